Background: an optimization exercise with open tools, aiming at small area, a short achievable clock period and few clock cycles per item. Do not read the settings as production practice.
Where RTL was checked, it was by simulation tests only, not by an equivalence proof against the original.
Runs are listed by start time; runs that overlapped did not see each other's results, and the first one shown may already differ from the original design.
The series may have gaps, and a smaller design here may also do less where the tests do not look.
Only the layout flow was run in runs 2 and 3; the RTL was not checked for function there.

File: flow/config.mk
export PLATFORM = sky130hd
export DESIGN_NAME = cordic_magphase
export DESIGN_NICKNAME = cordic_magphase
export VERILOG_FILES = /design/flow/design.v
export SDC_FILE = /design/flow/constraint.sdc
export NUM_CORES = 4
export LEC_CHECK = 0
export CAP_MARGIN = 20
export CORE_MARGIN = 2
export CORE_UTILIZATION = 40
export SLEW_MARGIN = 20
File: flow/constraint.sdc
create_clock -name core_clock -period 20.0 [get_ports {clk}]
set_input_delay 4.0000 -clock core_clock [delete_from_list [all_inputs] [get_ports {clk}]]
set_output_delay 4.0000 -clock core_clock [all_outputs]
set_load 0.01 [all_outputs]
File: flow/design.v
module cordic_magphase #(
    parameter integer INPUT_WIDTH      = 16,
    parameter integer INT_WIDTH        = 32,
    parameter integer ITERATIONS       = 32,
    parameter integer GAIN_FRAC_BITS   = 28,
    parameter integer OUTPUT_FRAC_BITS = 14
) (
    input  wire                          clk,
    input  wire                          rst_n,
    input  wire                          start,
    input  wire signed [INPUT_WIDTH-1:0] x_in,
    input  wire signed [INPUT_WIDTH-1:0] y_in,
    output reg                           busy,
    output reg                           done,
    output reg  signed [INT_WIDTH-1:0]   magnitude,
    output reg  signed [INT_WIDTH-1:0]   phase
);
    localparam IDLE         = 2'd0;
    localparam ITERATE      = 2'd1;
    localparam POST_PROCESS = 2'd2;
    localparam DONE_STATE   = 2'd3;
    reg [1:0] state, state_next;
    reg signed [INT_WIDTH-1:0] x_reg, y_reg, x_next, y_next;
    reg signed [INT_WIDTH-1:0] z_reg, z_next;
    reg [5:0]                  iter_cnt, iter_cnt_next;
    reg signed [1:0] pi_correction, pi_correction_next;  
    localparam [31:0] PI_CONST32    = 32'h3243F6A8;  
    localparam [31:0] TWOPI_CONST32 = 32'h6487ED51;  
    localparam [31:0] K_INV32       = 32'd162600000;
    localparam signed [INT_WIDTH-1:0] PI_CONST    = {{(INT_WIDTH-32){PI_CONST32[31]}}, PI_CONST32};
    localparam signed [INT_WIDTH-1:0] TWOPI_CONST = {{(INT_WIDTH-32){TWOPI_CONST32[31]}}, TWOPI_CONST32};
    localparam signed [INT_WIDTH-1:0] K_INV       = {{(INT_WIDTH-32){K_INV32[31]}}, K_INV32};
    function signed [31:0] atan_lut;
        input [4:0] idx;
        begin
            case (idx)
                4'd0:  atan_lut = 32'sh0C90FDAA;
                4'd1:  atan_lut = 32'sh076B19C1;
                4'd2:  atan_lut = 32'sh03EB6EBF;
                4'd3:  atan_lut = 32'sh01FD5BA9;
                4'd4:  atan_lut = 32'sh00FFAAE0;
                4'd5:  atan_lut = 32'sh007FF55B;
                4'd6:  atan_lut = 32'sh003FFEA8;
                4'd7:  atan_lut = 32'sh001FFFDA;
                4'd8:  atan_lut = 32'sh000FFFEF;
                4'd9:  atan_lut = 32'sh0007FFFF;
                4'd10: atan_lut = 32'sh0003FFFF;
                4'd11: atan_lut = 32'sh0001FFFF;
                4'd12: atan_lut = 32'sh0000FFFF;
                4'd13: atan_lut = 32'sh00007FFF;
                4'd14: atan_lut = 32'sh00003FFF;
                4'd15: atan_lut = 32'sh00001FFF;  
                5'd16: atan_lut = 32'sh00000FFF;  
                5'd17: atan_lut = 32'sh000007FF;  
                5'd18: atan_lut = 32'sh000003FF;  
                5'd19: atan_lut = 32'sh000001FF;  
                5'd20: atan_lut = 32'sh000000FF;  
                5'd21: atan_lut = 32'sh0000007F;  
                5'd22: atan_lut = 32'sh0000003F;  
                5'd23: atan_lut = 32'sh0000001F;  
                5'd24: atan_lut = 32'sh0000000F;  
                5'd25: atan_lut = 32'sh00000007;  
                5'd26: atan_lut = 32'sh00000003;  
                5'd27: atan_lut = 32'sh00000001;  
                default: atan_lut = 32'sh00000000;  
            endcase
        end
    endfunction
    wire signed [47:0] mag_prod = x_reg * K_INV;  
    wire signed [INT_WIDTH-1:0] mag_corr = mag_prod >>> GAIN_FRAC_BITS;
    reg  signed [INT_WIDTH-1:0] phase_tmp;
    always @(posedge clk or negedge rst_n) begin
        if (!rst_n) begin
            state     <= IDLE;
            busy      <= 1'b0;
            done      <= 1'b0;
            x_reg     <= 0;
            y_reg     <= 0;
            z_reg     <= 0;
            iter_cnt  <= 0;
            magnitude <= 0;
            phase     <= 0;
            pi_correction <= 2'sd0;
        end else begin
            state    <= state_next;
            x_reg    <= x_next;
            y_reg    <= y_next;
            z_reg    <= z_next;
            iter_cnt <= iter_cnt_next;
            pi_correction <= pi_correction_next;
            busy     <= (state_next != IDLE) && (state_next != DONE_STATE);
            done     <= (state_next == DONE_STATE);
            if (state_next == DONE_STATE) begin
                magnitude <= ((mag_corr < 0) ? -mag_corr : mag_corr) << OUTPUT_FRAC_BITS;
                case (pi_correction)
                    -2'sd1: phase_tmp = z_next - PI_CONST;
                    2'sd0:  phase_tmp = z_next;
                    default: phase_tmp = z_next + PI_CONST;
                endcase
                if (phase_tmp > PI_CONST)
                    phase_tmp = phase_tmp - TWOPI_CONST;
                else if (phase_tmp < -PI_CONST)
                    phase_tmp = phase_tmp + TWOPI_CONST;
                phase <= phase_tmp;
            end
        end
    end
    always @* begin
        state_next          = state;
        x_next              = x_reg;
        y_next              = y_reg;
        z_next              = z_reg;
        iter_cnt_next       = iter_cnt;
        pi_correction_next  = pi_correction;
        case (state)
            IDLE, DONE_STATE: begin
                if (start) begin
                    x_next = {{(INT_WIDTH-INPUT_WIDTH){x_in[INPUT_WIDTH-1]}}, x_in};
                    y_next = {{(INT_WIDTH-INPUT_WIDTH){y_in[INPUT_WIDTH-1]}}, y_in};
                    if (x_next < 0) begin
                        x_next = -x_next;
                        y_next = -y_next;
                        pi_correction_next = (y_next >= 0) ? 2'sd1 : -2'sd1;
                    end else begin
                        pi_correction_next = 2'sd0;
                    end
                    z_next        = 0;
                    iter_cnt_next = 0;
                    state_next    = ITERATE;
                end else begin
                    state_next    = IDLE;
                end
            end
            ITERATE: begin
                if (iter_cnt < ITERATIONS) begin
                    if (y_reg >= 0) begin
                        x_next = x_reg + (y_reg >>> iter_cnt);
                        y_next = y_reg - (x_reg >>> iter_cnt);
                        z_next = z_reg + atan_lut(iter_cnt[4:0]);
                    end else begin
                        x_next = x_reg - (y_reg >>> iter_cnt);
                        y_next = y_reg + (x_reg >>> iter_cnt);
                        z_next = z_reg - atan_lut(iter_cnt[4:0]);
                    end
                    iter_cnt_next = iter_cnt + 1'b1;
                    if (iter_cnt == ITERATIONS-1)
                        state_next = POST_PROCESS;
                end else begin
                    state_next = POST_PROCESS;
                end
            end
            POST_PROCESS: begin
                state_next = DONE_STATE;
            end
            default: state_next = IDLE;
        endcase
    end
endmodule
File: flow/run.sh
#!/bin/bash
# synth_recipe.tcl (not shown) runs the flow's synth.tcl, then flattens the netlist and writes it again
# the make line also repeats each setting of config.mk as NAME=value (left out here)
make -C /OpenROAD-flow-scripts/flow DESIGN_CONFIG=/design/flow/config.mk WORK_HOME=/design/flow/orfs CLKGATE_MAP_FILE= SYNTH_SCRIPT=/design/flow/synth_recipe.tcl finish
==> flow_summary.yaml, run 1 <==
status:
  status: "timing/DRC/antenna clean"
final_layout:
  nets: 4332
  drive_gt1_share_pct: 7.44
  area_delta_synth_final_pct: 7.62
  fillCellCount: 7793
  antenna_cells: 0
timing:
  setup_viol: 0
  max_clock_freq_mhz: 96.9
  layout_min_cycle_time_ns: 10.32
  skew_ns: 0.0178
  drv_slew: 0
  period_share_pct: 51.6
  fin_tns_setup_ns: 0
  finalHoldViolCount: 0
  max_slew_margin_pct: 32.7
  worstMarginPinSlew_ns: 1.00
  rsz0062_at_grt: "false"
route:
  wl_per_cell_microns: 19.0
  first_pass_iters: 6
  wirelength_mm: 91.3
  viasPerCell: 5.78
  drc_errors: 0
  ant_nets: 0
  drt_iter0_drc: 2506
  vias: 27864
logic_synthesis:
  synthFlopType: "dfrtp_1"
  synth_edf_count: 0
  synth_area_sq_um: 30800
  ys_seq_area_share_pct: 12.8
  yosysWarnings: 1
  synth_top_area_cell: "ha_1"
  syn_avg_cell_area_sq_um: 8.11
  synthArstFlopShare_pct: 100
  synth_cell_types: 114
  netlist.area_leader.share_pct: 14.1
  synth_area_leaders: "ha_1 (14%), dfrtp_1 (13%), fa_1 (11%), mux4_2 (5.3%), inv_1 (4.8%)"
  yosys_register_bits: 158
  syn_inst: 3795
critical_path:
  r2r_cells: 36
  crit_fanout: 38
  r2r-start: "iter_cnt[1]"
  worstPathRequired_ns: 20.42
  rrSetupSlack_ns: 9.88
  timing.rr.end: "phase[9]"
  worstPathArrival_ns: 10.74
  crit_chain: "clkdlybuf4s50_1 > and2b_1 > buf_4 > nor2_2 > buf_4 > o32ai_1 > and2_1 > ha_1 > a41o_1 > o31ai_4 > a21oi_1 > or3_1 > a221oi_1 > o21ai_1 > a2bb2oi_1 > nand3_1 > a221oi_2 > mux2i_1 > nand2_1 > o311ai_4 > buf_4 > a21oi_1 > or3_1 > a31oi_1"
  critical_path_class: "primary input to flip-flop"
  cpPeakStageDelay_ns: 0.55
  cpMostUsedCell: "buf_4"
  cp-end-kind: "flip-flop"
  endpoint: "phase[9]"
  critPathSlowestCell: "clkdlybuf4s50_1"
  startpoint_type: "primary input"
  critPathLaunch: "start"
placed_design:
  place_congestion: 0.924
  io_buffers: 86
  hpwl_mm: 70.5
die:
  io_pins: 101
  die_w_microns: 281
  coreArea_sq_um: 76100
  die_h_microns: 281
  rows: 101
  initial_core_util_pct: 40.5
  dieArea_sq_um: 79200
clock_network:
  cts_resized: 0
  postCtsSetupBuffers: 0
  clk_pin_slew_worst_paths_ns: 0.08
  clockBufferDepth: 2
  hold_buffers: 0
  cts_root_buffer: "clkbuf_16"
  cts_tree: "done"
  cts.sinks: 158
  htreeDepth: 4
  cts-buffers-inserted: 17
  clock_latency_ns: 0.51
global_route:
  antenna_found_initial: 0
  overflow: 0
  grt_max_degree: 94
  grt_pass1_wl_mm: 147
  first_global_vias: 26751
  grt_usage_pct: 23.2
run:
  max_cap_viol_count: 0
min_path:
  hp-class: "flip-flop to flip-flop"
metrics by stage:
stage	worst slack, ns	std cells	hold slack (ns)	util, %	cell area, sq um
after floorplan	10.77	3808	0.505	-	30800
after global placement	9.38	4786	0.497	42.8	32600
after detailed placement	9.26	4786	0.504	42.8	32600
after CTS	9.79	4818	0.522	43.6	33100
after global routing	8.90	4818	0.545	43.6	33100
final	9.68	4818	0.515	43.6	33100
kinds of logic after synthesis:
logic type | count (synthesis) | synth area share [%]
compound gates | 1023 | 22.0
other cells | 1 | 0.0122
flops | 158 | 12.8
buf+inv | 591 | 7.78
mux | 150 | 7.98
xor+xnor | 242 | 6.93
fa+ha+maj | 523 | 25.5
simple gates | 1107 | 16.9
routing by layer:
layer  vias up  GRT usage [%]  part of all wire, %
li1      13521              -                    -
met3       128           2.44                  4.9
met5         -              0                    0
met4         0           7.36                  2.7
met2       812           37.1                   46
met1     13403           32.7                   47
synthesized netlist by cell type (all sizes together), types with 21 or more instances:
| cell | instances |
|---|---|
| a211oi | 40 |
| a21oi | 260 |
| and2 | 26 |
| or3 | 33 |
| xnor2 | 165 |
| o21a | 33 |
| mux2 | 33 |
| nor2 | 288 |
| clkbuf | 125 |
| o21ai | 254 |
| xor2 | 77 |
| a211o | 22 |
| a21o | 46 |
| and3 | 28 |
| fa | 175 |
| nor3 | 103 |
| o31ai | 36 |
| ha | 347 |
| nand2b | 31 |
| inv | 394 |
| nand2 | 365 |
| dfrtp | 158 |
| mux4 | 73 |
| a31oi | 58 |
| o21bai | 22 |
| nand4 | 29 |
| nand3 | 85 |
| mux2i | 44 |
| o211ai | 34 |
| or2 | 22 |
| buf | 70 |
| nor2b | 21 |
| o22ai | 30 |
final cells by class:
class / count / area (sq um) / area share (%)
well taps: 1030 / 1290 / 3.89
inverters: 396 / 1490 / 4.49
clock buffers: 19 / 433 / 1.31
flip-flops and latches: 158 / 3960 / 12.0
multi-input cells: 3059 / 24500 / 74.0
repair buffers: 143 / 1290 / 3.89
clock inverters: 13 / 150 / 0.453
critical path, delay by kind of cell:
family	cells	cell delay (ns)
adder cells (fa/ha/maj)	1	0.32
AO/OA/AOI/OAI	11	2.71
buffers and inverters	4	1.55
multiplexers	1	0.41
AND/OR/NAND/NOR	7	1.70
worst min-delay path by stage:
stage / start / endpoint / slack [ns] / depth (start not counted)
2_1_floorplan: y_reg[2] / y_reg[2] / 0.51 / 2
3_3_place_gp: magnitude[17] / magnitude[17] / 0.50 / 2
3_5_place_dp: magnitude[20] / magnitude[20] / 0.50 / 1
4_1_cts: magnitude[20] / magnitude[20] / 0.52 / 1
5_1_grt: magnitude[20] / magnitude[20] / 0.54 / 1
6_report: magnitude[16] / magnitude[16] / 0.52 / 2
cell usage in the layout (no fill, tap or decap), types with 28 or more instances in the layout:
master / netlist / routed
a21oi_1: 257 / 257
o21a_1: 33 / 33
a31oi_1: 57 / 57
a211oi_1: 39 / 39
nor3_1: 103 / 103
buf_4: 21 / 57
xnor2_1: 163 / 163
nor2_1: 287 / 285
ha_1: 347 / 345
nand4_1: 28 / 28
mux4_2: 73 / 73
o31ai_1: 31 / 31
nand3_1: 83 / 83
fa_1: 175 / 175
clkdlybuf4s50_1: 0 / 85
xor2_1: 77 / 77
o211ai_1: 31 / 31
dfrtp_1: 158 / 152
inv_1: 390 / 388
or3_1: 33 / 33
o22ai_1: 30 / 30
nand2b_1: 31 / 31
mux2_2: 33 / 33
nand2_1: 364 / 364
mux2i_1: 44 / 44
o21ai_0: 233 / 232
a21o_1: 46 / 46
Testbench counts, summed over its fixed seeds: cycles 108,800, ops 3,200.
Power of run 1 is left out: the tool's default activity adds up to more than one toggle a clock period on the data nets, which glitch-free logic cannot reach.
==> run 2, diff against run 1 <==
==> flow/design.v (replaced) <==
module cordic_magphase (
    input  wire        clk,
    input  wire        rst_n,
    input  wire        start,
    input  wire signed [15:0] x_in,
    input  wire signed [15:0] y_in,
    output reg         busy,
    output reg         done,
    output wire [31:0] magnitude,
    output wire [31:0] phase
);
    reg [3:0] cnt;
    reg [16:0] xr;               
    reg signed [16:0] yr;
    reg signed [29:0] zr;
    reg cneg, cpos;              
    reg [15:0] mag_r;
    reg [30:0] ph_r;
    assign magnitude = {2'b00, mag_r, 14'b0};
    assign phase = {ph_r[30], ph_r};
    wire xneg = x_in[15];
    wire [16:0] xa = xneg ? -{x_in[15], x_in} : {x_in[15], x_in};
    wire signed [16:0] ya = xneg ? -{y_in[15], y_in} : {y_in[15], y_in};
    wire [16:0] xs0;
    wire signed [16:0] ys0;
    reg  [16:0] xsh0;
    reg  signed [16:0] ysh0;
    reg  [29:0] at0;
    always @* begin
        case (cnt)
        0: begin xsh0 = xr >> 0; ysh0 = yr >>> 0; at0 = 30'd210828714; end
        1: begin xsh0 = xr >> 2; ysh0 = yr >>> 2; at0 = 30'd65760959; end
        2: begin xsh0 = xr >> 4; ysh0 = yr >>> 4; at0 = 30'd16755424; end
        3: begin xsh0 = xr >> 6; ysh0 = yr >>> 6; at0 = 30'd4193960; end
        4: begin xsh0 = xr >> 8; ysh0 = yr >>> 8; at0 = 30'd1048559; end
        5: begin xsh0 = xr >> 10; ysh0 = {17{yr[16]}}; at0 = 30'd262143; end
        6: begin xsh0 = xr >> 12; ysh0 = {17{yr[16]}}; at0 = 30'd65535; end
        7: begin xsh0 = xr >> 14; ysh0 = {17{yr[16]}}; at0 = 30'd16383; end
        8: begin xsh0 = xr >> 16; ysh0 = {17{yr[16]}}; at0 = 30'd4095; end
        default: begin xsh0 = 17'bx; ysh0 = 17'bx; at0 = 30'bx; end
        endcase
    end
    wire d0 = ~yr[16];    
    assign xs0 = d0 ? xr + ysh0 : xr - ysh0;
    assign ys0 = d0 ? yr - xsh0 : yr + xsh0;
    wire [16:0] xs1;
    wire signed [16:0] ys1;
    reg  [16:0] xsh1;
    reg  signed [16:0] ysh1;
    reg  [29:0] at1;
    always @* begin
        case (cnt)
        0: begin xsh1 = xs0 >> 1; ysh1 = ys0 >>> 1; at1 = 30'd124459457; end
        1: begin xsh1 = xs0 >> 3; ysh1 = ys0 >>> 3; at1 = 30'd33381289; end
        2: begin xsh1 = xs0 >> 5; ysh1 = ys0 >>> 5; at1 = 30'd8385883; end
        3: begin xsh1 = xs0 >> 7; ysh1 = ys0 >>> 7; at1 = 30'd2097114; end
        4: begin xsh1 = xs0 >> 9; ysh1 = {17{ys0[16]}}; at1 = 30'd524287; end
        5: begin xsh1 = xs0 >> 11; ysh1 = {17{ys0[16]}}; at1 = 30'd131071; end
        6: begin xsh1 = xs0 >> 13; ysh1 = {17{ys0[16]}}; at1 = 30'd32767; end
        7: begin xsh1 = xs0 >> 15; ysh1 = {17{ys0[16]}}; at1 = 30'd8191; end
        8: begin xsh1 = xs0 >> 17; ysh1 = {17{ys0[16]}}; at1 = 30'd2047; end
        default: begin xsh1 = 17'bx; ysh1 = 17'bx; at1 = 30'bx; end
        endcase
    end
    wire d1 = ~ys0[16];    
    assign xs1 = d1 ? xs0 + ysh1 : xs0 - ysh1;
    assign ys1 = d1 ? ys0 - xsh1 : ys0 + xsh1;
    wire signed [29:0] zb = (cnt == 0) ? 30'sd0 : zr;
    wire signed [29:0] zs = zb + (d0 ? at0 : -at0) + (d1 ? at1 : -at1);
    wire tneg = yr[16];
    wire [16:0] xf = xr + (tneg ? 17'd14 : 17'd0);
    wire [39:0] prod = xf * 22'd2540625;
    wire signed [29:0] zf = tneg ? zr - 30'sd2036 : zr + 30'sd2036;
    wire signed [31:0] zfx = {{2{zf[29]}}, zf};
    reg signed [31:0] pt;
    always @* begin
        pt = cpos ? zfx + 32'sh3243F6A8 : cneg ? zfx - 32'sh3243F6A8 : zfx;
        if (pt > 32'sh3243F6A8) pt = pt - 32'sh6487ED51;
        else if (pt < -32'sh3243F6A8) pt = pt + 32'sh6487ED51;
    end
    always @(posedge clk or negedge rst_n) begin
        if (!rst_n) begin
            busy <= 1'b0;
            done <= 1'b0;
            cnt  <= 0;
        end else if (!busy) begin
            busy <= start;
            done <= 1'b0;
            cnt  <= 0;
        end else begin
            cnt  <= cnt + 1'b1;
            busy <= (cnt != 9);
            done <= (cnt == 9);
        end
    end
    always @(posedge clk) begin
        if (!busy) begin
            xr   <= xa;
            yr   <= ya;
            cneg <= xneg & ya[16];
            cpos <= xneg & ~ya[16];
        end else if (cnt != 9) begin
            xr <= xs1;
            yr <= ys1;
            zr <= zs;
        end
        if (busy && cnt == 9) begin
            mag_r <= prod[37:22];
            ph_r  <= pt[30:0];
        end
    end
endmodule
==> flow_summary.yaml, run 2 <==
final_layout:
  regMostFlops: "ph_r"
  top_regs: "ph_r: 31 flops, zr: 30 flops"
  area_delta_synth_final_pct: 9.24
  largest_reg_flops: 31
  fin_util_pct: 44.1
  fillCellCount: 5639
  layout.cells.non_filler: 3515
  drive_gt1_share_pct: 4.71
  antenna_cells: 0
  nets: 3191
  final_common_cell: "ha_1"
  final_cell_mix: "ha_1 (294), inv_1 (250), nor2_1 (212), nand2_1 (187), xnor2_1 (182)"
critical_path:
  rrSetupSlack_ns: 8.61
  cpLargestDelayFamily: "compound AO/OA/AOI/OAI gates"
  path_buf_inv: 5
  startpoint_type: "flip-flop"
  worstPathRequired_ns: 20.24
  r2r-start: "cnt[0]"
  critPathSlowestCell: "a2111oi_0"
  worstPathArrival_ns: 11.64
  crit_fanout: 39
  cpMostUsedCell: "o21ai_0"
  critPathLaunch: "cnt[0]"
  timing.rr.end: "zr[29]"
  cpPeakStageDelay_ns: 0.91
  worstSetupPathDepth: 39
  endpoint: "zr[29]"
  critical_path_class: "flip-flop to flip-flop"
  cp-end-kind: "flip-flop"
  r2r_cells: 39
die:
  initial_core_util_pct: 40.4
  rows: 87
  dieArea_sq_um: 58900
  coreArea_sq_um: 56400
  io_pins: 101
  die_h_microns: 243
  die_w_microns: 243
timing:
  layout_min_cycle_time_ns: 11.39
  setup_viol: 0
  drv_slew: 0
  fin_tns_setup_ns: 0
  max_clock_freq_mhz: 87.8
  whs_ns: 0.526
  skew_ns: 0.0239
  worstMarginPinSlew_ns: 1.15
  rsz0062_at_grt: "false"
  max_slew_margin_pct: 22.5
  period_share_pct: 57.0
  finalHoldViolCount: 0
clock_network:
  clockBufferDepth: 2
  clk_pin_slew_worst_paths_ns: 0.07
  cts_tree: "done"
  clock_latency_ns: 0.50
  htreeDepth: 4
  cts.sinks: 119
  hold_buffers: 0
  cts-buffers-inserted: 17
  cts_root_buffer: "clkbuf_16"
  cts_resized: 0
  postCtsSetupBuffers: 0
logic_synthesis:
  synthSimpleGateAreaFrac_pct: 16.6
  synthAdderAreaFrac_pct: 26.3
  yosysWarnings: 1
  synth_area_sq_um: 22800
  synth_area_leaders: "ha_1 (16%), edfxtp_1 (15%), fa_1 (10%), xnor2_1 (7.0%), inv_1 (4.1%)"
  synth.most_common_cell: "ha_1"
  synth_common_cells: "ha_1 (294), inv_1 (251), nor2_1 (212), nand2_1 (187), xnor2_1 (182)"
  yosys_register_bits: 119
  synthArstFlopShare_pct: 5.04
  synth_edf_count: 113
  syn_avg_cell_area_sq_um: 8.34
  synth_mux_area_share_pct: 0.412
  netlist.area_leader.share_pct: 16.2
  syn_inst: 2732
  synth_compound_area_share_pct: 23.1
  synth_top_family_by_area: "adder cells"
  synthXorXnorAreaFrac_pct: 11.2
  ys_seq_area_share_pct: 15.6
  synth_top_area_cell: "ha_1"
  synthFlopType: "edfxtp_1"
  synth_cell_types: 99
placed_design:
  place_congestion: 0.936
  place_inst: 3483
  io_buffers: 84
  hpwl_mm: 55.7
route:
  wl_per_cell_microns: 20.1
  viasPerCell: 5.83
  wirelength_mm: 70.6
  first_pass_iters: 9
  vias: 20505
  drc_errors: 0
  drt_iter0_drc: 1744
  ant_nets: 0
status:
  status: "timing/DRC/antenna clean"
global_route:
  antenna_found_initial: 0
  grt_pass1_wl_mm: 112
  overflow: 0
  grt_max_degree: 50
  grt_usage_pct: 24.0
  first_global_vias: 20103
min_path:
  holdCritStartpoint: "cnt[0]"
  hp-class: "flip-flop to flip-flop"
run:
  max_cap_viol_count: 0
[run 2: logic make-up (layout without fill, tap and decap cells)]
logic type,Yosys count,count (layout)
and+or+nand+nor,771,771
AOI/OAI and AO/OA,750,750
adders and majority gates,410,410
buffers and inverters,386,398
xor gates and xnor gates,286,286
DFF,119,119
muxes,9,9
other,1,16
[run 2: worst min-delay path by stage]
stage               endpoint  slack, ns  cells past startpoint
global placement      cnt[0]       0.50                      1
CTS                   cnt[0]       0.53                      1
global route          cnt[0]       0.55                      1
floorplan             cnt[0]       0.48                      1
detailed placement    cnt[0]       0.52                      1
finish                cnt[0]       0.53                      1
[run 2: per-stage QoR]
stage | instance area, sq um | setup WS [ns]
after floorplan | 22800 | 10.25
after global routing | 24900 | 7.73
after detailed placement | 24300 | 8.81
after global placement | 24300 | 9.02
final | 24900 | 8.61
after CTS | 24900 | 8.73
[run 2: final cells by class]
type | count | area [sq um] | area share [%]
Multi-Input combinational cell | 2242 | 17800 | 71.5
Sequential cell | 119 | 3540 | 14.2
Timing Repair Buffer | 114 | 1070 | 4.29
Clock inverter | 12 | 119 | 0.478
Tap cell | 756 | 946 | 3.80
Clock buffer | 20 | 457 | 1.84
Inverter | 252 | 947 | 3.81
[run 2: layer usage]
metal / track usage, % / vias to the layer above / routed length [microns]
li1: - / 9867 / -
met1: 32.5 / 9860 / 32200
met2: 38.6 / 657 / 31800
met3: 3.65 / 121 / 4100
met4: 9.42 / 0 / 2450
met5: 0 / - / 0
Power of run 2 is left out for the same reason.
==> run 3, diff against run 2 <==
==> flow/design.v (replaced) <==
module cordic_magphase (
    input  wire        clk,
    input  wire        rst_n,
    input  wire        start,
    input  wire [15:0] x_in,
    input  wire [15:0] y_in,
    output reg         busy,
    output reg         done,
    output wire [31:0] magnitude,
    output wire [31:0] phase
);
    reg [3:0] cnt;
    reg [16:0] xr;                   
    reg signed [16:0] yr;
    reg signed [31:0] zr;            
    reg cneg, cpos;                  
    reg [15:0] mag_r;
    reg [30:0] ph_r;
    assign magnitude = {2'b00, mag_r, 14'b0};
    assign phase = {ph_r[30], ph_r};
    wire xneg = x_in[15];
    wire [16:0] xa = xneg ? -{x_in[15], x_in} : {x_in[15], x_in};
    wire signed [16:0] ya = xneg ? -{y_in[15], y_in} : {y_in[15], y_in};
    wire last = (cnt == 7);
    wire post = (cnt == 8);
    wire [16:0] xs0;
    wire signed [16:0] ys0;
    reg  [16:0] xsh0;
    reg  signed [16:0] ysh0;
    always @* begin
        case (cnt)
        0: begin xsh0 = xr >> 0; ysh0 = yr >>> 0; end
        1: begin xsh0 = xr >> 2; ysh0 = yr >>> 2; end
        2: begin xsh0 = xr >> 4; ysh0 = yr >>> 4; end
        3: begin xsh0 = xr >> 6; ysh0 = yr >>> 6; end
        4: begin xsh0 = xr >> 8; ysh0 = yr >>> 8; end
        5: begin xsh0 = xr >> 10; ysh0 = {17{yr[16]}}; end
        6: begin xsh0 = xr >> 12; ysh0 = {17{yr[16]}}; end
        7: begin xsh0 = xr >> 14; ysh0 = {17{yr[16]}}; end
        default: begin xsh0 = 17'bx; ysh0 = 17'bx; end
        endcase
    end
    wire d0 = ~yr[16];    
    assign xs0 = d0 ? xr + ysh0 : xr - ysh0;
    assign ys0 = d0 ? yr - xsh0 : yr + xsh0;
    wire [16:0] xs1;
    wire signed [16:0] ys1;
    reg  [16:0] xsh1;
    reg  signed [16:0] ysh1;
    always @* begin
        case (cnt)
        0: begin xsh1 = xs0 >> 1; ysh1 = ys0 >>> 1; end
        1: begin xsh1 = xs0 >> 3; ysh1 = ys0 >>> 3; end
        2: begin xsh1 = xs0 >> 5; ysh1 = ys0 >>> 5; end
        3: begin xsh1 = xs0 >> 7; ysh1 = ys0 >>> 7; end
        4: begin xsh1 = xs0 >> 9; ysh1 = {17{ys0[16]}}; end
        5: begin xsh1 = xs0 >> 11; ysh1 = {17{ys0[16]}}; end
        6: begin xsh1 = xs0 >> 13; ysh1 = {17{ys0[16]}}; end
        7: begin xsh1 = xs0 >> 15; ysh1 = {17{ys0[16]}}; end
        default: begin xsh1 = 17'bx; ysh1 = 17'bx; end
        endcase
    end
    wire d1 = ~ys0[16];    
    wire [16:0] xadd1 = last ? {12'd0, xtail} : ysh1;
    assign xs1 = (d1 | last) ? xs0 + xadd1 : xs0 - ysh1;
    assign ys1 = d1 ? ys0 - xsh1 : ys0 + xsh1;
    wire [16:0] nx14 = xr;
    wire signed [7:0] ny14 = yr[7:0];
    wire nn14 = ny14[7];
    wire [16:0] nxs14 = nx14 >> 14;
    wire signed [7:0] ny15 = nn14 ? ny14 + $signed({1'b0, nxs14[6:0]}) : ny14 - $signed({1'b0, nxs14[6:0]});
    wire [16:0] nx15 = nx14 + nn14;
    wire nn15 = ny15[7];
    wire [16:0] nxs15 = nx15 >> 15;
    wire signed [7:0] ny16 = nn15 ? ny15 + $signed({1'b0, nxs15[6:0]}) : ny15 - $signed({1'b0, nxs15[6:0]});
    wire [16:0] nx16 = nx15 + nn15;
    wire nn16 = ny16[7];
    wire [16:0] nxs16 = nx16 >> 16;
    wire signed [7:0] ny17 = nn16 ? ny16 + $signed({1'b0, nxs16[6:0]}) : ny16 - $signed({1'b0, nxs16[6:0]});
    wire [16:0] nx17 = nx16 + nn16;
    wire nn17 = ny17[7];
    wire [4:0] xtail = {4'd0, nn15} + {4'd0, nn16} + (nn17 ? 5'd15 : 5'd0);
    reg signed [31:0] zt;
    always @* begin
        zt = 32'sd0;
        case (cnt)
        0: case ({cneg, cpos, d0, d1})
            4'd0: zt = 32'hEC03E895;
            4'd1: zt = 32'hFADA1C17;
            4'd2: zt = 32'h0525E3E9;
            4'd3: zt = 32'h13FC176B;
            4'd4: zt = 32'h1E47DF3D;
            4'd5: zt = 32'h2D1E12BF;
            4'd6: zt = 32'h3769DA91;
            4'd7: zt = 32'h46400E13;
            4'd8: zt = 32'hB9BFF1ED;
            4'd9: zt = 32'hC896256F;
            4'd10: zt = 32'hD2E1ED41;
            4'd11: zt = 32'hE1B820C3;
            default: zt = 32'bx;
            endcase
        1: case ({d0, d1})
            2'd0: zt = 32'hFA173598;
            2'd1: zt = 32'hFE11ECEA;
            2'd2: zt = 32'h01EE1316;
            2'd3: zt = 32'h05E8CA68;
            default: zt = 32'bx;
            endcase
        2: case ({d0, d1})
            2'd0: zt = 32'hFE805FC5;
            2'd1: zt = 32'hFF804A7B;
            2'd2: zt = 32'h007FB585;
            2'd3: zt = 32'h017FA03B;
            default: zt = 32'bx;
            endcase
        3: case ({d0, d1})
            2'd0: zt = 32'hFFA0017E;
            2'd1: zt = 32'hFFE00132;
            2'd2: zt = 32'h001FFECE;
            2'd3: zt = 32'h005FFE82;
            default: zt = 32'bx;
            endcase
        4: case ({d0, d1})
            2'd0: zt = 32'hFFE80012;
            2'd1: zt = 32'hFFF80010;
            2'd2: zt = 32'h0007FFF0;
            2'd3: zt = 32'h0017FFEE;
            default: zt = 32'bx;
            endcase
        5: case ({d0, d1})
            2'd0: zt = 32'hFFFA0002;
            2'd1: zt = 32'hFFFE0000;
            2'd2: zt = 32'h00020000;
            2'd3: zt = 32'h0005FFFE;
            default: zt = 32'bx;
            endcase
        6: case ({d0, d1})
            2'd0: zt = 32'hFFFE8002;
            2'd1: zt = 32'hFFFF8000;
            2'd2: zt = 32'h00008000;
            2'd3: zt = 32'h00017FFE;
            default: zt = 32'bx;
            endcase
        7: case ({d0, d1, ~nn16, ~nn17})
            4'd0: zt = 32'hFFFF8010;
            4'd1: zt = 32'hFFFF9FF6;
            4'd2: zt = 32'hFFFFA00E;
            4'd3: zt = 32'hFFFFBFF4;
            4'd4: zt = 32'hFFFFC00E;
            4'd5: zt = 32'hFFFFDFF4;
            4'd6: zt = 32'hFFFFE00C;
            4'd7: zt = 32'hFFFFFFF2;
            4'd8: zt = 32'h0000000E;
            4'd9: zt = 32'h00001FF4;
            4'd10: zt = 32'h0000200C;
            4'd11: zt = 32'h00003FF2;
            4'd12: zt = 32'h0000400C;
            4'd13: zt = 32'h00005FF2;
            4'd14: zt = 32'h0000600A;
            4'd15: zt = 32'h00007FF0;
            default: zt = 32'bx;
            endcase
        default: begin
            if (zr > 32'sh3243F6A8) zt = 32'h9B7812AF;
            else if (zr < -32'sh3243F6A8) zt = 32'h6487ED51;
            else zt = 32'd0;
        end
        endcase
    end
    wire signed [31:0] zb = (cnt == 0) ? 32'sd0 : zr;
    wire signed [31:0] zs = zb + zt;
    wire [39:0] prod = xr * 22'd2540625;
    always @(posedge clk or negedge rst_n) begin
        if (!rst_n) begin
            busy <= 1'b0;
            done <= 1'b0;
            cnt  <= 0;
        end else if (!busy) begin
            busy <= start;
            done <= 1'b0;
            cnt  <= 0;
        end else begin
            cnt  <= cnt + 1'b1;
            busy <= !post;
            done <= post;
        end
    end
    always @(posedge clk) begin
        if (!busy) begin
            xr   <= xa;
            yr   <= ya;
            cneg <= xneg & ya[16];
            cpos <= xneg & ~ya[16];
        end else begin
            xr <= xs1;
            yr <= ys1;
        end
        zr <= zs;
        if (busy && post) begin
            mag_r <= prod[37:22];
            ph_r  <= zs[30:0];
        end
    end
endmodule
==> flow_summary.yaml, run 3 <==
die:
  rows: 81
  io_pins: 101
  initial_core_util_pct: 40.5
  dieArea_sq_um: 51300
  die_w_microns: 227
  die_h_microns: 227
  coreArea_sq_um: 49000
critical_path:
  critical_path_class: "flip-flop to flip-flop"
  rrSetupSlack_ns: 8.03
  cp-end-kind: "flip-flop"
  timing.rr.end: "ph_r[30]"
  crit_fanout: 17
  r2r-start: "xr[14]"
  worstPathRequired_ns: 20.24
  worstPathArrival_ns: 12.21
  r2r_cells: 45
  cpPeakStageDelay_ns: 0.85
  critPathSlowestCell: "dfxtp_1"
  startpoint_type: "flip-flop"
  cpMostUsedCell: "ha_1"
global_route:
  antenna_found_initial: 0
  grt_usage_pct: 26.0
  first_global_vias: 18152
  grt_pass1_wl_mm: 103
  grt_max_degree: 64
  overflow: 0
clock_network:
  htreeDepth: 4
  cts.sinks: 121
  cts-buffers-inserted: 17
  clockBufferDepth: 2
  cts_tree: "done"
  clk_pin_slew_worst_paths_ns: 0.06
  cts_root_buffer: "clkbuf_16"
  hold_buffers: 0
  cts_resized: 0
  clock_latency_ns: 0.50
  postCtsSetupBuffers: 0
final_layout:
  area_delta_synth_final_pct: 10.6
  top_regs: "zr: 32 flops, ph_r: 31 flops"
  final_common_cell: "ha_1"
  final_cell_mix: "ha_1 (301), inv_1 (206), nor2_1 (184), a21oi_1 (165), nand2_1 (159)"
  largest_reg_flops: 32
  regMostFlops: "zr"
  drive_gt1_share_pct: 5.07
  nets: 2895
  fillCellCount: 4786
  antenna_cells: 0
timing:
  layout_min_cycle_time_ns: 11.97
  skew_ns: 0.0171
  finalHoldViolCount: 0
  period_share_pct: 59.8
  worstMarginPinSlew_ns: 0.977
  rsz0062_at_grt: "false"
  max_clock_freq_mhz: 83.5
  drv_slew: 0
  setup_viol: 0
  fin_tns_setup_ns: 0
  max_slew_margin_pct: 34.3
route:
  drt_iter0_drc: 1814
  wirelength_mm: 66.2
  first_pass_iters: 9
  wl_per_cell_microns: 21.0
  drc_errors: 0
  ant_nets: 0
  viasPerCell: 5.96
  vias: 18760
logic_synthesis:
  syn_inst: 2432
  synth.most_common_cell: "ha_1"
  synth_area_sq_um: 19800
  synthFlopType: "dfxtp_1"
  yosys_register_bits: 121
  synthArstFlopShare_pct: 4.96
  synth_area_leaders: "ha_1 (19%), fa_1 (8.9%), edfxtp_1 (7.4%), dfxtp_1 (6.7%), xnor2_1 (5.4%)"
  synth_cell_types: 102
  yosysWarnings: 1
  synth_edf_count: 49
  synth_top_area_cell: "ha_1"
  syn_avg_cell_area_sq_um: 8.15
  ys_seq_area_share_pct: 14.9
  synth_common_cells: "ha_1 (301), inv_1 (206), nor2_1 (184), a21oi_1 (165), nand2_1 (159)"
  netlist.area_leader.share_pct: 19.0
min_path:
  hp-class: "flip-flop to flip-flop"
  min_path_cells: 1
  holdCritStartpoint: "cnt[0]"
  whs_endpoint: "cnt[0]"
placed_design:
  hpwl_mm: 51.7
  place_congestion: 0.983
  io_buffers: 84
run:
  max_cap_viol_count: 0
status:
  status: "timing/DRC/antenna clean"
run 3: cell types whose count changed after synthesis, moves of 45 or more:
cell	previous run	this run
dfxtp_1	0	66
edfxtp_1	113	49
inv_1	251	206
xnor2_1	182	123
xor2_1	99	51
run 3: worst max path at each step:
stage / startpoint / end / cells after the start
floorplan: xr[15] / ph_r[29] / 47
global placement: xr[14] / ph_r[30] / 45
detailed placement: xr[14] / ph_r[30] / 45
CTS: xr[14] / ph_r[30] / 45
global route: xr[14] / ph_r[30] / 45
finish: xr[14] / ph_r[30] / 45
run 3: cells by family after synthesis:
logic type                 share of synthesized area (%)
DFF                                                 14.9
AOI/OAI and AO/OA                                   24.0
and+or+nand+nor                                     18.1
other                                             0.0189
xor gates and xnor gates                            7.81
adders and majority gates                           28.0
muxes                                              0.524
buffers and inverters                               6.75
run 3: area by class of cell:
type	count	area, sq um	area share, %
inverter	207	777	3.55
tap	664	831	3.79
multi-input combinational	1998	15600	71.3
clock buffer	22	475	2.17
sequential	121	2940	13.4
clock inverter	10	115	0.525
timing repair buffer	126	1160	5.28
run 3: layer usage:
metal  vias to the layer above  wire, microns  part of all wire (%)  global-route usage [%]
met5                         -              0                     0                       0
met4                         0           2350                   3.5                    10.5
met3                       134           4830                   7.3                    4.98
met2                       750          29400                    44                    40.9
met1                      8958          29600                    45                    35.1
li1                       8918              -                     -                       -
run 3: metrics by stage:
stage | hold slack (ns) | util, % | setup WS [ns] | std cells | area (sq um)
6_report | 0.524 | 44.8 | 8.03 | 3148 | 21900
2_1_floorplan | 0.480 | - | 9.95 | 2447 | 19900
3_5_place_dp | 0.513 | 43.5 | 8.23 | 3116 | 21300
5_1_grt | 0.547 | 44.8 | 7.09 | 3148 | 21900
4_1_cts | 0.522 | 44.8 | 8.22 | 3148 | 21900
3_3_place_gp | 0.501 | 43.5 | 8.57 | 3116 | 21300
run 3: worst max-delay path, delay by kind of cell (launching register included):
family	cells	cell delay, ns
compound gates	24	5.75
simple gates	10	2.17
fa+ha+maj	7	1.86
flops	1	0.85
buf+inv	2	0.67
mux	1	0.28
xor+xnor	1	0.09
Power of run 3 is left out for the same reason.
==> run 4, diff against run 3 <==
==> flow/design.v (replaced) <==
module cordic_magphase (
    input  wire        clk,
    input  wire        rst_n,
    input  wire        start,
    input  wire [15:0] x_in,
    input  wire [15:0] y_in,
    output reg         busy,
    output reg         done,
    output wire [31:0] magnitude,
    output wire [31:0] phase
);
    reg [4:0] cnt;
    reg [16:0] xr;                   
    reg signed [16:0] yr;
    reg signed [31:0] zr;
    reg cneg, cpos;                  
    reg [15:0] mag_r;
    reg [30:0] ph_r;
    assign magnitude = {2'b00, mag_r, 14'b0};
    assign phase = {ph_r[30], ph_r};
    wire xneg = x_in[15];
    wire [16:0] xa = xneg ? -{x_in[15], x_in} : {x_in[15], x_in};
    wire signed [16:0] ya = xneg ? -{y_in[15], y_in} : {y_in[15], y_in};
    wire last = (cnt == 5'd15);
    reg  post;                       
    reg  idle;                       
    wire d = ~yr[16];                
    reg  [16:0] xsh;
    reg  signed [16:0] ysh;
    wire signed [16:0] yfill = {17{yr[16]}};
    always @* begin
        xsh = xr >> cnt[3:0];
        ysh = (cnt[3] & (cnt[2:0] != 3'd0)) ? yfill : (yr >>> cnt[3:0]);
    end
    wire m14 = yr[16];
    wire signed [5:0] v14 = yr[5:0];
    wire signed [5:0] u14 = {3'b0, xr[16:14]};
    wire signed [5:0] v15 = m14 ? v14 + u14 : v14 - u14;
    wire m15 = v15[5];
    wire [16:0] w15 = xr + m14;
    wire signed [5:0] u15 = {4'b0, w15[16:15]};
    wire signed [5:0] v16 = m15 ? v15 + u15 : v15 - u15;
    wire m16 = v16[5];
    wire w16b = w15[16] | (&w15[15:0] & m15);    
    wire signed [5:0] u16 = {5'b0, w16b};
    wire signed [5:0] v17 = m16 ? v16 + u16 : v16 - u16;
    wire m17 = v17[5];
    reg n16, n17;
    always @(posedge clk) begin
        n16 <= m16;
        n17 <= m17;
    end
    wire n15 = yr[16];
    wire [4:0] xtail = {4'd0, n15} + {4'd0, n16} + (n17 ? 5'd15 : 5'd0);
    wire [16:0] xadd = last ? {12'd0, xtail} : ysh;
    wire [16:0] xs = (d | last) ? xr + xadd : xr - ysh;
    wire signed [16:0] ys = d ? yr - xsh : yr + xsh;
    reg [31:0] zt;
    always @* begin
        case (cnt)
        5'd0: case ({cneg, cpos, d})
            3'b000: zt = 32'hE41B7F96;
            3'b001: zt = 32'hFD3D7AEA;
            3'b010: zt = 32'h165F763E;
            3'b011: zt = 32'h2F817192;
            3'b100: zt = 32'hB1D788EE;
            3'b101: zt = 32'hCAF98442;
            default: zt = 32'bx;
            endcase
        5'd1: zt = d ? 32'h0ED63382 : 32'd0;
        5'd2: zt = d ? 32'h07D6DD7E : 32'd0;
        5'd3: zt = d ? 32'h03FAB752 : 32'd0;
        5'd4: zt = d ? 32'h01FF55C0 : 32'd0;
        5'd5: zt = d ? 32'h00FFEAB6 : 32'd0;
        5'd6: zt = d ? 32'h007FFD50 : 32'd0;
        5'd7: zt = d ? 32'h003FFFB4 : 32'd0;
        5'd8: zt = d ? 32'h001FFFDE : 32'd0;
        5'd9: zt = d ? 32'h000FFFFE : 32'd0;
        5'd10: zt = d ? 32'h0007FFFE : 32'd0;
        5'd11: zt = d ? 32'h0003FFFE : 32'd0;
        5'd12: zt = d ? 32'h0001FFFE : 32'd0;
        5'd13: zt = d ? 32'h0000FFFE : 32'd0;
        5'd14: zt = d ? 32'h00007FFE : 32'd0;
        5'd15: case ({d, n16, n17})
            3'd0: zt = 32'h00003FE4;
            3'd1: zt = 32'h00001FFE;
            3'd2: zt = 32'h00001FE6;
            3'd3: zt = 32'h00000000;
            3'd4: zt = 32'h00007FE2;
            3'd5: zt = 32'h00005FFC;
            3'd6: zt = 32'h00005FE4;
            3'd7: zt = 32'h00003FFE;
            endcase
        default: begin
            if (zr > 32'sh3243F6A8) zt = 32'h9B7812AF;
            else if (zr < -32'sh3243F6A8) zt = 32'h6487ED51;
            else zt = 32'd0;
        end
        endcase
    end
    wire [31:0] zs = zr + zt;
    function [79:0] csa(input [39:0] a, input [39:0] b, input [39:0] c);
        csa = {a ^ b ^ c, ((a & b) | (a & c) | (b & c)) << 1};
    endfunction
    wire [39:0] X = {23'd0, xr};
    wire [39:0] s0, c0, s1, c1, s2, c2, s3, c3, s4, c4, s5, c5, s6, c6;
    assign {s0, c0} = csa(X, X << 4, X << 6);
    assign {s1, c1} = csa(X << 10, X << 14, X << 15);
    assign {s2, c2} = csa(X << 17, X << 18, X << 21);
    assign {s3, c3} = csa(s0, c0, s1);
    assign {s4, c4} = csa(c1, s2, c2);
    assign {s5, c5} = csa(s3, c3, s4);
    assign {s6, c6} = csa(s5, c5, c4);
    wire [39:0] prod = s6 + c6;
    always @(posedge clk or negedge rst_n) begin
        if (!rst_n) begin
            busy <= 1'b0;
            idle <= 1'b1;
            done <= 1'b0;
            post <= 1'b0;
            cnt  <= 5'd0;
        end else if (idle) begin
            busy <= start;
            idle <= !start;
            done <= 1'b0;
            post <= 1'b0;
            cnt  <= 5'd0;
        end else begin
            cnt  <= cnt + 1'b1;
            busy <= !post;
            idle <= post;
            done <= post;
            post <= last;
        end
    end
    always @(posedge clk) begin
        if (idle) begin
            xr   <= xa;
            yr   <= ya;
            cneg <= xneg & ya[16];
            cpos <= xneg & ~ya[16];
        end else begin
            xr <= xs;
            yr <= ys;
        end
        zr <= idle ? 32'd0 : zs;
        if (post) begin
            mag_r <= prod[37:22];
            ph_r  <= zs[30:0];
        end
    end
endmodule
==> flow_summary.yaml, run 4 <==
status:
  status: "timing/DRC/antenna clean"
logic_synthesis:
  syn_inst: 1793
  synth_top_family_by_area: "adder cells"
  synthFlopType: "dfxtp_1"
  syn_avg_cell_area_sq_um: 8.79
  synth.most_common_cell: "ha_1"
  synth_area_sq_um: 15800
  synthXorXnorAreaFrac_pct: 7.01
  synth_edf_count: 49
  yosysWarnings: 1
  ys_seq_area_share_pct: 19.4
  netlist.area_leader.share_pct: 15.1
  yosys_register_bits: 126
  synth_area_leaders: "ha_1 (15%), fa_1 (12%), edfxtp_1 (9.3%), dfxtp_1 (8.6%), xnor2_1 (4.4%)"
  synth_cell_types: 88
  synthAdderAreaFrac_pct: 26.7
  synthSimpleGateAreaFrac_pct: 15.9
  synth_common_cells: "ha_1 (190), inv_1 (149), nor2_1 (146), nand2_1 (135), a21oi_1 (110)"
  synth_top_area_cell: "ha_1"
  synth_mux_area_share_pct: 6.76
  synth_compound_area_share_pct: 18.1
  synthArstFlopShare_pct: 7.14
critical_path:
  rrSetupSlack_ns: 13.57
  worstPathArrival_ns: 6.63
  crit_chain: "ha_1 > and3_1 > ha_1 > or4_1 > nor2_1 > a21oi_1 > ha_1 > a2111oi_0 > o21ai_0 > a41o_1 > a221oi_1 > o31a_1 > o21bai_1 > a211oi_1 > nor2_1"
  r2r-start: "cnt[1]"
  cp-end-kind: "flip-flop"
  critPathSlowestCell: "or4_1"
  critical_path_class: "flip-flop to flip-flop"
  timing.rr.end: "ph_r[29]"
  worstPathRequired_ns: 20.20
  r2r_cells: 15
  startpoint_type: "flip-flop"
  crit_fanout: 46
  cpPeakStageDelay_ns: 0.82
  cpMostUsedCell: "ha_1"
route:
  wl_per_cell_microns: 17.7
  first_pass_iters: 6
  wirelength_mm: 42.2
  drt_iter0_drc: 934
  vias: 13288
  drc_errors: 0
  viasPerCell: 5.56
  ant_nets: 0
timing:
  period_share_pct: 32.1
  fin_tns_setup_ns: 0
  skew_ns: 0.0221
  max_slew_margin_pct: 33.7
  worstMarginPinSlew_ns: 0.993
  rsz0062_at_grt: "false"
  max_clock_freq_mhz: 156
  drv_slew: 0
  layout_min_cycle_time_ns: 6.43
  setup_viol: 0
  finalHoldViolCount: 0
die:
  dieArea_sq_um: 41000
  initial_core_util_pct: 40.7
  die_h_microns: 202
  io_pins: 101
  rows: 72
  coreArea_sq_um: 38700
  die_w_microns: 202
final_layout:
  regMostFlops: "zr"
  nets: 2173
  layout.cells.non_filler: 2388
  top_regs: "zr: 32 flops, ph_r: 31 flops"
  largest_reg_flops: 32
  final_common_cell: "ha_1"
  final_cell_mix: "ha_1 (190), inv_1 (149), nor2_1 (146), nand2_1 (135), a21oi_1 (110)"
  fillCellCount: 3786
  fin_util_pct: 45.6
  antenna_cells: 0
  area_delta_synth_final_pct: 12.0
  drive_gt1_share_pct: 6.68
min_path:
  hp-class: "flip-flop to flip-flop"
  holdCritStartpoint: "zr[0]"
  whs_endpoint: "ph_r[0]"
  min_path_cells: 1
global_route:
  overflow: 0
  grt_usage_pct: 21.1
  grt_pass1_wl_mm: 68.7
  antenna_found_initial: 0
  first_global_vias: 13187
  grt_max_degree: 71
placed_design:
  hpwl_mm: 32.8
  io_buffers: 84
  place_congestion: 0.919
  place_inst: 2356
clock_network:
  clock_latency_ns: 0.47
  postCtsSetupBuffers: 0
  htreeDepth: 4
  cts.sinks: 126
  cts-buffers-inserted: 17
  cts_tree: "done"
  cts_resized: 0
  clk_pin_slew_worst_paths_ns: 0.06
  hold_buffers: 0
  cts_root_buffer: "clkbuf_16"
  clockBufferDepth: 2
run:
  max_cap_viol_count: 0
## run 4: changes by cell type after synthesis, moves of 33 or more
| cell | delta |
|---|---|
| ha_1 | -111 |
| inv_1 | -57 |
| nor2_1 | -38 |
| o21ai_0 | -52 |
| nor3_1 | -33 |
| xnor2_1 | -44 |
| a21oi_1 | -55 |
## run 4: worst max-delay path by stage
| stage | startpoint | end | slack (ns) | cells past startpoint |
|---|---|---|---|---|
| 2_1_floorplan | y_in[3] | yr[13] | 14.58 | 8 |
| 3_3_place_gp | cnt[1] | ph_r[29] | 13.86 | 15 |
| 3_5_place_dp | cnt[1] | ph_r[29] | 13.67 | 15 |
| 4_1_cts | cnt[1] | ph_r[29] | 13.65 | 15 |
| 5_1_grt | cnt[1] | ph_r[29] | 13.14 | 17 |
| 6_report | cnt[1] | ph_r[29] | 13.57 | 15 |
## run 4: cell families after synthesis
logic type / count (synthesis)
other cells: 1
mux: 78
simple gates: 512
flops: 126
buf+inv: 228
fa+ha+maj: 281
xor+xnor: 126
compound gates: 441
## run 4: metal layers
layer,track usage [%],up-vias,part of all wire [%]
li1,-,6524,-
met1,29.1,6357,48
met2,34.2,363,45
met3,3.18,44,4.9
met4,6.49,0,1.8
met5,0,-,0
## run 4: final cells by class
type / count / area, sq um / share of cell area, %
sequential: 126 / 3060 / 17.4
inverter: 150 / 563 / 3.19
multi-input combinational: 1454 / 11800 / 66.8
timing repair buffer: 108 / 1020 / 5.79
clock inverter: 15 / 136 / 0.773
tap: 518 / 648 / 3.67
clock buffer: 17 / 425 / 2.41
## run 4: critical path: cells and delay by family, from the launching register on
kind,cells,cell delay (ns)
AOI/OAI and AO/OA,8,2.39
adders and majority gates,3,1.18
DFF,1,0.74
and+or+nand+nor,4,1.84
## run 4: per-stage QoR
| stage | hold slack, ns | area [sq um] | worst slack [ns] |
|---|---|---|---|
| 3_5_place_dp | 0.653 | 17100 | 13.67 |
| 4_1_cts | 0.671 | 17600 | 13.65 |
| 3_3_place_gp | 0.684 | 17100 | 13.86 |
| 2_1_floorplan | 0.548 | 15800 | 14.58 |
| 6_report | 0.678 | 17600 | 13.57 |
| 5_1_grt | 0.705 | 17600 | 13.14 |
Testbench counts for the RTL of run 4, summed over its fixed seeds: cycles 57,600, ops 3,200.
Power of run 4 is left out for the same reason.
==> run 5, diff against run 4 <==
--- a/flow/design.v
+++ b/flow/design.v
@@ -21,4 +21,6 @@
     wire xneg = x_in[15];
-    wire [16:0] xa = xneg ? -{x_in[15], x_in} : {x_in[15], x_in};
-    wire signed [16:0] ya = xneg ? -{y_in[15], y_in} : {y_in[15], y_in};
+    wire [16:0] xa;
+    wire signed [16:0] ya;
+    cordic_magphase_negif negx (.v(x_in), .n(xneg), .r(xa));
+    cordic_magphase_negif negy (.v(y_in), .n(xneg), .r(ya));
     wire last = (cnt == 5'd15);
@@ -152 +154,17 @@
 endmodule
+module cordic_magphase_negif (
+    input  wire [15:0] v,
+    input  wire        n,
+    output wire [16:0] r
+);
+    wire [15:0] lo;                  
+    assign lo[0] = 1'b0;
+    genvar k;
+    generate
+        for (k = 1; k < 16; k = k + 1) begin : g
+            assign lo[k] = |v[k-1:0];
+        end
+    endgenerate
+    assign r[15:0] = v ^ ({16{n}} & lo);
+    assign r[16] = v[15] ^ (n & (|v));
+endmodule
==> flow/flow/run.sh (new file) <==
#!/bin/bash
# Layout flow: the standard flow (standard.sh: the standard synthesis
# script and ORFS steps, unchanged), with two settings added to config.mk:
#  - SYNTH_HIERARCHICAL 1: each module is mapped by ABC on its own, so the
#    small input-conditioning module is mapped for speed;
set -o pipefail
cp config.mk config_orig.txt
{
  echo "export SYNTH_HIERARCHICAL = 1"
  echo "export SETUP_SLACK_MARGIN = 15"
} >> config.mk
bash standard.sh > standard.log 2>&1
==> flow/standard.sh (new file) <==
#!/bin/bash
# synth_recipe.tcl (not shown) runs the flow's synth.tcl, then flattens the netlist and writes it again
# the make line also repeats each setting of config.mk as NAME=value (left out here)
make -C /OpenROAD-flow-scripts/flow DESIGN_CONFIG=/design/flow/config.mk WORK_HOME=/design/flow/orfs CLKGATE_MAP_FILE= SYNTH_SCRIPT=/design/flow/synth_recipe.tcl "${@:-finish}"
--- a/flow/config.mk
+++ b/flow/config.mk
@@ -11 +11,3 @@
 export SLEW_MARGIN = 20
+export SYNTH_HIERARCHICAL = 1
+export SETUP_SLACK_MARGIN = 15
removed: flow/run.sh
==> flow_summary.yaml, run 5 <==
status:
  status: "timing/DRC/antenna clean"
global_route:
  grt_pass1_wl_mm: 73.4
  grt_usage_pct: 21.8
  antenna_found_initial: 0
  grt_max_degree: 73
  overflow: 0
  first_global_vias: 13735
logic_synthesis:
  synthArstFlopShare_pct: 7.14
  syn_inst: 1845
  yosys_register_bits: 126
  synth_cell_types: 105
  synth.most_common_cell: "ha_1"
  netlist.area_leader.share_pct: 14.3
  ys_seq_area_share_pct: 18.6
  synth_edf_count: 49
  synthFlopType: "dfxtp_1"
  syn_avg_cell_area_sq_um: 8.90
  synth_area_leaders: "ha_1 (14%), fa_1 (11%), edfxtp_1 (9.0%), dfxtp_1 (8.3%), xnor2_1 (4.7%)"
  synth_common_cells: "ha_1 (188), inv_1 (153), nand2_1 (147), nor2_1 (126), a21oi_1 (113)"
  synth_area_sq_um: 16400
  yosysWarnings: 7
  synth_top_area_cell: "ha_1"
final_layout:
  fillCellCount: 3857
  nets: 2274
  seq_area_sq_um: 3110
  top_regs: "zr: 32 flops, ph_r: 31 flops"
  final_common_cell: "ha_1"
  antenna_cells: 0
  multi_input_area_sq_um: 12900
  final_cell_mix: "ha_1 (177), inv_1 (148), nand2_1 (146), nor2_1 (122), a21oi_1 (97)"
  drive_gt1_share_pct: 18.8
  regMostFlops: "zr"
  stdcell_area_sq_um: 19300
  largest_reg_flops: 32
  area_delta_synth_final_pct: 17.8
clock_network:
  cts.sinks: 126
  clk_pin_slew_worst_paths_ns: 0.07
  clockBufferDepth: 2
  cts_tree: "done"
  clock_latency_ns: 0.46
  htreeDepth: 4
  cts_root_buffer: "clkbuf_16"
  cts-buffers-inserted: 17
critical_path:
  path_buf_inv: 1
  critPathSlowestCell: "edfxtp_1"
  worstPathRequired_ns: 16.00
  worstPathArrival_ns: 1.01
  startpoint_type: "flip-flop"
  cp-end-kind: "output pin"
  cpPeakStageDelay_ns: 0.40
  cpLargestDelayFamily: "flip-flops"
  critical_path_class: "flip-flop to output pin"
  crit_chain: "buf_2"
  crit_fanout: 2
timing:
  max_clock_freq_mhz: 199
  skew_ns: 0.0140
  worstMarginPinSlew_ns: 0.813
  period_share_pct: 25.1
  fin_tns_setup_ns: 0
  rsz0062_at_grt: "true"
  max_slew_margin_pct: 45.6
  layout_min_cycle_time_ns: 5.01
  whs_ns: 0.665
  setup_viol: 0
  finalHoldViolCount: 0
  drv_slew: 0
placed_design:
  place_congestion: 0.918
  hpwl_mm: 33.4
  post_dp_cell_area_sq_um: 17700
  io_buffers: 84
die:
  initial_core_util_pct: 40.4
  die_w_microns: 207
  io_pins: 101
  die_h_microns: 207
  coreArea_sq_um: 40600
  rows: 74
  dieArea_sq_um: 42700
route:
  first_pass_iters: 6
  viasPerCell: 5.73
  vias: 14347
  ant_nets: 0
  wl_per_cell_microns: 18.8
  drt_iter0_drc: 1014
  drc_errors: 0
  wirelength_mm: 47.1
run:
  max_cap_viol_count: 0
min_path:
  hp-class: "flip-flop to flip-flop"
run 5: cell count changes after synthesis, moves of 19 or more:
cell     before  now
nor2b_1      22   45
nor3_1       27   46
nor2_1      146  126
and2_1       36   13
run 5: final timing paths:
kind / cells after the start / to / slack, ns / start
min in group asynchronous: 1 / cnt[4] / 3.86 / rst_n
setup / recovery: 1 / phase[30] / 14.99 / ph_r[30]
setup reg to reg: 18 / mag_r[9] / 15.13 / xr[16]
hold / removal: 1 / ph_r[0] / 0.66 / zr[0]
max in group asynchronous: 1 / post / 15.79 / rst_n
hold reg to reg: 1 / ph_r[0] / 0.66 / zr[0]
run 5: Yosys stat by module (local to each module, per instance):
module	copies in the design	area, sq um	cells	flip-flops and latches
cordic_magphase_negif	2	365	41	0
cordic_magphase	1	15700	1763	126
run 5: through the flow:
step | setup WS, ns | util (%) | instances
floorplan | 14.92 | - | 1860
global placement | 14.10 | 43.5 | 2402
detailed placement | 14.06 | 43.5 | 2402
CTS | 14.95 | 45.7 | 2462
global route | 14.91 | 47.6 | 2505
finish | 14.99 | 47.6 | 2505
run 5: worst reg2reg max path, delay by kind of cell (launching register included):
kind,cells,cell delay [ns]
AOI/OAI and AO/OA,6,1.03
and+or+nand+nor,2,0.72
buffers and inverters,5,0.49
adders and majority gates,5,2.15
DFF,1,0.36
run 5: cell type report:
class	count	area share (%)
clock buffer	20	2.31
multi-input combinational	1490	66.7
inverter	155	3.12
timing repair inverter	2	0.0647
timing repair buffer	168	7.44
tap	532	3.44
sequential	126	16.1
clock inverter	12	0.808
run 5: logic make-up after synthesis:
group / Yosys count / share of synthesized area, %
compound gates: 475 / 19.7
other cells: 1 / 0.0228
fa+ha+maj: 279 / 25.4
simple gates: 516 / 16.1
buf+inv: 244 / 6.26
flops: 126 / 18.6
mux: 79 / 7.23
xor+xnor: 125 / 6.67
run 5: timing repair:
action | in CTS | in global routing
resized for setup | 347 | 87
setup buffers | 26 | 36
setup endpoints to repair | 132 | 59
hold buffers | 0 | 0
pin swaps | 21 | 32
gates cloned | 2 | 7
hold endpoints to repair | 0 | 0
run 5: layer usage:
layer	vias to the layer above	global-route usage [%]	part of all wire, %
li1	6851	-	-
met1	6840	30.1	45
met2	547	35.0	46
met3	109	3.25	6.2
met4	0	6.96	3.0
met5	-	0	0
Testbench counts for the RTL of run 5, summed over its fixed seeds: cycles 57,600, ops 3,200.
Power of run 5 is left out for the same reason.
==> run 6, diff against run 5 <==
--- a/flow/flow/run.sh
+++ b/flow/flow/run.sh
@@ -10,2 +10,4 @@
   echo "export SETUP_SLACK_MARGIN = 15"
+  echo "export CTS_BUF_LIST = sky130_fd_sc_hd__clkbuf_8"
+  echo "export CTS_CLUSTER_SIZE = 30"
 } >> config.mk
--- a/flow/config.mk
+++ b/flow/config.mk
@@ -13 +13,3 @@
 export SETUP_SLACK_MARGIN = 15
+export CTS_BUF_LIST = sky130_fd_sc_hd__clkbuf_8
+export CTS_CLUSTER_SIZE = 30
==> flow_summary.yaml, run 6 <==
die:
  rows: 74
  io_pins: 101
  initial_core_util_pct: 40.4
  die_h_microns: 207
  coreArea_sq_um: 40600
  dieArea_sq_um: 42700
  die_w_microns: 207
global_route:
  overflow: 0
  use_met2_pct: 34.9
  grt-busiest-layer: "met2"
  use_met3_pct: 2.92
  grt_pass1_wl_mm: 73.1
  antenna_found_initial: 0
  grt_max_degree: 73
  grt_usage_pct: 21.7
  first_global_vias: 13643
  grt_use_met1_pct: 30.4
logic_synthesis:
  synth.most_common_cell: "ha_1"
  netlist.area_leader.share_pct: 14.3
  synth_top_area_cell: "ha_1"
  synth_area_leaders: "ha_1 (14%), fa_1 (11%), edfxtp_1 (9.0%), dfxtp_1 (8.3%), xnor2_1 (4.7%)"
  yosys_register_bits: 126
  synthFlopType: "dfxtp_1"
  yosysWarnings: 7
  synthArstFlopShare_pct: 7.14
  synth_cell_types: 105
  synth_area_sq_um: 16400
  synth_common_cells: "ha_1 (188), inv_1 (153), nand2_1 (147), nor2_1 (126), a21oi_1 (113)"
  syn_inst: 1845
  syn_avg_cell_area_sq_um: 8.90
  synth_edf_count: 49
  ys_seq_area_share_pct: 18.6
final_layout:
  final_cell_mix: "ha_1 (178), inv_1 (149), nand2_1 (146), nor2_1 (122), a21oi_1 (97)"
  regMostFlops: "zr"
  area_delta_synth_final_pct: 16.9
  nets: 2280
  top_regs: "zr: 32 flops, ph_r: 31 flops"
  final_common_cell: "ha_1"
  fin_util_pct: 47.2
  antenna_cells: 0
  drive_gt1_share_pct: 18.6
  largest_reg_flops: 32
  stdcell_area_sq_um: 19200
clock_network:
  cts_tree: "done"
  cts_root_buffer: "clkbuf_8"
  clock_latency_ns: 0.50
  htreeDepth: 4
  cts.sinks: 126
  hold_buffers: 0
  clockBufferDepth: 2
  clk_pin_slew_worst_paths_ns: 0.09
  cts-buffers-inserted: 17
route:
  ant_nets: 0
  first_pass_iters: 7
  vias: 14337
  drt_iter0_drc: 1068
  drc_errors: 0
  wirelength_mm: 47.2
  viasPerCell: 5.71
  wl_per_cell_microns: 18.8
timing:
  rsz0062_at_grt: "true"
  drv_slew: 0
  max_slew_margin_pct: 48.6
  fin_tns_setup_ns: 0
  layout_min_cycle_time_ns: 5.06
  finalHoldViolCount: 0
  worstMarginPinSlew_ns: 0.769
  setup_viol: 0
  skew_ns: 0.0210
  max_clock_freq_mhz: 198
  period_share_pct: 25.3
critical_path:
  worstPathArrival_ns: 1.06
  crit_chain: "buf_2"
  startpoint_type: "flip-flop"
  cpLargestDelayFamily: "flip-flops"
  critPathLaunch: "ph_r[30]"
  cp-end-kind: "output pin"
  r2r-start: "xr[4]"
  critPathSlowestCell: "edfxtp_1"
  cpPeakStageDelay_ns: 0.41
  path_buf_inv: 1
  crit_fanout: 2
  critical_path_class: "flip-flop to output pin"
  rrSetupSlack_ns: 15.14
  worstPathRequired_ns: 16.00
run:
  max_cap_viol_count: 0
placed_design:
  post_dp_cell_area_sq_um: 17700
  hpwl_mm: 33.4
  io_buffers: 84
  place_congestion: 0.918
min_path:
  holdCritStartpoint: "zr[0]"
  hp-class: "flip-flop to flip-flop"
status:
  status: "timing/DRC/antenna clean"
run 6: area by class of cell:
| class | count | area [sq um] |
|---|---|---|
| Tap cell | 532 | 666 |
| Clock inverter | 14 | 164 |
| Sequential cell | 126 | 3110 |
| Multi-Input combinational cell | 1490 | 12900 |
| Inverter | 155 | 607 |
| Timing Repair Buffer | 174 | 1490 |
| Fill cell | 3879 | 21500 |
| Timing Repair inverter | 2 | 12.5 |
| Clock buffer | 18 | 248 |
run 6: logic make-up after synthesis:
family                   after synthesis  share of synthesized area (%)
AO/OA/AOI/OAI                        475                           19.7
XOR/XNOR                             125                           6.67
adder cells (fa/ha/maj)              279                           25.4
buffers and inverters                244                           6.26
flip-flops                           126                           18.6
multiplexers                          79                           7.23
other                                  1                         0.0228
AND/OR/NAND/NOR                      516                           16.1
run 6: path summary, 6_finish.rpt:
check | endpoint | cells after the start
min in group asynchronous | cnt[4] | 1
worst max register to register | mag_r[15] | 18
worst min-delay path | ph_r[0] | 1
max in group asynchronous | post | 1
worst max-delay path | phase[30] | 1
worst min register to register | ph_r[0] | 1
run 6: per-module statistics from Yosys, one instance, submodules excluded:
module	flops+latches	cells	copies in the design	area, sq um
cordic_magphase_negif	0	41	2	365
cordic_magphase	126	1763	1	15700
run 6: per-layer routing:
| layer | wire length [microns] | part of all wire [%] | vias to the layer above |
|---|---|---|---|
| met5 | 0 | 0 | - |
| met3 | 2960 | 6.3 | 85 |
| met1 | 21400 | 45 | 6864 |
| li1 | - | - | 6870 |
| met4 | 1150 | 2.4 | 0 |
| met2 | 21700 | 46 | 518 |
run 6: timing repair:
| action | CTS | global route |
|---|---|---|
| resized for setup | 316 | 89 |
| endpoints found under the hold margin | 0 | 0 |
| gates cloned | 2 | 7 |
| buffers inserted | 23 | 45 |
| pin swaps | 17 | 32 |
| endpoints found under the setup margin | 131 | 106 |
run 6: stage by stage:
stage / hold slack, ns / setup slack (ns) / cells
finish: 0.668 / 14.94 / 2511
global route: 0.692 / 14.86 / 2511
floorplan: 0.535 / 14.92 / 1860
detailed placement: 0.641 / 14.06 / 2402
global placement: 0.645 / 14.10 / 2402
CTS: 0.671 / 14.88 / 2459
Power of run 6 is left out for the same reason.
==> run 7, diff against run 6 <==
--- a/flow/flow/run.sh
+++ b/flow/flow/run.sh
@@ -10,4 +10,2 @@
   echo "export SETUP_SLACK_MARGIN = 15"
-  echo "export CTS_BUF_LIST = sky130_fd_sc_hd__clkbuf_8"
-  echo "export CTS_CLUSTER_SIZE = 30"
 } >> config.mk
--- a/flow/config.mk
+++ b/flow/config.mk
@@ -9,3 +9,3 @@
 export CORE_MARGIN = 2
-export CORE_UTILIZATION = 40
+export CORE_UTILIZATION = 60
 export SLEW_MARGIN = 20
@@ -13,3 +13 @@
 export SETUP_SLACK_MARGIN = 15
-export CTS_BUF_LIST = sky130_fd_sc_hd__clkbuf_8
-export CTS_CLUSTER_SIZE = 30
==> flow_summary.yaml, run 7 <==
status:
  status: "timing/DRC/antenna clean"
min_path:
  hp-class: "flip-flop to flip-flop"
final_layout:
  regMostFlops: "zr"
  antenna_cells: 0
  nets: 2274
  area_delta_synth_final_pct: 16.1
  final_cell_mix: "ha_1 (176), inv_1 (148), nand2_1 (144), nor2_1 (122), a21oi_1 (101)"
  top_regs: "zr: 32 flops, ph_r: 31 flops"
  largest_reg_flops: 32
  final_common_cell: "ha_1"
  drive_gt1_share_pct: 19.0
  fin_util_pct: 70.9
critical_path:
  cp-end-kind: "flip-flop"
  endpoint: "yr[9]"
  timing.rr.end: "xr[15]"
  critPathLaunch: "y_in[0]"
  startpoint_type: "primary input"
  critPathSlowestCell: "nor4_4"
  path_buf_inv: 3
  worstSetupPathDepth: 9
  rrSetupSlack_ns: 15.13
  crit_chain: "buf_8 > nor4_4 > buf_4 > nand2_4 > buf_6 > o31ai_4 > xnor2_1 > nand2_1 > o21ai_1"
  cpPeakStageDelay_ns: 0.30
  crit_fanout: 3
  r2r_cells: 19
  cpLargestDelayFamily: "simple AND/OR/NAND/NOR gates"
  critical_path_class: "primary input to flip-flop"
  r2r-start: "cnt[1]"
  worstPathArrival_ns: 5.36
  worstPathRequired_ns: 20.38
clock_network:
  clockBufferDepth: 2
  clk_pin_slew_worst_paths_ns: 0.08
  htreeDepth: 4
  hold_buffers: 0
  cts-buffers-inserted: 17
  clock_latency_ns: 0.44
  cts_tree: "done"
  cts_root_buffer: "clkbuf_16"
  cts.sinks: 126
logic_synthesis:
  netlist.area_leader.share_pct: 14.3
  synth_top_area_cell: "ha_1"
  synthArstFlopShare_pct: 7.14
  syn_avg_cell_area_sq_um: 8.90
  synth_cell_types: 105
  yosysWarnings: 7
  synth_edf_count: 49
  synth_area_sq_um: 16400
  synthFlopType: "dfxtp_1"
  ys_seq_area_share_pct: 18.6
  synth_common_cells: "ha_1 (188), inv_1 (153), nand2_1 (147), nor2_1 (126), a21oi_1 (113)"
  synth_area_leaders: "ha_1 (14%), fa_1 (11%), edfxtp_1 (9.0%), dfxtp_1 (8.3%), xnor2_1 (4.7%)"
  synth.most_common_cell: "ha_1"
  yosys_register_bits: 126
  syn_inst: 1845
placed_design:
  hpwl_mm: 32.5
  io_buffers: 84
  place_congestion: 0.909
die:
  initial_core_util_pct: 61.1
  io_pins: 101
  rows: 60
  die_w_microns: 169
  die_h_microns: 169
  dieArea_sq_um: 28700
  coreArea_sq_um: 26900
route:
  drc_errors: 0
  ant_nets: 0
  vias: 14528
  viasPerCell: 6.28
  drt_iter0_drc: 1393
  wl_per_cell_microns: 19.9
  wirelength_mm: 46.1
  first_pass_iters: 5
global_route:
  use_met2_pct: 52.4
  use_met3_pct: 4.43
  grt_usage_pct: 31.6
  antenna_found_initial: 0
  grt_use_met1_pct: 43.4
  overflow: 0
  grt_pass1_wl_mm: 72.3
  grt-busiest-layer: "met2"
  first_global_vias: 13912
  grt_max_degree: 59
timing:
  worstMarginPinSlew_ns: 0.823
  max_clock_freq_mhz: 201
  max_slew_margin_pct: 44.9
  rsz0062_at_grt: "true"
  skew_ns: 0.0123
  finalHoldViolCount: 0
  drv_slew: 0
  layout_min_cycle_time_ns: 4.98
  fin_tns_setup_ns: 0
  period_share_pct: 24.9
  setup_viol: 0
run:
  max_cap_viol_count: 0
[run 7: cell counts after synthesis]
Identical to the previous run, type by type.
[run 7: how the worst min path moves through the flow]
stage	startpoint	endpoint	slack, ns	depth (start not counted)
after floorplan	idle	cneg	0.54	0
after global placement	zr[0]	ph_r[0]	0.61	1
after detailed placement	zr[0]	ph_r[0]	0.62	1
after CTS	zr[0]	ph_r[0]	0.64	1
after global routing	zr[0]	ph_r[0]	0.69	1
final	zr[0]	ph_r[0]	0.64	1
[run 7: through the flow]
step | instances | cell area, sq um | worst slack, ns | hold slack (ns)
5_1_grt | 2314 | 19100 | 14.90 | 0.689
6_report | 2314 | 19100 | 15.02 | 0.636
4_1_cts | 2278 | 18300 | 14.98 | 0.644
2_1_floorplan | 1860 | 16500 | 14.92 | 0.535
3_3_place_gp | 2212 | 17400 | 14.11 | 0.611
3_5_place_dp | 2212 | 17400 | 14.08 | 0.616
[run 7: final cells by class]
type                    count  area [sq um]
inverters                 155           596
repair inverters            2          12.5
repair buffers            168          1370
flip-flops and latches    126          3110
clock buffers              17           425
clock inverters            15           169
multi-input cells        1490         12900
fillers                  2183          7810
well taps                 341           427
[run 7: modules after synthesis, one instance, submodules excluded]
module	cells	flops+latches	times used
cordic_magphase	1763	126	1
cordic_magphase_negif	41	0	2
[run 7: kinds of logic after synthesis]
group	share of synthesized area, %
compound gates	19.7
xor+xnor	6.67
fa+ha+maj	25.4
buf+inv	6.26
flops	18.6
mux	7.23
other cells	0.0228
simple gates	16.1
[run 7: repair_timing]
action | 4_1_cts | 5_1_grt
buffers inserted | 30 | 33
gates cloned | 4 | 3
endpoints found under the setup margin | 133 | 50
hold endpoints to repair | 0 | 0
resized for setup | 352 | 122
pin swaps | 21 | 33
[run 7: per-layer routing]
metal	up-vias	wire length [microns]	share of wire (%)
met5	-	0	0
met4	0	1110	2.4
met3	96	3080	6.7
met2	548	21700	47
met1	7014	20200	44
li1	6870	-	-
[run 7: worst register-to-register path, stage by stage (launching register included)]
cell and delay, ns:
dfrtp_2 0.43, buf_12 0.21, mux4_2 0.53, mux2_2 0.33, mux2i_4 0.20, nor2_1 0.06, a21oi_1 0.14, ha_2 0.24
o2111ai_4 0.17, or2_1 0.31, mux2_1 0.32, a21oi_1 0.16, nor2_1 0.06, ha_1 0.37, nand2_2 0.10, or4_1 0.49
a31oi_4 0.22, o211a_1 0.21, o21a_1 0.12, o31ai_1 0.06
Power of run 7 is left out for the same reason.
==> run 8, diff against run 7 <==
--- a/flow/design.v
+++ b/flow/design.v
@@ -15,3 +15,2 @@
     reg signed [31:0] zr;
-    reg cneg, cpos;                  
     reg [15:0] mag_r;
@@ -26,2 +25,3 @@
     wire last = (cnt == 5'd15);
+    wire [31:0] zinit = ~xneg ? 32'hE41B7F96 : ya[16] ? 32'hB1D788EE : 32'h165F763E;
     reg  post;                       
@@ -62,11 +62,3 @@
         case (cnt)
-        5'd0: case ({cneg, cpos, d})
-            3'b000: zt = 32'hE41B7F96;
-            3'b001: zt = 32'hFD3D7AEA;
-            3'b010: zt = 32'h165F763E;
-            3'b011: zt = 32'h2F817192;
-            3'b100: zt = 32'hB1D788EE;
-            3'b101: zt = 32'hCAF98442;
-            default: zt = 32'bx;
-            endcase
+        5'd0: zt = d ? 32'h1921FB54 : 32'd0;
         5'd1: zt = d ? 32'h0ED63382 : 32'd0;
@@ -107,6 +99,7 @@
     wire [39:0] X = {23'd0, xr};
+    wire [39:0] N = {23'd0, ~xr};
     wire [39:0] s0, c0, s1, c1, s2, c2, s3, c3, s4, c4, s5, c5, s6, c6;
     assign {s0, c0} = csa(X, X << 4, X << 6);
-    assign {s1, c1} = csa(X << 10, X << 14, X << 15);
-    assign {s2, c2} = csa(X << 17, X << 18, X << 21);
+    assign {s1, c1} = csa(X << 10, N << 14, N << 16);
+    assign {s2, c2} = csa(X << 19, X << 21, 40'hFD80014000);
     assign {s3, c3} = csa(s0, c0, s1);
@@ -115,3 +108,4 @@
     assign {s6, c6} = csa(s5, c5, c4);
-    wire [39:0] prod = s6 + c6;
+    wire [39:0] psum = s6 + c6;
+    wire [15:0] prod = psum[37:22];
     always @(posedge clk or negedge rst_n) begin
@@ -141,4 +135,2 @@
             yr   <= ya;
-            cneg <= xneg & ya[16];
-            cpos <= xneg & ~ya[16];
         end else begin
@@ -147,5 +139,5 @@
         end
-        zr <= idle ? 32'd0 : zs;
+        zr <= idle ? zinit : zs;
         if (post) begin
-            mag_r <= prod[37:22];
+            mag_r <= prod;
             ph_r  <= zs[30:0];
--- a/flow/config.mk
+++ b/flow/config.mk
@@ -9,3 +9,3 @@
 export CORE_MARGIN = 2
-export CORE_UTILIZATION = 60
+export CORE_UTILIZATION = 40
 export SLEW_MARGIN = 20
==> flow_summary.yaml, run 8 <==
status:
  status: "timing/DRC/antenna clean"
logic_synthesis:
  ys_seq_area_share_pct: 19.0
  synthArstFlopShare_pct: 7.26
  synthAdderAreaFrac_pct: 25.5
  synth_common_cells: "ha_1 (203), nand2_1 (145), inv_1 (141), nor2_1 (122), a21oi_1 (121)"
  synth_compound_area_share_pct: 19.7
  synthSimpleGateAreaFrac_pct: 15.8
  synth_area_leaders: "ha_1 (16%), fa_1 (9.4%), edfxtp_1 (9.0%), dfxtp_1 (8.6%), xnor2_1 (5.0%)"
  syn_inst: 1777
  yosys_register_bits: 124
  synth_edf_count: 47
  synthXorXnorAreaFrac_pct: 6.90
  synthFlopType: "dfxtp_1"
  synth_top_area_cell: "ha_1"
  yosysWarnings: 7
  netlist.area_leader.share_pct: 16.1
  synth.most_common_cell: "ha_1"
  synth_area_sq_um: 15700
  syn_avg_cell_area_sq_um: 8.86
  synth_cell_types: 94
  synth_mux_area_share_pct: 6.67
  synth_top_family_by_area: "adder cells"
global_route:
  grt_max_degree: 77
  grt_usage_pct: 22.2
  overflow: 0
  grt_pass1_wl_mm: 72.1
  antenna_found_initial: 0
  first_global_vias: 13174
die:
  die_h_microns: 202
  initial_core_util_pct: 40.7
  io_pins: 101
  dieArea_sq_um: 41000
  coreArea_sq_um: 38700
  die_w_microns: 202
  rows: 72
timing:
  drv_slew: 0
  rsz0062_at_grt: "true"
  period_share_pct: 25.0
  worstMarginPinSlew_ns: 1.02
  finalHoldViolCount: 0
  skew_ns: 0.0149
  max_slew_margin_pct: 32.2
  fin_tns_setup_ns: 0
  max_clock_freq_mhz: 200
  setup_viol: 0
  layout_min_cycle_time_ns: 5.00
  setup_slack_ns: 15.00
final_layout:
  final_cell_mix: "ha_1 (197), nand2_1 (143), inv_1 (131), nor2_1 (116), a21oi_1 (109)"
  fin_util_pct: 47.9
  top_regs: "zr: 32 flops, ph_r: 31 flops"
  largest_reg_flops: 32
  final_common_cell: "ha_1"
  layout.cells.non_filler: 2425
  nets: 2206
  fillCellCount: 3755
  regMostFlops: "zr"
  area_delta_synth_final_pct: 17.7
  antenna_cells: 0
  drive_gt1_share_pct: 20.0
route:
  first_pass_iters: 5
  vias: 13847
  drc_errors: 0
  drt_iter0_drc: 983
  wirelength_mm: 46.9
  ant_nets: 0
  viasPerCell: 5.71
  wl_per_cell_microns: 19.3
critical_path:
  critical_path_class: "primary input to flip-flop"
  cp-end-kind: "flip-flop"
  critPathSlowestCell: "nor4_4"
  startpoint_type: "primary input"
  worstPathArrival_ns: 5.32
  cpPeakStageDelay_ns: 0.37
  crit_fanout: 3
  r2r_cells: 18
  crit_chain: "buf_6 > nor4_4 > nand3_2 > o31ai_2 > xnor2_1 > mux2_4"
  worstPathRequired_ns: 20.32
min_path:
  hp-class: "flip-flop to flip-flop"
  min_path_cells: 1
clock_network:
  cts_root_buffer: "clkbuf_16"
  clockBufferDepth: 2
  clock_latency_ns: 0.45
  cts.sinks: 124
  cts-buffers-inserted: 17
  htreeDepth: 4
  hold_buffers: 0
  clk_pin_slew_worst_paths_ns: 0.06
  cts_tree: "done"
run:
  max_cap_viol_count: 0
placed_design:
  hpwl_mm: 34.3
  place_inst: 2325
  place_congestion: 0.931
  io_buffers: 84
  dp_slack_ns: 13.48
[run 8: changes by cell type after synthesis, sizes merged, moves of 9 or more]
cell	previous run	this run
nor2b	45	17
fa	91	74
a21oi	113	122
a31oi	32	19
nand3	25	35
clkbuf	50	35
o21ai	100	118
inv	154	141
ha	188	203
buf	39	50
[run 8: stage by stage]
step	cell area, sq um	hold slack (ns)
global route	18500	0.650
finish	18500	0.601
global placement	17000	0.600
detailed placement	17000	0.589
floorplan	15800	0.539
CTS	17900	0.605
[run 8: area by class of cell]
type | instances | area [sq um] | area share, %
Multi-Input combinational cell | 1440 | 12300 | 66.2
Sequential cell | 124 | 3050 | 16.4
Timing Repair Buffer | 168 | 1360 | 7.35
Tap cell | 518 | 648 | 3.50
Inverter | 143 | 583 | 3.15
Clock buffer | 19 | 433 | 2.34
Clock inverter | 13 | 190 | 1.03
[run 8: cells by family after synthesis]
kind of cell | count (synthesis)
xor gates and xnor gates | 124
muxes | 68
buffers and inverters | 228
DFF | 124
and+or+nand+nor | 489
adders and majority gates | 277
other | 1
AOI/OAI and AO/OA | 466
[run 8: worst paths after layout]
path	startpoint	to	slack [ns]
hold reg to reg	zr[0]	ph_r[0]	0.60
setup / recovery	x_in[3]	xr[13]	15.00
setup reg to reg	xr[16]	mag_r[8]	15.17
max in group asynchronous	rst_n	idle	15.81
min in group asynchronous	rst_n	done	3.86
hold / removal	zr[0]	ph_r[0]	0.60
[run 8: Yosys stat by module, one instance, submodules excluded]
module | copies in the design | cells inside | area (sq um) | flops+latches
cordic_magphase | 1 | 1695 | 15000 | 124
cordic_magphase_negif | 2 | 41 | 365 | 0
[run 8: worst max-delay path, delay by kind of cell]
kind,cells,cell delay (ns)
mux,1,0.28
buf+inv,1,0.11
compound gates,1,0.25
simple gates,2,0.54
xor+xnor,1,0.14
[run 8: what timing repair did]
action,4_1_cts,5_1_grt
gates cloned,2,3
gates resized for setup,395,92
setup buffers,29,34
pin swaps,25,31
setup endpoints to repair,150,65
[run 8: routing by layer]
| metal | global-route usage (%) | routed length (microns) | vias up |
|---|---|---|---|
| met2 | 36.4 | 22200 | 438 |
| li1 | - | - | 6616 |
| met3 | 3.56 | 2650 | 57 |
| met1 | 30.5 | 21300 | 6736 |
| met4 | 5.74 | 745 | 0 |
| met5 | 0 | 0 | - |
Testbench counts for the RTL of run 8, summed over its fixed seeds: cycles 57,600, ops 3,200.
Power of run 8 is left out for the same reason.
==> run 9, diff against run 8 <==
==> flow/design.v (replaced) <==
module cordic_magphase (
    input  wire        clk,
    input  wire        rst_n,
    input  wire        start,
    input  wire [15:0] x_in,
    input  wire [15:0] y_in,
    output reg         busy,
    output reg         done,
    output wire [31:0] magnitude,
    output wire [31:0] phase
);
    reg [3:0] cnt;
    reg idle;                        
    reg post;                        
    reg wide;                        
    reg [16:0] xr;                   
    reg signed [16:0] yr;            
    reg signed [31:0] zr;
    reg [1:0] nr;                    
    reg [15:0] mag_r;
    reg [30:0] ph_r;
    assign magnitude = {2'b00, mag_r, 14'b0};
    assign phase = {ph_r[30], ph_r};
    wire xneg = x_in[15];
    wire [16:0] xa;
    wire signed [16:0] ya;
    cordic_magphase_negif negx (.v(x_in), .n(xneg), .r(xa));
    cordic_magphase_negif negy (.v(y_in), .n(xneg), .r(ya));
    wire [31:0] zinit = ~xneg ? 32'hE41B7F96 : ya[16] ? 32'hB1D788EE : 32'h165F763E;
    wire d = ~yr[16];                
    wire [16:0] xsh = xr >> cnt;
    wire signed [16:0] ysh = yr >>> cnt;
    wire signed [16:0] ys = d ? yr - xsh : yr + xsh;
    wire [1:0] o = {1'b0, nr[1]} + {1'b0, nr[0]};    
    wire n17 = yr[9];
    wire [4:0] ncnt = {3'd0, o} + ((cnt == 4'd13 && n17) ? 5'd15 : 5'd0);
    wire [16:0] xop = wide ? ysh : {12'd0, ncnt};
    wire xadd = ~wide | d;
    wire [16:0] xs = xadd ? xr + xop : xr - xop;
    wire m0, m1;
    wire [9:0] v2;
    cordic_magphase_narrow narrow (.x(xr), .k(cnt[1:0]), .o(o), .v0(yr[9:0]), .m({m0, m1}), .v2(v2));
    reg [31:0] zt;
    always @* begin
        case (cnt)
        4'd0: zt = d ? 32'h1921FB54 : 32'd0;
        4'd1: zt = d ? 32'h0ED63382 : 32'd0;
        4'd2: zt = d ? 32'h07D6DD7E : 32'd0;
        4'd3: zt = d ? 32'h03FAB752 : 32'd0;
        4'd4: zt = d ? 32'h01FF55C0 : 32'd0;
        4'd5: zt = d ? 32'h00FFEAB6 : 32'd0;
        4'd6: zt = d ? 32'h007FFD50 : 32'd0;
        4'd7: zt = d ? 32'h003FFFB4 : 32'd0;
        4'd8: zt = d ? 32'h001FFFDE : 32'd0;
        4'd9: zt = 32'd0;
        4'd10: case (nr)
            2'd0: zt = 32'h0017FFFC;
            2'd1: zt = 32'h000FFFFE;
            2'd2: zt = 32'h0007FFFE;
            2'd3: zt = 32'h00000000;
            endcase
        4'd11: case (nr)
            2'd0: zt = 32'h0005FFFC;
            2'd1: zt = 32'h0003FFFE;
            2'd2: zt = 32'h0001FFFE;
            2'd3: zt = 32'h00000000;
            endcase
        4'd12: case (nr)
            2'd0: zt = 32'h00017FFC;
            2'd1: zt = 32'h0000FFFE;
            2'd2: zt = 32'h00007FFE;
            2'd3: zt = 32'h00000000;
            endcase
        4'd13: case ({nr, n17})
            3'd0: zt = 32'h00007FE2;
            3'd1: zt = 32'h00005FFC;
            3'd2: zt = 32'h00005FE4;
            3'd3: zt = 32'h00003FFE;
            3'd4: zt = 32'h00003FE4;
            3'd5: zt = 32'h00001FFE;
            3'd6: zt = 32'h00001FE6;
            3'd7: zt = 32'h00000000;
            endcase
        default: begin
            if (zr > 32'sh3243F6A8) zt = 32'h9B7812AF;
            else if (zr < -32'sh3243F6A8) zt = 32'h6487ED51;
            else zt = 32'd0;
        end
        endcase
    end
    wire [31:0] zs = zr + zt;
    function [79:0] csa(input [39:0] a, input [39:0] b, input [39:0] c);
        csa = {a ^ b ^ c, ((a & b) | (a & c) | (b & c)) << 1};
    endfunction
    wire [39:0] X = {23'd0, xr};
    wire [39:0] N = {23'd0, ~xr};
    wire [39:0] s0, c0, s1, c1, s2, c2, s3, c3, s4, c4, s5, c5, s6, c6;
    assign {s0, c0} = csa(X, X << 4, X << 6);
    assign {s1, c1} = csa(X << 10, N << 14, N << 16);
    assign {s2, c2} = csa(X << 19, X << 21, 40'hFD80014000);
    assign {s3, c3} = csa(s0, c0, s1);
    assign {s4, c4} = csa(c1, s2, c2);
    assign {s5, c5} = csa(s3, c3, s4);
    assign {s6, c6} = csa(s5, c5, c4);
    wire [39:0] psum = s6 + c6;
    always @(posedge clk or negedge rst_n) begin
        if (!rst_n) begin
            busy <= 1'b0;
            idle <= 1'b1;
            done <= 1'b0;
            post <= 1'b0;
            wide <= 1'b1;
            cnt  <= 4'd0;
        end else if (idle) begin
            busy <= start;
            idle <= !start;
            done <= 1'b0;
            post <= 1'b0;
            wide <= 1'b1;
            cnt  <= 4'd0;
        end else begin
            cnt  <= cnt + 1'b1;
            busy <= !post;
            idle <= post;
            done <= post;
            post <= (cnt == 4'd13);
            wide <= (cnt < 4'd8);
        end
    end
    always @(posedge clk) begin
        if (idle) begin
            xr <= xa;
            yr <= ya;
        end else begin
            xr <= xs;
            if (wide) yr <= ys;
            else yr[9:0] <= v2;
        end
        nr <= wide ? 2'd0 : {m0, m1};
        zr <= idle ? zinit : zs;
        if (post) begin
            mag_r <= psum[37:22];
            ph_r  <= zs[30:0];
        end
    end
endmodule
module cordic_magphase_negif (
    input  wire [15:0] v,
    input  wire        n,
    output wire [16:0] r
);
    wire [15:0] lo;                  
    assign lo[0] = 1'b0;
    genvar k;
    generate
        for (k = 1; k < 16; k = k + 1) begin : g
            assign lo[k] = |v[k-1:0];
        end
    endgenerate
    assign r[15:0] = v ^ ({16{n}} & lo);
    assign r[16] = v[15] ^ (n & (|v));
endmodule
module cordic_magphase_narrow (
    input  wire [16:0] x,
    input  wire [1:0]  k,
    input  wire [1:0]  o,
    input  wire [9:0]  v0,
    output wire [1:0]  m,
    output wire [9:0]  v2
);
    reg [7:0] hi0;
    reg [6:0] hi1;
    reg lo0, lo1;
    always @* begin
        case (k)
        2'd1: begin hi0 = x[16:9];          hi1 = x[16:10];         lo0 = &x[8:3];  lo1 = &x[9:3];  end
        2'd2: begin hi0 = {2'd0, x[16:11]}; hi1 = {2'd0, x[16:12]}; lo0 = &x[10:3]; lo1 = &x[11:3]; end
        2'd3: begin hi0 = {4'd0, x[16:13]}; hi1 = {4'd0, x[16:14]}; lo0 = &x[12:3]; lo1 = &x[13:3]; end
        default: begin hi0 = {6'd0, x[16:15]}; hi1 = {6'd0, x[16]}; lo0 = &x[14:3]; lo1 = &x[15:3]; end
        endcase
    end
    wire [3:0] xo = {1'b0, x[2:0]} + {2'b0, o};
    wire g0 = xo[3];
    wire g1 = (xo >= 4'd7);
    assign m[1] = v0[9];
    wire cy0 = lo0 & g0;
    wire [10:0] s1 = {v0, 1'b1} + {m[1] ? {2'b0, hi0} : ~{2'b0, hi0}, m[1] ? cy0 : ~cy0};
    wire [9:0] v1 = s1[10:1];
    assign m[0] = v1[9];
    wire cy1 = lo1 & (m[1] ? g1 : g0);
    wire [10:0] s2 = {v1, 1'b1} + {m[0] ? {3'b0, hi1} : ~{3'b0, hi1}, m[0] ? cy1 : ~cy1};
    assign v2 = s2[10:1];
endmodule
==> flow_summary.yaml, run 9 <==
logic_synthesis:
  synth_top_area_cell: "ha_1"
  synth.most_common_cell: "ha_1"
  synth_mux_area_share_pct: 8.19
  synthXorXnorAreaFrac_pct: 8.29
  synth_area_leaders: "ha_1 (16%), edfxtp_1 (9.8%), fa_1 (8.9%), dfxtp_1 (7.4%), xnor2_1 (6.0%)"
  yosys_register_bits: 124
  synth_edf_count: 54
  synthFlopType: "dfxtp_1"
  netlist.area_leader.share_pct: 15.5
  synth_compound_area_share_pct: 19.3
  synth_area_sq_um: 16600
  synthAdderAreaFrac_pct: 24.4
  syn_avg_cell_area_sq_um: 8.98
  syn_inst: 1848
  ys_seq_area_share_pct: 18.5
  synth_top_family_by_area: "adder cells"
  yosysWarnings: 8
  synthSimpleGateAreaFrac_pct: 15.1
  synth_common_cells: "ha_1 (206), nand2_1 (150), inv_1 (143), a21oi_1 (113), xnor2_1 (113)"
  synth_cell_types: 102
  synthArstFlopShare_pct: 7.26
critical_path:
  cp-end-kind: "flip-flop"
  critical_path_class: "primary input to flip-flop"
  worstPathRequired_ns: 20.36
  endpoint: "zr[19]"
  worstPathArrival_ns: 5.46
  r2r-start: "nr[0]"
  critPathLaunch: "y_in[0]"
  startpoint_type: "primary input"
  r2r_cells: 24
  rrSetupSlack_ns: 15.15
  timing.rr.end: "yr[8]"
  crit_fanout: 6
die:
  io_pins: 101
  die_h_microns: 208
  initial_core_util_pct: 40.6
  rows: 74
  die_w_microns: 208
  dieArea_sq_um: 43100
  coreArea_sq_um: 40900
final_layout:
  largest_reg_flops: 32
  regMostFlops: "zr"
  antenna_cells: 0
  fillCellCount: 3962
  drive_gt1_share_pct: 21.3
  nets: 2291
  area_delta_synth_final_pct: 17.6
  top_regs: "zr: 32 flops, ph_r: 31 flops"
  final_cell_mix: "ha_1 (195), nand2_1 (147), inv_1 (134), xnor2_1 (111), a21oi_1 (107)"
  final_common_cell: "ha_1"
timing:
  period_share_pct: 25.5
  setup_viol: 0
  rsz0062_at_grt: "true"
  finalHoldViolCount: 0
  max_clock_freq_mhz: 196
  layout_min_cycle_time_ns: 5.10
  drv_slew: 0
  skew_ns: 0.0185
  max_slew_margin_pct: 25.5
  worstMarginPinSlew_ns: 1.12
  fin_tns_setup_ns: 0
clock_network:
  clock_latency_ns: 0.45
  cts_tree: "done"
  clk_pin_slew_worst_paths_ns: 0.07
  clockBufferDepth: 2
  cts.sinks: 124
  cts-buffers-inserted: 17
  htreeDepth: 4
  cts_root_buffer: "clkbuf_16"
route:
  wirelength_mm: 47.9
  wl_per_cell_microns: 19.0
  ant_nets: 0
  vias: 14224
  first_pass_iters: 5
  drc_errors: 0
  drt_iter0_drc: 1086
  viasPerCell: 5.64
global_route:
  grt_pass1_wl_mm: 74.1
  antenna_found_initial: 0
  grt_usage_pct: 21.4
  first_global_vias: 13617
  grt_max_degree: 63
  overflow: 0
placed_design:
  hpwl_mm: 34.5
  io_buffers: 84
  place_congestion: 0.918
min_path:
  min_path_cells: 1
  hp-class: "flip-flop to flip-flop"
status:
  status: "timing/DRC/antenna clean"
run:
  max_cap_viol_count: 0
[run 9: cell types whose count changed after synthesis, moves of 8 or more]
| cell | previous run | this run |
|---|---|---|
| nor2_1 | 122 | 110 |
| mux2i_1 | 18 | 39 |
| a211oi_1 | 24 | 12 |
| o21a_1 | 18 | 29 |
| a21oi_1 | 121 | 113 |
| nor3_1 | 39 | 31 |
| o21ai_0 | 111 | 96 |
| clkbuf_1 | 35 | 48 |
| xnor2_1 | 90 | 113 |
[run 9: how the worst min path moves through the flow]
| stage | slack [ns] | to | from |
|---|---|---|---|
| 2_1_floorplan | 0.55 | ph_r[0] | zr[0] |
| 3_3_place_gp | 0.61 | ph_r[0] | zr[0] |
| 3_5_place_dp | 0.63 | ph_r[0] | zr[0] |
| 4_1_cts | 0.66 | ph_r[0] | zr[0] |
| 5_1_grt | 0.70 | ph_r[0] | zr[0] |
| 6_report | 0.67 | ph_r[0] | zr[0] |
[run 9: timing repair]
item	CTS	global route
buffers inserted	23	56
endpoints found under the setup margin	139	59
hold buffers	0	0
pin swaps	28	46
hold endpoints to repair	0	0
gates cloned	1	4
gates resized for setup	385	108
[run 9: stage by stage]
step	utilization (%)	setup slack (ns)	area [sq um]	hold slack [ns]	std cells
finish	47.7	14.90	19500	0.670	2521
global route	47.7	14.81	19500	0.696	2521
CTS	45.8	14.86	18700	0.664	2461
floorplan	-	14.69	16700	0.548	1863
global placement	43.7	13.45	17900	0.615	2405
detailed placement	43.7	13.39	17900	0.631	2405
[run 9: cell type report]
cell class | instances | area [sq um] | area share [%]
clock buffers | 18 | 429 | 2.20
clock inverters | 14 | 144 | 0.737
inverters | 145 | 568 | 2.91
multi-input cells | 1501 | 13100 | 66.9
flip-flops and latches | 124 | 3120 | 16.0
well taps | 532 | 666 | 3.41
repair buffers | 186 | 1540 | 7.86
repair inverters | 1 | 5.00 | 0.0256
[run 9: logic make-up (layout without fill, tap and decap cells)]
kind of cell,after synthesis,after routing
fa+ha+maj,280,280
buf+inv,238,364
mux,94,94
simple gates,487,487
other cells,1,16
xor+xnor,155,155
compound gates,469,469
flops,124,124
[run 9: worst max-delay path, stage by stage]
cell and delay (ns):
buf_8 0.11, nor4_4 0.34, nand2_2 0.17, o21ai_4 0.18, mux2i_4 0.12, nand3_4 0.11, o41ai_2 0.08, a31o_2 0.24
a211oi_2 0.13
[run 9: metal layers]
layer  up-vias  routed length (microns)  track usage, %
met3        92                     2450            3.27
met4         0                     1330            6.82
met5         -                        0               0
met1      6820                    21300            28.4
met2       415                    22800            35.9
li1       6897                        -               -
[run 9: per-module statistics from Yosys, one instance, submodules excluded]
module,cells inside,times used,area (sq um)
cordic_magphase_negif,41,2,365
cordic_magphase_narrow,149,1,1290
cordic_magphase,1617,1,14600
Testbench counts for the RTL of run 9, summed over its fixed seeds: cycles 51,200, ops 3,200.
Power of run 9 is left out for the same reason.
==> run 10, diff against run 9 <==
--- a/flow/flow/run.sh
+++ b/flow/flow/run.sh
@@ -10,2 +10,4 @@
   echo "export SETUP_SLACK_MARGIN = 15"
+  echo "export CTS_BUF_LIST = sky130_fd_sc_hd__clkbuf_8"
+  echo "export CTS_CLUSTER_SIZE = 30"
 } >> config.mk
--- a/flow/config.mk
+++ b/flow/config.mk
@@ -13 +13,3 @@
 export SETUP_SLACK_MARGIN = 15
+export CTS_BUF_LIST = sky130_fd_sc_hd__clkbuf_8
+export CTS_CLUSTER_SIZE = 30
==> flow_summary.yaml, run 10 <==
route:
  wl_per_cell_microns: 19.0
  wirelength_mm: 47.8
  drt_iter0_drc: 1026
  vias: 14255
  first_pass_iters: 8
  viasPerCell: 5.66
  drc_errors: 0
  ant_nets: 0
die:
  coreArea_sq_um: 40900
  initial_core_util_pct: 40.6
  rows: 74
  die_h_microns: 208
  dieArea_sq_um: 43100
  die_w_microns: 208
  io_pins: 101
status:
  status: "timing/DRC/antenna clean"
global_route:
  grt_usage_pct: 21.4
  overflow: 0
  antenna_found_initial: 0
  first_global_vias: 13630
  grt_pass1_wl_mm: 74.0
  grt_max_degree: 63
critical_path:
  path_buf_inv: 1
  cp-end-kind: "flip-flop"
  crit_fanout: 6
  worstPathRequired_ns: 20.41
  worstSetupPathDepth: 9
  crit_chain: "buf_8 > nor4_4 > nand2_2 > o21ai_4 > mux2i_4 > nand3_4 > o41ai_2 > a31o_2 > a211oi_2"
  r2r_cells: 22
  worstPathArrival_ns: 5.47
  timing.rr.end: "xr[16]"
  cpLargestDelayFamily: "compound AO/OA/AOI/OAI gates"
  critPathSlowestCell: "nor4_4"
  rrSetupSlack_ns: 15.10
  r2r-start: "cnt[1]"
  cpPeakStageDelay_ns: 0.34
  startpoint_type: "primary input"
  critical_path_class: "primary input to flip-flop"
placed_design:
  io_buffers: 84
  place_congestion: 0.918
  place_inst: 2405
  hpwl_mm: 34.5
final_layout:
  fillCellCount: 4001
  area_delta_synth_final_pct: 16.0
  antenna_cells: 0
  layout.cells.non_filler: 2517
  drive_gt1_share_pct: 21.1
  nets: 2287
  top_regs: "zr: 32 flops, ph_r: 31 flops"
  regMostFlops: "zr"
  largest_reg_flops: 32
  final_cell_mix: "ha_1 (196), nand2_1 (148), inv_1 (134), xnor2_1 (111), a21oi_1 (105)"
  final_common_cell: "ha_1"
min_path:
  min_path_cells: 1
  holdCritStartpoint: "zr[0]"
  whs_endpoint: "ph_r[0]"
  hp-class: "flip-flop to flip-flop"
clock_network:
  htreeDepth: 4
  clockBufferDepth: 2
  clk_pin_slew_worst_paths_ns: 0.09
  cts_tree: "done"
  hold_buffers: 0
  cts_root_buffer: "clkbuf_8"
  cts-buffers-inserted: 17
  cts.sinks: 124
  clock_latency_ns: 0.50
logic_synthesis:
  synth.most_common_cell: "ha_1"
  synth_top_area_cell: "ha_1"
  syn_avg_cell_area_sq_um: 8.98
  synth_area_leaders: "ha_1 (16%), edfxtp_1 (9.8%), fa_1 (8.9%), dfxtp_1 (7.4%), xnor2_1 (6.0%)"
  syn_inst: 1848
  synthArstFlopShare_pct: 7.26
  yosys_register_bits: 124
  yosysWarnings: 8
  synth_cell_types: 102
  synth_area_sq_um: 16600
  netlist.area_leader.share_pct: 15.5
  synth_common_cells: "ha_1 (206), nand2_1 (150), inv_1 (143), a21oi_1 (113), xnor2_1 (113)"
  synth_edf_count: 54
  ys_seq_area_share_pct: 18.5
  synthFlopType: "dfxtp_1"
timing:
  finalHoldViolCount: 0
  worstMarginPinSlew_ns: 1.09
  rsz0062_at_grt: "true"
  period_share_pct: 25.3
  layout_min_cycle_time_ns: 5.06
  fin_tns_setup_ns: 0
  setup_viol: 0
  skew_ns: 0.0352
  drv_slew: 0
  max_clock_freq_mhz: 197
  max_slew_margin_pct: 27.0
run:
  max_cap_viol_count: 0
## run 10: cell counts after synthesis
Identical to the previous run, type by type.
## run 10: Yosys stat by module (local to each module, per instance)
module	cells	flops+latches
cordic_magphase	1617	124
cordic_magphase_narrow	149	0
cordic_magphase_negif	41	0
## run 10: cell type report
cell class / instances / area (sq um) / share of cell area (%)
timing repair inverter: 1 / 5.00 / 0.0260
multi-input combinational: 1501 / 13100 / 67.9
inverter: 145 / 568 / 2.95
tap: 532 / 666 / 3.46
sequential: 124 / 3120 / 16.2
timing repair buffer: 182 / 1450 / 7.52
clock buffer: 17 / 234 / 1.21
clock inverter: 15 / 148 / 0.766
## run 10: cell families after synthesis
group | Yosys count | synth area share [%]
buffers and inverters | 238 | 6.17
DFF | 124 | 18.5
and+or+nand+nor | 487 | 15.1
AOI/OAI and AO/OA | 469 | 19.3
other | 1 | 0.0226
xor gates and xnor gates | 155 | 8.29
adders and majority gates | 280 | 24.4
muxes | 94 | 8.19
## run 10: how the worst max path moves through the flow
stage / end / slack, ns / from
global placement: zr[19] / 13.45 / y_in[1]
detailed placement: zr[19] / 13.39 / y_in[1]
floorplan: zr[23] / 14.69 / y_in[1]
global route: zr[19] / 14.86 / y_in[0]
finish: zr[19] / 14.94 / y_in[0]
CTS: yr[14] / 14.91 / y_in[3]
## run 10: timing repair
action,4_1_cts,5_1_grt
gates cloned,1,3
gates resized for setup,370,101
endpoints found under the setup margin,139,99
pin swaps,30,51
buffers inserted,23,53
## run 10: worst reg2reg max path, cell delays in order, from the launching register on
cell and delay (ns):
dfrtp_2 0.50, clkinvlp_4 0.25, ha_4 0.29, and3_1 0.21
and3_1 0.20, ha_1 0.18, a21o_1 0.15, ha_1 0.26
nor2_1 0.14, o31ai_1 0.10, o41a_1 0.16, nand2_1 0.10
a21oi_1 0.08, xor2_1 0.17, and2_1 0.17, ha_1 0.32
nor2b_1 0.16, or4_1 0.51, nand2_1 0.16, o211ai_1 0.16
a41oi_1 0.29, or3_1 0.14, nand3_1 0.07
## run 10: metrics by stage
stage	setup slack (ns)	utilization, %	instance area [sq um]	hold WS (ns)
finish	14.94	47.1	19300	0.684
global route	14.86	47.1	19300	0.711
CTS	14.91	45.2	18500	0.680
detailed placement	13.39	43.7	17900	0.631
global placement	13.45	43.7	17900	0.615
floorplan	14.69	-	16700	0.548
## run 10: routing by layer
layer	share of wire (%)	global-route usage [%]	wire, microns	up-vias
li1	-	-	-	6889
met1	44	28.4	21100	6832
met4	2.8	6.92	1350	0
met5	0	0	0	-
met2	47	35.8	22700	443
met3	5.5	3.19	2640	91
Power of run 10 is left out for the same reason.
==> run 11, diff against run 10 <==
--- a/flow/flow/run.sh
+++ b/flow/flow/run.sh
@@ -9,5 +9,3 @@
   echo "export SYNTH_HIERARCHICAL = 1"
-  echo "export SETUP_SLACK_MARGIN = 15"
-  echo "export CTS_BUF_LIST = sky130_fd_sc_hd__clkbuf_8"
-  echo "export CTS_CLUSTER_SIZE = 30"
+  echo "export SETUP_SLACK_MARGIN = 14.85"
 } >> config.mk
--- a/flow/config.mk
+++ b/flow/config.mk
@@ -12,4 +12,2 @@
 export SYNTH_HIERARCHICAL = 1
-export SETUP_SLACK_MARGIN = 15
-export CTS_BUF_LIST = sky130_fd_sc_hd__clkbuf_8
-export CTS_CLUSTER_SIZE = 30
+export SETUP_SLACK_MARGIN = 14.85
==> flow_summary.yaml, run 11 <==
global_route:
  grt_max_degree: 89
  grt_pass1_wl_mm: 74.3
  first_global_vias: 13653
  antenna_found_initial: 0
  grt_usage_pct: 21.3
  overflow: 0
logic_synthesis:
  syn_inst: 1848
  synth_cell_types: 102
  synth_top_family_by_area: "adder cells"
  synth_mux_area_share_pct: 8.19
  synthSimpleGateAreaFrac_pct: 15.1
  yosysWarnings: 8
  synth_common_cells: "ha_1 (206), nand2_1 (150), inv_1 (143), a21oi_1 (113), xnor2_1 (113)"
  ys_seq_area_share_pct: 18.5
  synth_edf_count: 54
  synth.most_common_cell: "ha_1"
  synth_compound_area_share_pct: 19.3
  netlist.area_leader.share_pct: 15.5
  yosys_register_bits: 124
  synthFlopType: "dfxtp_1"
  synthAdderAreaFrac_pct: 24.4
  syn_avg_cell_area_sq_um: 8.98
  synth_area_leaders: "ha_1 (16%), edfxtp_1 (9.8%), fa_1 (8.9%), dfxtp_1 (7.4%), xnor2_1 (6.0%)"
  synth_top_area_cell: "ha_1"
  synthArstFlopShare_pct: 7.26
  synth_area_sq_um: 16600
  synthXorXnorAreaFrac_pct: 8.29
critical_path:
  cpLargestDelayFamily: "buffers and inverters"
  critPathSlowestCell: "nor4_4"
  startpoint_type: "primary input"
  cpPeakStageDelay_ns: 0.29
  critical_path_class: "primary input to flip-flop"
  critPathLaunch: "y_in[14]"
  path_buf_inv: 3
  r2r-start: "xr[3]"
  worstPathRequired_ns: 20.14
  cp-end-kind: "flip-flop"
  worstPathArrival_ns: 5.37
  rrSetupSlack_ns: 15.03
  crit_chain: "dlygate4sd2_1 > nor4_4 > nand2_2 > o21ai_4 > mux2i_4 > buf_4 > buf_6 > nor2_1 > a31oi_1"
  crit_fanout: 3
final_layout:
  final_common_cell: "ha_1"
  regMostFlops: "zr"
  antenna_cells: 0
  area_delta_synth_final_pct: 17.4
  final_cell_mix: "ha_1 (197), nand2_1 (149), inv_1 (135), xnor2_1 (110), a21oi_1 (109)"
  top_regs: "zr: 32 flops, ph_r: 31 flops"
  nets: 2270
  drive_gt1_share_pct: 16.2
  fin_util_pct: 47.6
  layout.cells.non_filler: 2500
  largest_reg_flops: 32
timing:
  setup_slack_ns: 14.78
  rsz0062_at_grt: "true"
  layout_min_cycle_time_ns: 5.22
  setup_viol: 0
  period_share_pct: 26.1
  finalHoldViolCount: 0
  max_clock_freq_mhz: 191
  fin_tns_setup_ns: 0
  worstMarginPinSlew_ns: 1.07
  drv_slew: 0
  max_slew_margin_pct: 29.0
  skew_ns: 0.0166
route:
  first_pass_iters: 5
  vias: 14109
  wirelength_mm: 46.7
  highest_layer: "met4"
  viasPerCell: 5.64
  routed-wl-met2_mm: 22.3
  drc_errors: 0
  wl_per_cell_microns: 18.7
  drt_iter0_drc: 1017
  met1Wirelength_mm: 20.8
  ant_nets: 0
  dr_wl_met3_mm: 2.30
clock_network:
  cts_root_buffer: "clkbuf_16"
  cts.sinks: 124
  cts_tree: "done"
  clk_pin_slew_worst_paths_ns: 0.06
  clock_latency_ns: 0.45
  hold_buffers: 0
  clockBufferDepth: 2
  htreeDepth: 4
  cts-buffers-inserted: 17
run:
  max_cap_viol_count: 0
die:
  initial_core_util_pct: 40.6
  io_pins: 101
  die_w_microns: 208
  die_h_microns: 208
  dieArea_sq_um: 43100
  rows: 74
  coreArea_sq_um: 40900
min_path:
  holdCritStartpoint: "idle"
  hp-class: "flip-flop to flip-flop"
placed_design:
  place_inst: 2407
  io_buffers: 84
  place_congestion: 0.905
  hpwl_mm: 34.2
  dp_slack_ns: 13.37
status:
  status: "timing/DRC/antenna clean"
[run 11: layout make-up]
type                            count  area (sq um)
Clock buffer                       19           433
Clock inverter                     13           143
Fill cell                        3929         21400
Inverter                          145           568
Multi-Input combinational cell   1501         13000
Sequential cell                   124          3100
Tap cell                          532           666
Timing Repair Buffer              165          1520
Timing Repair inverter              1          7.51
[run 11: kinds of logic (layout without fill, tap and decap cells)]
family	after synthesis	in the layout
xor gates and xnor gates	155	155
muxes	94	94
other	1	16
adders and majority gates	280	280
AOI/OAI and AO/OA	469	469
buffers and inverters	238	343
and+or+nand+nor	487	487
DFF	124	124
[run 11: per-module statistics from Yosys, one instance, submodules excluded]
module	flops+latches	cell area [sq um]	copies in the design	cells inside
cordic_magphase	124	14600	1	1617
cordic_magphase_negif	0	365	2	41
cordic_magphase_narrow	0	1290	1	149
[run 11: routing by layer]
| metal | vias up | GRT usage (%) |
|---|---|---|
| met3 | 78 | 3.36 |
| met1 | 6805 | 27.9 |
| met4 | 0 | 7.29 |
| met2 | 378 | 35.9 |
| li1 | 6848 | - |
| met5 | - | 0 |
[run 11: per-stage QoR]
step	cell area [sq um]	hold slack, ns
after global placement	17900	0.542
after floorplan	16700	0.548
after detailed placement	17900	0.558
after CTS	18800	0.588
final	19500	0.578
after global routing	19500	0.605
[run 11: what timing repair did]
action,in CTS,in global routing
cloned,1,2
buffers inserted,20,38
pin swaps,16,40
gates resized for setup,182,106
endpoints found under the setup margin,133,65
[run 11: path summary, 6_finish.rpt]
path                              to  cells after the start
max                           yr[16]                      9
min                             done                      1
max reg2reg                mag_r[10]                     16
min reg2reg                     done                      1
max in group asynchronous       post                      1
min in group asynchronous       done                      1
[run 11: worst reg2reg max path, cell delays in order (launching register included)]
cell      delay, ns
dfxtp_1        0.34
buf_8          0.18
fa_2           0.49
fa_1           0.50
fa_1           0.54
inv_1          0.06
fa_1           0.53
inv_1          0.04
ha_1           0.28
a211o_1        0.28
a211o_1        0.29
o21ai_2        0.22
o21ai_4        0.12
o21a_4         0.26
a221oi_4       0.30
nor2b_1        0.07
o31a_1         0.23
Power of run 11 is left out for the same reason.
==> run 12, diff against run 11 <==
--- a/flow/design.v
+++ b/flow/design.v
@@ -28,3 +28,3 @@
     cordic_magphase_negif negy (.v(y_in), .n(xneg), .r(ya));
-    wire [31:0] zinit = ~xneg ? 32'hE41B7F96 : ya[16] ? 32'hB1D788EE : 32'h165F763E;
+    reg cneg, cpos;                  
     wire d = ~yr[16];                
@@ -45,3 +45,11 @@
         case (cnt)
-        4'd0: zt = d ? 32'h1921FB54 : 32'd0;
+        4'd0: case ({cneg, cpos, d})
+            3'b000: zt = 32'h00000000;
+            3'b001: zt = 32'h1921FB54;
+            3'b010: zt = 32'h3243F6A8;
+            3'b011: zt = 32'h4B65F1FC;
+            3'b100: zt = 32'hCDBC0958;
+            3'b101: zt = 32'hE6DE04AC;
+            default: zt = 32'bx;
+            endcase
         4'd1: zt = d ? 32'h0ED63382 : 32'd0;
@@ -133,2 +141,4 @@
             yr <= ya;
+            cneg <= xneg & ya[16];
+            cpos <= xneg & ~ya[16];
         end else begin
@@ -139,3 +149,3 @@
         nr <= wide ? 2'd0 : {m0, m1};
-        zr <= idle ? zinit : zs;
+        zr <= idle ? 32'hE41B7F96 : zs;      
         if (post) begin
==> flow/flow/run.sh (replaced) <==
#!/bin/bash
# Layout flow: the standard flow (standard.sh: the standard synthesis
# script and ORFS steps, unchanged), with settings added to config.mk:
#  - SYNTH_HIERARCHICAL 1: each module is mapped by ABC on its own, so the
#    small modules on the paths from the inputs and the narrow iterations
#    are mapped for speed;
#  - SETUP_SLACK_MARGIN 15: ORFS's repair_timing sizes and buffers the
#    design for 15 ns of setup margin at the 20 ns clock;
set -o pipefail
cp config.mk config_orig.txt
{
  echo "export SYNTH_HIERARCHICAL = 1"
  echo "export SETUP_SLACK_MARGIN = 15"
  echo "export CTS_BUF_LIST = sky130_fd_sc_hd__clkbuf_8"
  echo "export CTS_CLUSTER_SIZE = 30"
} >> config.mk
bash standard.sh > standard.log 2>&1
--- a/flow/config.mk
+++ b/flow/config.mk
@@ -12,2 +12,4 @@
 export SYNTH_HIERARCHICAL = 1
-export SETUP_SLACK_MARGIN = 14.85
+export SETUP_SLACK_MARGIN = 15
+export CTS_BUF_LIST = sky130_fd_sc_hd__clkbuf_8
+export CTS_CLUSTER_SIZE = 30
==> flow_summary.yaml, run 12 <==
logic_synthesis:
  synth_area_leaders: "ha_1 (16%), edfxtp_1 (10%), fa_1 (9.0%), dfxtp_1 (7.4%), xnor2_1 (6.3%)"
  synth_area_sq_um: 16400
  synth_cell_types: 103
  syn_avg_cell_area_sq_um: 9.14
  yosysWarnings: 8
  synthArstFlopShare_pct: 7.14
  netlist.area_leader.share_pct: 15.6
  synth.most_common_cell: "ha_1"
  synth_common_cells: "ha_1 (205), nand2_1 (133), inv_1 (132), xnor2_1 (118), nor2_1 (112)"
  synthFlopType: "dfxtp_1"
  synth_top_area_cell: "ha_1"
  syn_inst: 1793
  yosys_register_bits: 126
  synth_edf_count: 56
  ys_seq_area_share_pct: 19.1
placed_design:
  place_congestion: 0.959
  io_buffers: 84
  hpwl_mm: 34.5
  dp_slack_ns: 13.81
final_layout:
  regMostFlops: "zr"
  final_cell_mix: "ha_1 (191), nand2_1 (129), inv_1 (119), xnor2_1 (113), buf_4 (113)"
  drive_gt1_share_pct: 25.0
  largest_reg_flops: 32
  top_regs: "zr: 32 flops, ph_r: 31 flops"
  fin_util_pct: 47.9
  area_delta_synth_final_pct: 18.7
  final_common_cell: "ha_1"
  nets: 2276
route:
  ant_nets: 0
  wl_per_cell_microns: 19.1
  vias: 14144
  drt_iter0_drc: 849
  wirelength_mm: 47.9
  drc_errors: 0
  viasPerCell: 5.64
  first_pass_iters: 5
min_path:
  min_path_cells: 1
  hp-class: "flip-flop to flip-flop"
status:
  status: "timing/DRC/antenna clean"
timing:
  layout_min_cycle_time_ns: 5.05
  worstMarginPinSlew_ns: 0.975
  max_clock_freq_mhz: 198
  fin_tns_setup_ns: 0
  rsz0062_at_grt: "true"
  drv_slew: 0
  max_slew_margin_pct: 35.0
  setup_slack_ns: 14.95
  setup_viol: 0
  whs_ns: 0.598
  period_share_pct: 25.3
  finalHoldViolCount: 0
  skew_ns: 0.0237
critical_path:
  cpPeakStageDelay_ns: 0.52
  cp-end-kind: "flip-flop"
  crit_fanout: 16
  crit_chain: "buf_4 > buf_16 > mux4_2 > mux4_2 > mux2_4 > inv_1 > ha_2 > nand4_1 > nand2b_4 > a21boi_2 > o22a_1 > nor2_1 > ha_1 > and3_1 > a311oi_2 > o21ai_2 > a21o_1 > nand4_1 > nand4b_1 > xnor3_1 > mux2_2"
  worstPathRequired_ns: 20.37
  critPathSlowestCell: "mux4_2"
  r2r_cells: 21
  critical_path_class: "flip-flop to flip-flop"
  startpoint_type: "flip-flop"
  worstPathArrival_ns: 5.43
global_route:
  grt_max_degree: 113
  first_global_vias: 13777
  grt_usage_pct: 22.3
  overflow: 0
  antenna_found_initial: 1
  grt_pass1_wl_mm: 74.5
die:
  die_w_microns: 206
  die_h_microns: 206
  coreArea_sq_um: 40600
  rows: 74
  initial_core_util_pct: 40.3
  io_pins: 101
  dieArea_sq_um: 42600
clock_network:
  cts-buffers-inserted: 17
  hold_buffers: 0
  clock_latency_ns: 0.49
  cts_tree: "done"
  htreeDepth: 4
  clk_pin_slew_worst_paths_ns: 0.10
  clockBufferDepth: 2
  cts.sinks: 126
  cts_root_buffer: "clkbuf_8"
run:
  max_cap_viol_count: 0
[run 12: cell count changes after synthesis, sizes merged, moves of 9 or more]
cell    delta
o21a       -9
o211ai    -12
mux2i     -10
clkbuf    -14
or2       +17
nand2     -18
xor2      +10
inv       -11
nand4      -9
a31oi     +11
nor2b     +16
[run 12: cells by family after synthesis]
kind of cell	share of synthesized area (%)
other	0.0229
XOR/XNOR	9.34
buffers and inverters	5.97
adder cells (fa/ha/maj)	24.7
AND/OR/NAND/NOR	15.7
multiplexers	7.11
AO/OA/AOI/OAI	18.1
flip-flops	19.1
[run 12: what timing repair did]
item                       CTS  global route
pin swaps                   28            76
gates cloned                 5             2
gates resized for setup    366           147
buffers inserted            26            89
setup endpoints to repair  135            88
[run 12: Yosys stat by module, one instance, submodules excluded]
module | flip-flops and latches | copies in the design | cells | area [sq um]
cordic_magphase | 126 | 1 | 1562 | 14400
cordic_magphase_narrow | 0 | 1 | 149 | 1290
cordic_magphase_negif | 0 | 2 | 41 | 365
[run 12: through the flow]
stage                     area (sq um)  std cells
after floorplan                  16500       1808
after global placement           17600       2353
after detailed placement         17600       2353
after CTS                        18300       2416
after global routing             19500       2508
final                            19500       2508
[run 12: worst paths after layout]
| check | startpoint | end | slack [ns] |
|---|---|---|---|
| worst max-delay path | cnt[0] | xr[16] | 14.95 |
| worst min-delay path | zr[0] | ph_r[0] | 0.60 |
| worst max register to register | cnt[0] | xr[16] | 14.95 |
| worst min register to register | zr[0] | ph_r[0] | 0.60 |
| max in group asynchronous | rst_n | post | 15.73 |
| min in group asynchronous | rst_n | cnt[0] | 3.85 |
[run 12: layout make-up]
class / instances / area [sq um]
timing repair inverter: 1 / 5.00
clock inverter: 15 / 111
inverter: 135 / 541
sequential: 126 / 3200
tap: 532 / 666
multi-input combinational: 1465 / 13000
antenna: 1 / 2.50
clock buffer: 17 / 234
fill: 3836 / 21200
timing repair buffer: 216 / 1740
[run 12: metal layers]
| layer | vias up | global-route usage, % | part of all wire (%) |
|---|---|---|---|
| li1 | 6752 | - | - |
| met1 | 6799 | 28.6 | 43 |
| met2 | 483 | 37.4 | 49 |
| met3 | 110 | 3.41 | 5.6 |
| met4 | 0 | 9.06 | 3.0 |
| met5 | - | 0 | 0 |
[run 12: worst max-delay path, delay by kind of cell (launching register included)]
kind            cells  cell delay [ns]
simple gates        6             0.80
mux                 4             1.60
buf+inv             3             0.38
fa+ha+maj           2             0.55
compound gates      5             0.94
xor+xnor            1             0.19
flops               1             0.47
Testbench counts for the RTL of run 12, summed over its fixed seeds: cycles 51,200, ops 3,200.
Power of run 12 is left out for the same reason.
==> run 13, diff against run 12 <==
--- a/flow/design.v
+++ b/flow/design.v
@@ -12,2 +12,3 @@
     reg [3:0] cnt;
+    reg [3:0] sh;                    
     reg idle;                        
@@ -30,4 +31,4 @@
     wire d = ~yr[16];                
-    wire [16:0] xsh = xr >> cnt;
-    wire signed [16:0] ysh = yr >>> cnt;
+    wire [16:0] xsh = xr >> sh;
+    wire signed [16:0] ysh = yr >>> sh;
     wire signed [16:0] ys = d ? yr - xsh : yr + xsh;
@@ -149,2 +150,3 @@
         nr <= wide ? 2'd0 : {m0, m1};
+        sh <= idle ? 4'd0 : sh + 1'b1;
         zr <= idle ? 32'hE41B7F96 : zs;      
==> flow_summary.yaml, run 13 <==
global_route:
  grt_max_degree: 75
  first_global_vias: 13755
  grt_pass1_wl_mm: 74.3
  overflow: 0
  grt_usage_pct: 21.3
  antenna_found_initial: 0
logic_synthesis:
  ys_seq_area_share_pct: 19.4
  synthArstFlopShare_pct: 6.92
  synth_area_sq_um: 16600
  synth_top_area_cell: "ha_1"
  yosys_register_bits: 130
  synthSimpleGateAreaFrac_pct: 16.3
  synth_top_family_by_area: "adder cells"
  synth_cell_types: 98
  yosysWarnings: 8
  synthXorXnorAreaFrac_pct: 8.86
  synth_common_cells: "ha_1 (206), nand2_1 (138), inv_1 (135), a21oi_1 (129), nor2_1 (117)"
  netlist.area_leader.share_pct: 15.5
  synthAdderAreaFrac_pct: 24.5
  synth.most_common_cell: "ha_1"
  syn_inst: 1844
  syn_avg_cell_area_sq_um: 8.99
  synth_edf_count: 56
  synthFlopType: "dfxtp_1"
  synth_area_leaders: "ha_1 (16%), edfxtp_1 (10%), fa_1 (8.9%), dfxtp_1 (7.8%), xnor2_1 (5.8%)"
  synth_mux_area_share_pct: 6.86
  synth_compound_area_share_pct: 18.1
critical_path:
  startpoint_type: "flip-flop"
  r2r_cells: 17
  r2r-start: "zr[21]"
  worstPathArrival_ns: 1.03
  cp-end-kind: "output pin"
  critical_path_class: "flip-flop to output pin"
  crit_fanout: 2
  cpLargestDelayFamily: "flip-flops"
  rrSetupSlack_ns: 15.15
  path_buf_inv: 1
  crit_chain: "buf_2"
  worstPathRequired_ns: 16.00
  cpPeakStageDelay_ns: 0.39
  timing.rr.end: "zr[30]"
  critPathSlowestCell: "edfxtp_1"
clock_network:
  cts.sinks: 130
  clk_pin_slew_worst_paths_ns: 0.08
  cts_tree: "done"
  cts_root_buffer: "clkbuf_8"
  clock_latency_ns: 0.50
  clockBufferDepth: 2
  hold_buffers: 0
  cts-buffers-inserted: 17
  htreeDepth: 4
timing:
  fin_tns_setup_ns: 0
  setup_viol: 0
  layout_min_cycle_time_ns: 5.03
  max_slew_margin_pct: 48.2
  finalHoldViolCount: 0
  period_share_pct: 25.2
  worstMarginPinSlew_ns: 0.769
  drv_slew: 0
  skew_ns: 0.0235
  max_clock_freq_mhz: 199
  rsz0062_at_grt: "true"
die:
  initial_core_util_pct: 40.6
  die_h_microns: 208
  io_pins: 101
  rows: 74
  die_w_microns: 208
  coreArea_sq_um: 40800
  dieArea_sq_um: 43100
route:
  first_pass_iters: 7
  vias: 14289
  ant_nets: 0
  viasPerCell: 5.70
  drt_iter0_drc: 1003
  drc_errors: 0
  wirelength_mm: 47.4
  wl_per_cell_microns: 18.9
status:
  status: "timing/DRC/antenna clean"
final_layout:
  largest_reg_flops: 32
  final_cell_mix: "ha_1 (196), nand2_1 (134), inv_1 (127), a21oi_1 (122), nor2_1 (114)"
  top_regs: "zr: 32 flops, ph_r: 31 flops"
  area_delta_synth_final_pct: 15.6
  regMostFlops: "zr"
  drive_gt1_share_pct: 20.4
  antenna_cells: 0
  nets: 2278
  final_common_cell: "ha_1"
  fillCellCount: 3913
placed_design:
  place_congestion: 0.904
  io_buffers: 84
  hpwl_mm: 34.6
run:
  max_cap_viol_count: 0
min_path:
  min_path_cells: 2
  hp-class: "flip-flop to flip-flop"
  holdCritStartpoint: "cnt[0]"
  whs_endpoint: "cnt[0]"
==> run 13: cell types whose count changed after synthesis, sizes merged, moves of 6 or more <==
| cell | change |
|---|---|
| nand2b | +6 |
| o211ai | +7 |
| nor4 | -6 |
| a21oi | +19 |
| nand3 | +11 |
| xnor2 | -8 |
| and3 | +9 |
| a21o | -8 |
| nand2 | +7 |
| clkbuf | +10 |
| mux2 | -6 |
==> run 13: modules after synthesis, one instance, submodules excluded <==
module	flip-flops and latches	area, sq um	times used	cells
cordic_magphase_narrow	0	1290	1	149
cordic_magphase	130	14600	1	1613
cordic_magphase_negif	0	365	2	41
==> run 13: cells by family after synthesis <==
family                     Yosys count
adders and majority gates          280
and+or+nand+nor                    518
other                                1
AOI/OAI and AO/OA                  456
buffers and inverters              226
xor gates and xnor gates           164
muxes                               69
DFF                                130
==> run 13: how the worst max path moves through the flow <==
stage	start	end	slack, ns	cells past startpoint
floorplan	y_in[1]	yr[16]	14.80	5
global placement	y_in[1]	yr[16]	14.12	6
detailed placement	y_in[1]	yr[16]	14.08	6
CTS	ph_r[30]	phase[30]	14.92	1
global route	ph_r[30]	phase[30]	14.92	1
finish	ph_r[30]	phase[30]	14.97	1
==> run 13: routing by layer <==
layer | wire (microns) | track usage [%] | up-vias
met1 | 21300 | 28.5 | 6895
li1 | - | - | 6824
met5 | 0 | 0 | -
met3 | 2320 | 2.95 | 98
met4 | 1550 | 7.64 | 0
met2 | 22200 | 35.2 | 472
==> run 13: through the flow <==
stage	utilization [%]	setup WS, ns	hold WS [ns]	cell area, sq um	cells
after detailed placement	43.7	14.08	0.634	17800	2404
after global placement	43.7	14.12	0.635	17800	2404
after global routing	46.9	14.92	0.664	19200	2508
after CTS	45.1	14.92	0.622	18400	2465
final	46.9	14.97	0.634	19200	2508
after floorplan	-	14.80	0.530	16700	1859
==> run 13: area by class of cell <==
class / instances / area, sq um / share of cell area [%]
Tap cell: 532 / 666 / 3.47
Multi-Input combinational cell: 1503 / 12900 / 67.2
Timing Repair Buffer: 172 / 1410 / 7.35
Clock buffer: 17 / 234 / 1.22
Inverter: 138 / 543 / 2.83
Clock inverter: 15 / 180 / 0.940
Timing Repair inverter: 1 / 5.00 / 0.0261
Sequential cell: 130 / 3260 / 17.0
==> run 13: timing repair <==
| item | 4_1_cts | 5_1_grt |
|---|---|---|
| cloned | 2 | 5 |
| pin swaps | 21 | 45 |
| endpoints found under the setup margin | 124 | 93 |
| resized for setup | 324 | 141 |
| setup buffers | 27 | 38 |
Testbench counts for the RTL of run 13, summed over its fixed seeds: cycles 51,200, ops 3,200.
Power of run 13 is left out for the same reason.

==> static timing again, ports no longer ideal <==
Ports are ideal in the flow. The routed layouts listed here were re-timed in OpenROAD.
Step 1 assumes that a clkbuf_16 drives the clock port and a buf_2 every other input.
Step 2 adds t to the input delays and takes it off the output delays; t is the mean of the earliest and latest rising clock arrival at the registers after step 1. Input paths then give back, and output paths get back, about the clock's delay inside the block.
Three values: ideal ports, drivers, drivers and shift; two values: the first two.
| run | shift t [ns] | setup slack, ns | worst setup path at the end | latest minus earliest clock arrival (ns) |
|---|---|---|---|---|
| run 1 | 0.568 | 9.679 / 9.667 / 9.099 | input to register | 0.018 / 0.018 |
| run 2 | 0.551 | 8.606 / 8.606 / 8.606 | register to register | 0.024 / 0.024 |
| run 3 | 0.552 | 8.031 / 8.031 / 8.031 | register to register | 0.018 / 0.017 |
| run 4 | 0.505 | 13.574 / 13.574 / 13.574 | register to register | 0.022 / 0.022 |
| run 5 | 0.502 | 14.987 / 14.933 / 14.541 | input to register | 0.014 / 0.015 |
| run 6 | 0.534 | 14.938 / 14.890 / 14.545 | input to register | 0.024 / 0.024 |
| run 7 | 0.488 | 15.017 / 14.982 / 14.544 | input to register | 0.013 / 0.013 |
| run 8 | 0.487 | 14.999 / 14.969 / 14.533 | input to register | 0.019 / 0.020 |
| run 9 | 0.492 | 14.900 / 14.915 / 14.422 | input to register | 0.024 / 0.023 |
| run 10 | 0.533 | 14.937 / 14.919 / 14.414 | input to register | 0.040 / 0.040 |
| run 11 | 0.494 | 14.777 / 14.810 / 14.316 | input to register | 0.017 / 0.017 |
| run 12 | 0.534 | 14.947 / 14.906 / 14.477 | input to register | 0.025 / 0.025 |
| run 13 | 0.536 | 14.970 / 14.921 / 14.492 | input to register | 0.025 / 0.025 |
After both steps setup and hold are still met in every run listed. The setup slack of run 1, which loses most, moves by -0.012 ns with the drivers and by -0.580 ns with both steps.
